What follows belongs to an exercise in optimizing a design on an open flow for small area and a short achievable clock period; a production flow would make more cautious choices. RTL that was checked went through simulation tests only; none was proved equivalent to the original. Runs are listed by start time; runs that overlapped did not see each other's results, and the first one shown may already differ from the original design. Some runs may be left out. An edit can pass the tests and still lose a function that they never use. The RTL of runs 7 and 12 was laid out without a check of its function.

[config.mk]
export PLATFORM = sky130hd
export DESIGN_NAME = HFT_ALPHA_CORE
export DESIGN_NICKNAME = HFT_ALPHA_CORE
export VERILOG_FILES = /design/flow/design.v
export SDC_FILE = /design/flow/constraint.sdc
export NUM_CORES = 4
export LEC_CHECK = 0
export CAP_MARGIN = 20
export CORE_MARGIN = 2
export CORE_UTILIZATION = 40
export SLEW_MARGIN = 20
[constraint.sdc]
create_clock -name core_clock -period 6.5 [get_ports {clk}]
set_input_delay 1.3000 -clock core_clock [delete_from_list [all_inputs] [get_ports {clk}]]
set_output_delay 1.3000 -clock core_clock [all_outputs]
set_load 0.01 [all_outputs]
[design.v]
`timescale 1ns / 1ps
module HFT_ALPHA_CORE #(
    parameter DATA_W        = 32,
    parameter Q_SCALE       = 16, 
    parameter ALPHA_12      = 10181, 
    parameter ALPHA_26      = 4854,  
    parameter ALPHA_9       = 13107, 
    parameter STOP_LOSS_PTS = 50     
)(
    input wire clk,
    input wire reset,
    input wire valid_tick,
    input wire [DATA_W-1:0] raw_price, 
    input wire [31:0] volume,
    output reg [1:0] order_signal, 
    output reg order_valid
);
    reg signed [47:0] price_q; 
    reg first_run;
    always @(posedge clk or posedge reset) begin
        if (reset)
            price_q <= 0;
        else if (valid_tick)
            price_q <= $signed(raw_price) <<< Q_SCALE; 
    end
    reg signed [47:0] ema_12, ema_26, ema_9_sig;
    reg signed [47:0] macd_line;
    reg signed [47:0] histogram;
    reg signed [47:0] diff_12, diff_26, diff_9;
    reg signed [47:0] prod_12, prod_26, prod_9;
    always @(posedge clk or posedge reset) begin
        if (reset) begin
            ema_12    <= 0;
            ema_26    <= 0;
            diff_12   <= 0;
            diff_26   <= 0;
            prod_12   <= 0;
            prod_26   <= 0;
            first_run <= 1;
        end 
        else if (valid_tick) begin
            if (first_run) begin
                ema_12    <= $signed(raw_price) <<< Q_SCALE;
                ema_26    <= $signed(raw_price) <<< Q_SCALE;
                first_run <= 0;
            end else begin
                diff_12 <= price_q - ema_12;
                diff_26 <= price_q - ema_26;
                prod_12 <= (diff_12 * $signed(ALPHA_12)) >>> Q_SCALE;
                prod_26 <= (diff_26 * $signed(ALPHA_26)) >>> Q_SCALE;
                ema_12 <= ema_12 + prod_12;
                ema_26 <= ema_26 + prod_26;
            end
        end
    end
    always @(posedge clk or posedge reset) begin
        if (reset) begin
            macd_line <= 0;
            diff_9    <= 0;
            prod_9    <= 0;
            ema_9_sig <= 0;
            histogram <= 0;
        end
        else begin
            macd_line <= ema_12 - ema_26;
            diff_9    <= macd_line - ema_9_sig;
            prod_9    <= (diff_9 * $signed(ALPHA_9)) >>> Q_SCALE;
            ema_9_sig <= ema_9_sig + prod_9;
            histogram <= macd_line - ema_9_sig;
        end
    end
    reg [1:0] current_position; 
    reg signed [31:0] entry_price;
    wire signed [31:0] current_price_int;
    assign current_price_int = raw_price; 
    always @(posedge clk or posedge reset) begin
        if (reset) begin
            order_signal <= 0;
            order_valid <= 0;
            current_position <= 0;
            entry_price <= 0;
        end
        else if (valid_tick) begin
            order_valid <= 1'b1;
            order_signal <= 2'b00; 
            if (current_position == 1) begin 
                if ((entry_price - current_price_int) >= STOP_LOSS_PTS) begin
                    order_signal <= 2'b11; 
                    current_position <= 0;
                end
            end
            else if (current_position == 2) begin 
                if ((current_price_int - entry_price) >= STOP_LOSS_PTS) begin
                    order_signal <= 2'b11; 
                    current_position <= 0;
                end
            end
            if (order_signal == 2'b00) begin
                if (histogram > 0 && current_position == 0) begin
                    order_signal <= 2'b01; 
                    current_position <= 1;
                    entry_price <= current_price_int;
                end
                else if (histogram < 0 && current_position == 0) begin
                    order_signal <= 2'b10; 
                    current_position <= 2;
                    entry_price <= current_price_int;
                end
                else if (current_position == 1 && histogram < 0) begin
                    order_signal <= 2'b10; 
                    current_position <= 0;
                end
                else if (current_position == 2 && histogram > 0) begin
                    order_signal <= 2'b01; 
                    current_position <= 0;
                end
            end
        end
        else begin
            order_valid <= 0;
        end
    end
endmodule
[run.sh]
#!/bin/bash
# synth_recipe.tcl (not shown) runs the flow's synth.tcl, then flattens the netlist and writes it again
# the make line also repeats each setting of config.mk as NAME=value (left out here)
make -C /OpenROAD-flow-scripts/flow DESIGN_CONFIG=/design/flow/config.mk WORK_HOME=/design/flow/orfs CLKGATE_MAP_FILE= SYNTH_SCRIPT=/design/flow/synth_recipe.tcl finish
==> results of run 1 <==
-- final cells by class --
cell class / instances / share of cell area [%]
Clock buffer: 93 / 2.860
Clock inverter: 27 / 0.3510
Inverter: 1271 / 6.868
Multi-Input combinational cell: 4869 / 65.52
Sequential cell: 501 / 18.07
Tap cell: 2058 / 3.704
Timing Repair Buffer: 220 / 2.619
-- worst max path at each step --
stage	endpoint	slack, ps
after floorplan	current_position[0]$_DFFE_PP0P_	-1600
after global placement	prod_12[30]$_DFFE_PP0P_	-210
after detailed placement	prod_12[30]$_DFFE_PP0P_	-210
after CTS	prod_12[29]$_DFFE_PP0P_	30
after global routing	prod_9[31]$_DFF_PP0_	-20
final	prod_9[31]$_DFF_PP0_	270
-- flip-flops by register name (all words and copies together) (netlist names), 47 cells and up --
register	cells
ema_12	48
histogram	48
ema_26	48
diff_26	47
ema_9_sig	48
macd_line	48
diff_12	48
-- synth_stat cells (all sizes together) (16+ instances only) --
| cell | number | area, sq um |
|---|---|---|
| a211oi | 51 | 392.9 |
| a21boi | 16 | 120.1 |
| a21o | 197 | 1479 |
| a21oi | 375 | 1877 |
| a221oi | 16 | 152.7 |
| a31oi | 37 | 237.7 |
| and2 | 22 | 137.6 |
| and3 | 33 | 206.5 |
| and4 | 24 | 215.2 |
| buf | 23 | 135.1 |
| clkbuf | 101 | 380.4 |
| dfrtp | 500 | 12510 |
| fa | 684 | 13690 |
| ha | 922 | 11540 |
| inv | 1271 | 4771 |
| mux2 | 36 | 405.4 |
| nand2 | 486 | 1834 |
| nand2b | 49 | 306.5 |
| nand3 | 82 | 410.4 |
| nand4 | 63 | 409.1 |
| nor2 | 268 | 1006 |
| nor2b | 43 | 269.0 |
| nor3 | 79 | 400.4 |
| nor4 | 18 | 125.1 |
| o211ai | 40 | 305.3 |
| o21a | 82 | 615.6 |
| o21ai | 464 | 2322 |
| o21bai | 45 | 337.8 |
| o22ai | 36 | 231.5 |
| o31ai | 43 | 332.8 |
| or3 | 17 | 106.4 |
| xnor2 | 296 | 2592 |
| xor2 | 150 | 1314 |
-- through the flow --
stage / util (%) / TNS (ps) / worst slack [ps] / std cells
floorplan: - / -798820 / -1598 / 6765
global placement: 42.71 / -441.9 / -211.3 / 8903
detailed placement: 42.71 / -423.7 / -206.9 / 8903
CTS: 44.15 / 0 / 32.24 / 9023
global route: 44.45 / -20.59 / -20.59 / 9039
finish: 44.45 / 0 / 271.5 / 9039
-- timing repair --
action                                  CTS  global route
resized for setup                         5            83
endpoints found under the setup margin    5            17
buffers inserted                          0            16
pin swaps                                 0            21
-- worst max-delay path: cells and delay by family (launching register included) --
family          cells  cell delay [ps]
xor+xnor            1              140
compound gates      9             1830
buf+inv             6              500
fa+ha+maj           7             2890
simple gates        2              270
flops               1              450
-- placed cells by master (no fill, tap or decap), types with 49 or more instances in the layout --
| cell type | count |
|---|---|
| clkbuf_16 | 70 |
| nor3_1 | 78 |
| nor2_1 | 267 |
| xor2_1 | 150 |
| ha_1 | 897 |
| nand4_1 | 62 |
| buf_4 | 177 |
| a21oi_1 | 371 |
| fa_1 | 676 |
| nand3_1 | 82 |
| nand2b_1 | 49 |
| dfrtp_1 | 479 |
| nand2_1 | 483 |
| inv_1 | 1262 |
| o21ai_0 | 441 |
| a21o_1 | 197 |
| xnor2_1 | 296 |
| o21a_1 | 82 |
-- layer usage --
layer / vias up / share of wire [%]
li1: 22943 / -
met1: 23224 / 47
met2: 878 / 47
met3: 199 / 3.6
met4: 0 / 2.2
met5: - / 0
-- cell families (layout without fill, tap and decap cells) --
kind of cell    count (synthesis)  count (layout)  synth area share, %
simple gates                 1224            1224                9.118
mux                            42              42               0.7388
fa+ha+maj                    1606            1606                40.05
buf+inv                      1395            1611                8.391
flops                         501             501                19.90
compound gates               1551            1551                15.60
xor+xnor                      446             446                6.201
==> qor.txt, run 1 <==
HP Start -> prod_9[0]$_DFF_PP0_
Asr flop ratio synth -> 100.0%
Status -> timing/DRC/antenna clean
Routed WL per cell -> 17.70 microns
Average vias per placed instance -> 5.227
Tmin final -> 6228 ps
Vias in the first global route -> 49325
H-tree levels -> 3
M2 GR Usage -> 33.93%
Cell Area, Synth -> 63000 sq um
Fin Hold WS -> 468.6 ps
Flop2flop setup slack -> 270 ps
GR Util met3 -> 1.862%
Main synth FF type -> dfrtp_1
Crit Path Max Fanout -> 5
CTS sink count -> 501
Critical Path Slowest Stage Cell -> fa_1
Final Net Count -> 8603
CP max stage delay -> 540 ps
Layout cells sized above 1 -> 6.661%
Post-Synthesis Cells -> 6765
Iter 0 DRT Violations -> 2428
Clk root buf -> clkbuf_16
#FFs+latches synth -> 501
Area Overhead vs Synth -> 10.35%
Hold WC Path Type -> flop to flop
Most frequent CP cell -> inv_1
1st-pass router iterations -> 5
Reg2Reg Launch Point -> histogram[12]$_DFF_PP0_
Total congestion overflow -> 0
# diodes -> 0
Mean Syn Cell Area -> 9.312 sq um
EDFF count, synth -> 0
FF-to-FF path depth -> 25
Area of the multi-input gates -> 45550 sq um
Total global-route track usage -> 20.18%
Final critical-path share of the clock period -> 95.82%
Die area -> 160700 sq um
Max-slew headroom -> 32.07%
Fin. max-slew vios -> 0
DRT Wirelength -> 160.0 mm
Arrival time at the worst endpoint -> 6740 ps
Die Y -> 400.9 microns
Worst Path Class, Setup -> flop to flop
Fmax -> 160.6 MHz
Sequential cell area -> 12560 sq um
IO Port Bufs -> 37
Hold path cells -> 1
Detail Placement HPWL -> 132.0 mm
DRC errors left -> 0
Worst Setup End Kind -> flop
Critical Path Source -> histogram[12]$_DFF_PP0_
Die X -> 400.9 microns
Clock transition at the registers of the reported paths -> 60 ps
Placed cell areas -> 66790 sq um
Placer Congestion -> 0.9177
FF-to-FF End -> prod_9[31]$_DFF_PP0_
Num CTS Buffers -> 67
I/O pin total -> 70
Required @ worst endpoint -> 7020 ps
Min-Delay Endpoint -> ema_9_sig[0]$_DFF_PP0_
Fillcell total -> 15061
Row cnt -> 145
Maxcap violations -> 0
Final Setup Violations -> 0
Syn_nets -> 8438
CTS tree -> yes
Netlist cell types -> 106
Antenna violations before repair -> 2
Initial core utilization -> 40.28%
Post-Route Skew -> 31.57 ps
Clock latency on the worst-skew pair -> 660 ps
GR peak layer -> met2
GR Util met1 -> 27.93%
Fin. Hold Viols -> 0
Clock Tree Buf Depth -> 3
Pin count of the biggest net entering global routing -> 157
Final Cell Area -> 69520 sq um
Hold-fix buffer count after cts -> 0
Vias post-DR -> 47244
CP startpoint kind -> flop
Synth warn -> 1
Routed Antenna Nets -> 0
First-pass GRT wire length -> 263.2 mm
Core area -> 156400 sq um
Worst slew pin tran -> 1019 ps
Register area share after synthesis -> 19.90%
Power of run 1 is not shown: default switching activity piles up to over one toggle a cycle in this logic, so the estimate is an artifact.
==> inputs of run 2 (changes only) <==
==> design.v (replaced) <==
`timescale 1ns / 1ps
module HFT_ALPHA_CORE #(
    parameter DATA_W        = 32,
    parameter Q_SCALE       = 16,
    parameter ALPHA_12      = 10181,
    parameter ALPHA_26      = 4854,
    parameter ALPHA_9       = 13107,
    parameter STOP_LOSS_PTS = 50
)(
    input wire clk,
    input wire reset,
    input wire valid_tick,
    input wire [DATA_W-1:0] raw_price,
    input wire [31:0] volume,
    output reg [1:0] order_signal,
    output reg order_valid
);
    reg [31:0] price_q;
    reg        first_run;
    reg [47:0] ema_12, ema_26, ema_9;
    reg [47:0] diff_12, diff_26;
    reg [31:0] prod_12, prod_26, prod_9;
    reg [47:0] macd_line;
    reg [47:0] hist;         
    wire [47:0] m12 = (diff_12 << 13) + (diff_12 << 11) - (diff_12 << 6) + (diff_12 << 2) + diff_12;
    wire [47:0] m26 = (diff_26 << 12) + (diff_26 << 9) + (diff_26 << 8) - (diff_26 << 3) - (diff_26 << 1);
    wire [47:0] m9  = (hist << 14) - (hist << 12) + (hist << 10) - (hist << 8)
                    + (hist << 6) - (hist << 4) + (hist << 2) - hist;
    wire [31:0] add_12 = valid_tick ? prod_12 : 32'd0;
    wire [31:0] add_26 = valid_tick ? prod_26 : 32'd0;
    wire [47:0] sum_12 = ema_12 + {{16{add_12[31]}}, add_12};
    wire [47:0] sum_26 = ema_26 + {{16{add_26[31]}}, add_26};
    wire [47:0] load   = (valid_tick && first_run) ? {raw_price, 16'd0} : 48'd0;
    always @(posedge clk or posedge reset) begin
        if (reset) begin
            price_q   <= 0;
            first_run <= 1;
            ema_12    <= 0;
            ema_26    <= 0;
            diff_12   <= 0;
            diff_26   <= 0;
            prod_12   <= 0;
            prod_26   <= 0;
        end else begin
            ema_12 <= sum_12 | load;
            ema_26 <= sum_26 | load;
            if (valid_tick) begin
                first_run <= 1'b0;
                price_q   <= raw_price;
                diff_12   <= {price_q, 16'd0} - ema_12;
                diff_26   <= {price_q, 16'd0} - ema_26;
                prod_12   <= m12[47:16];
                prod_26   <= m26[47:16];
            end
        end
    end
    always @(posedge clk or posedge reset) begin
        if (reset) begin
            macd_line <= 0;
            hist      <= 0;
            prod_9    <= 0;
            ema_9     <= 0;
        end else begin
            macd_line <= ema_12 - ema_26;
            hist      <= macd_line - ema_9;
            prod_9    <= m9[47:16];
            ema_9     <= ema_9 + {{16{prod_9[31]}}, prod_9};
        end
    end
    reg [1:0] current_position;
    reg [31:0] entry_price;
    wire [31:0] d_long  = entry_price - raw_price;
    wire [31:0] d_short = raw_price - entry_price;
    wire stop_long  = $signed(d_long)  >= STOP_LOSS_PTS;
    wire stop_short = $signed(d_short) >= STOP_LOSS_PTS;
    wire h_pos = !hist[47] && (hist != 48'd0);
    wire h_neg = hist[47];
    always @(posedge clk or posedge reset) begin
        if (reset) begin
            order_signal     <= 0;
            order_valid      <= 0;
            current_position <= 0;
        end else if (valid_tick) begin
            order_valid  <= 1'b1;
            order_signal <= 2'b00;
            if (current_position == 1) begin
                if (stop_long) begin
                    order_signal     <= 2'b11;
                    current_position <= 0;
                end
            end else if (current_position == 2) begin
                if (stop_short) begin
                    order_signal     <= 2'b11;
                    current_position <= 0;
                end
            end
            if (order_signal == 2'b00) begin
                if (h_pos && current_position == 0) begin
                    order_signal     <= 2'b01;
                    current_position <= 1;
                end else if (h_neg && current_position == 0) begin
                    order_signal     <= 2'b10;
                    current_position <= 2;
                end else if (current_position == 1 && h_neg) begin
                    order_signal     <= 2'b10;
                    current_position <= 0;
                end else if (current_position == 2 && h_pos) begin
                    order_signal     <= 2'b01;
                    current_position <= 0;
                end
            end
        end else begin
            order_valid <= 1'b0;
        end
    end
    always @(posedge clk) begin
        if (valid_tick && order_signal == 2'b00 && current_position == 0 && hist != 48'd0)
            entry_price <= raw_price;
    end
endmodule
==> run 2 against run 1 <==
Via count is 20% lower. Die area is 19% lower. Routed wire length is 19% lower. Sequential share of layout area is 4.9 points higher. Non-clock buffer count is 133 lower. Cell area is 20% lower. Global-route usage is 0.17 points lower.
==> qor.txt, run 2 <==
Cell taking the most area after synthesis -> dfrtp_1
Clock transition at the registers of the reported paths -> 60 ps
Initial core utilization -> 40.38%
H-tree levels -> 2
Fin cells -> 7029
FF-to-FF End -> prod_9[25]$_DFF_PP0_
Commonest cells in the netlist -> inv_1, ha_1, dfrtp_1
Fin. max-slew vios -> 0
Main synth FF type -> dfrtp_1
Post-CTS Setup Bufs -> 0
Most area-consuming cells after synthesis -> dfrtp_1, fa_1, ha_1, xnor2_1, inv_1
Layout cells sized above 1 -> 5.448%
Placed cell count -> 6916
Routed Antenna Nets -> 0
Area Overhead vs Synth -> 8.998%
CTS resizes -> 0
DRT Wirelength -> 129.9 mm
I/O pin total -> 70
Status -> timing/DRC/antenna clean
Clock Tree Buf Depth -> 3
Die area -> 129800 sq um
Highest Signal Layer -> met4
Min-Delay Endpoint -> prod_26[5]$_DFFE_PP0P_
Arrival time at the worst endpoint -> 6400 ps
Post-synth top area share -> 23.07%
CP max stage delay -> 520 ps
Cell Area, Synth -> 50770 sq um
Required @ worst endpoint -> 7080 ps
Clock latency on the worst-skew pair -> 670 ps
Critical Path Slowest Stage Cell -> fa_1
Routed WL per cell -> 18.48 microns
Detail Placement HPWL -> 105.7 mm
Netlist cell types -> 92
Commonest non-fill, non-tap cell in the layout -> inv_1
Vias in the first global route -> 38435
Num CTS Buffers -> 61
Flop2flop setup slack -> 680 ps
Post-Synthesis Cells -> 5275
Worst slew pin tran -> 1009 ps
Total global-route track usage -> 20.01%
Iter 0 DRT Violations -> 2193
Most frequent CP cell -> fa_1
Asr flop ratio synth -> 93.61%
Met1 WL -> 61.30 mm
Worst Path Class, Setup -> flop to flop
CP Buf/Inv Count -> 2
Fillcell total -> 12030
RSZ-0062 raised after global routing -> false
Hold path cells -> 1
Crit path max-delay family -> compound AO/OA/AOI/OAI gates
Syn_nets -> 6359
HP Start -> prod_26[5]$_DFFE_PP0P_
Synth warn -> 1
Total congestion overflow -> 0
Maxcap violations -> 0
Final Net Count -> 6413
Die Y -> 360.3 microns
Max-slew headroom -> 32.73%
CTS sink count -> 501
Tmin final -> 5819 ps
Pin count of the biggest net entering global routing -> 161
Mean Syn Cell Area -> 9.624 sq um
Post-Route Skew -> 25.07 ps
DR WL met2 -> 60.30 mm
Most frequent cells in the layout -> inv_1, ha_1, dfrtp_1, fa_1, a21oi_1
Average vias per placed instance -> 5.381
Final Setup Violations -> 0
Final critical-path share of the clock period -> 89.52%
DRC errors left -> 0
Die X -> 360.3 microns
Worst Setup End Kind -> flop
Routed wl met3 -> 5.266 mm
Setup Total Neg Slack -> 0 ps
Row cnt -> 130
CP startpoint kind -> flop
FF-to-FF path depth -> 18
Vias post-DR -> 37826
Hold-fix buffer count after cts -> 0
EDFF count, synth -> 32
Crit Path Max Fanout -> 6
1st-pass router iterations -> 6
Clk root buf -> clkbuf_16
IO Port Bufs -> 37
Antenna violations before repair -> 0
Hold WC Path Type -> flop to flop
Final Util -> 44.01%
Core area -> 125700 sq um
Crit path cell chain -> inv_1 -> fa_1 -> fa_1 -> fa_1 -> inv_1 -> ha_1 -> ha_1 -> or4_1 -> a221oi_1 -> o31ai_1 -> o21ai_1 -> nand2_1 -> a221o_1 -> a41o_1 -> o41a_1 -> a211o_1 -> a21oi_1 -> xnor2_1
#FFs+latches synth -> 501
CTS tree -> yes
Placer Congestion -> 0.9087
Fmax -> 171.9 MHz
Reg2Reg Launch Point -> hist[4]$_DFF_PP0_
Most frequent cell after synthesis -> inv_1
Fin. Hold Viols -> 0
Register area share after synthesis -> 25.01%
First-pass GRT wire length -> 208.1 mm
run 2: changes by cell type after synthesis, sizes merged, moves of 23 or more:
cell	delta
a21o	+53
and2	+60
dfrtp	-32
edfxtp	+32
fa	-229
ha	-360
inv	-665
mux2	+55
nand2	-136
nand2b	+32
nor2	-23
o21ai	-188
o22ai	-26
run 2: metal layers:
layer  track usage [%]  vias to the layer above
li1                  -                    18319
met2             33.04                      742
met5                 0                        -
met1             28.08                    18574
met4             4.663                        0
met3             2.283                      191
run 2: cell type report:
| type | count | area (sq um) | area share, % |
|---|---|---|---|
| clock buffers | 84 | 1695 | 3.064 |
| diodes | 1 | 2.502 | 0.004522 |
| flip-flops and latches | 501 | 12700 | 22.95 |
| repair buffers | 87 | 800.8 | 1.447 |
| inverters | 607 | 2282 | 4.124 |
| clock inverters | 28 | 354.1 | 0.6399 |
| multi-input cells | 4071 | 35440 | 64.04 |
| well taps | 1650 | 2064 | 3.731 |
run 2: how the worst max path moves through the flow:
stage,from,end,cells past startpoint
finish,hist[4]$_DFF_PP0_,prod_9[25]$_DFF_PP0_,18
global route,hist[4]$_DFF_PP0_,prod_9[31]$_DFF_PP0_,18
CTS,hist[4]$_DFF_PP0_,prod_9[25]$_DFF_PP0_,18
detailed placement,raw_price[0],order_signal[1]$_DFFE_PP0P_,19
global placement,raw_price[0],order_signal[1]$_DFFE_PP0P_,19
floorplan,reset,current_position[0]$_DFFE_PP0P_,1
run 2: stage by stage:
step / instance area, sq um / hold WS, ps / worst slack, ps
after global placement: 53280 / 455.9 / 593.2
after floorplan: 50770 / 443.0 / -1150
after global routing: 55330 / 489.5 / 289.0
after detailed placement: 53280 / 462.4 / 580.1
final: 55330 / 472.8 / 681.0
after CTS: 55330 / 476.6 / 593.0
run 2: kinds of logic after synthesis:
kind of cell / share of synthesized area [%]
compound gates: 16.71
simple gates: 11.65
fa+ha+maj: 31.79
buf+inv: 5.203
flops: 25.01
xor+xnor: 7.350
mux: 2.282
Power of run 2 is left out for the same reason.
==> inputs of run 3 (changes only) <==
--- a/design.v
+++ b/design.v
@@ -17,17 +17,80 @@
 );
-    reg [31:0] price_q;
+    function [47:0] add48;
+        input [47:0] a;
+        input [47:0] b;
+        input        cin;
+        reg   [47:0] g, p, G, P;
+        integer d, i;
+        begin
+            p = a ^ b;
+            g = a & b;
+            g[0] = g[0] | (p[0] & cin);
+            G = g;
+            P = p;
+            for (d = 1; d < 48; d = d * 2)
+                for (i = 2 * d - 1; i < 48; i = i + 2 * d) begin
+                    G[i] = G[i] | (P[i] & G[i - d]);
+                    P[i] = P[i] & P[i - d];
+                end
+            for (d = 16; d >= 1; d = d / 2)
+                for (i = 3 * d - 1; i < 48; i = i + 2 * d) begin
+                    G[i] = G[i] | (P[i] & G[i - d]);
+                    P[i] = P[i] & P[i - d];
+                end
+            add48 = p ^ {G[46:0], cin};
+        end
+    endfunction
+    function [95:0] csa;
+        input [47:0] x;
+        input [47:0] y;
+        input [47:0] z;
+        begin
+            csa[47:0]  = x ^ y ^ z;
+            csa[95:48] = ((x & y) | (x & z) | (y & z)) << 1;
+        end
+    endfunction
+    function [31:0] mul12;
+        input [47:0] x;
+        reg [95:0] r1, r2, r3;
+        reg [47:0] s;
+        begin
+            r1 = csa((x << 13) | 48'd64, x << 11, (~x) << 6);
+            r2 = csa(x << 2, x, r1[47:0]);
+            r3 = csa(r1[95:48], r2[47:0], r2[95:48]);
+            s  = add48(r3[47:0], r3[95:48], 1'b0);
+            mul12 = s[47:16];
+        end
+    endfunction
+    function [31:0] mul26;
+        input [47:0] x;
+        reg [95:0] r1, r2, r3;
+        reg [47:0] s;
+        begin
+            r1 = csa((x << 12) | 48'd266, x << 10, (~x) << 8);
+            r2 = csa((~x) << 3, (~x) << 1, r1[47:0]);
+            r3 = csa(r1[95:48], r2[47:0], r2[95:48]);
+            s  = add48(r3[47:0], r3[95:48], 1'b0);
+            mul26 = s[47:16];
+        end
+    endfunction
+    function [31:0] mul9;
+        input [47:0] x;
+        reg [95:0] r1, r2, r3, r4;
+        reg [47:0] s;
+        begin
+            r1 = csa(x, x << 1, x << 4);
+            r2 = csa(r1[47:0], r1[95:48], x << 5);
+            r3 = csa(r2[47:0], r2[95:48], r2[47:0] << 8);
+            r4 = csa(r3[47:0], r3[95:48], r2[95:48] << 8);
+            s  = add48(r4[47:0], r4[95:48], 1'b0);
+            mul9 = s[47:16];
+        end
+    endfunction
+    reg [31:0] price_q;      
     reg        first_run;
-    reg [47:0] ema_12, ema_26, ema_9;
+    reg [47:0] ema_12, ema_26;
     reg [47:0] diff_12, diff_26;
-    reg [31:0] prod_12, prod_26, prod_9;
-    reg [47:0] macd_line;
-    reg [47:0] hist;         
-    wire [47:0] m12 = (diff_12 << 13) + (diff_12 << 11) - (diff_12 << 6) + (diff_12 << 2) + diff_12;
-    wire [47:0] m26 = (diff_26 << 12) + (diff_26 << 9) + (diff_26 << 8) - (diff_26 << 3) - (diff_26 << 1);
-    wire [47:0] m9  = (hist << 14) - (hist << 12) + (hist << 10) - (hist << 8)
-                    + (hist << 6) - (hist << 4) + (hist << 2) - hist;
+    reg [31:0] prod_12, prod_26;
     wire [31:0] add_12 = valid_tick ? prod_12 : 32'd0;
     wire [31:0] add_26 = valid_tick ? prod_26 : 32'd0;
-    wire [47:0] sum_12 = ema_12 + {{16{add_12[31]}}, add_12};
-    wire [47:0] sum_26 = ema_26 + {{16{add_26[31]}}, add_26};
     wire [47:0] load   = (valid_tick && first_run) ? {raw_price, 16'd0} : 48'd0;
@@ -44,4 +107,4 @@
         end else begin
-            ema_12 <= sum_12 | load;
-            ema_26 <= sum_26 | load;
+            ema_12 <= add48(ema_12, {{16{add_12[31]}}, add_12}, 1'b0) | load;
+            ema_26 <= add48(ema_26, {{16{add_26[31]}}, add_26}, 1'b0) | load;
             if (valid_tick) begin
@@ -49,6 +112,6 @@
                 price_q   <= raw_price;
-                diff_12   <= {price_q, 16'd0} - ema_12;
-                diff_26   <= {price_q, 16'd0} - ema_26;
-                prod_12   <= m12[47:16];
-                prod_26   <= m26[47:16];
+                diff_12   <= add48({price_q, 16'd0}, ~ema_12, 1'b1);
+                diff_26   <= add48({price_q, 16'd0}, ~ema_26, 1'b1);
+                prod_12   <= mul12(diff_12);
+                prod_26   <= mul26(diff_26);
             end
@@ -56,2 +119,5 @@
     end
+    reg [47:0] macd_line, ema_9;
+    reg [47:0] hist;         
+    reg [31:0] prod_9;
     always @(posedge clk or posedge reset) begin
@@ -63,9 +129,9 @@
         end else begin
-            macd_line <= ema_12 - ema_26;
-            hist      <= macd_line - ema_9;
-            prod_9    <= m9[47:16];
-            ema_9     <= ema_9 + {{16{prod_9[31]}}, prod_9};
+            macd_line <= add48(ema_12, ~ema_26, 1'b1);
+            hist      <= add48(macd_line, ~ema_9, 1'b1);
+            prod_9    <= mul9(hist);
+            ema_9     <= add48(ema_9, {{16{prod_9[31]}}, prod_9}, 1'b0);
         end
     end
-    reg [1:0] current_position;
+    reg [1:0]  current_position;
     reg [31:0] entry_price;
==> flow/run.sh (new file) <==
#!/bin/bash
# Standard ORFS flow, except that after the standard synthesis the combinational
# logic is mapped again by ABC without the full-adder extraction (see reopt.ys).
set -euo pipefail
HERE=$(pwd)
FL=$HERE/flow
R=$HERE/orfs/results/$FLOW_PLATFORM/HFT_ALPHA_CORE/base
bash standard.sh synth > 1_synth_standard.log 2>&1
mkdir -p reopt
cp $R/1_2_yosys.v reopt/std.v
cp $FLOW_HOME/platforms/$FLOW_PLATFORM/lib/sky130_fd_sc_hd__tt_025C_1v80.lib reopt/lib.lib
cp $FL/reopt.ys $FL/keep_seq.tcl $FL/abc_run.tcl reopt/
export DONT_USE_LIST="$(grep -oE 'sky130_fd_sc_hd__(probe|lpflow)[a-z0-9_]+' $FLOW_HOME/platforms/$FLOW_PLATFORM/config.mk | sort -u | tr '\n' ' ')"
export ABC_SCRIPT=$FL/map.abc
(cd reopt && yosys -s reopt.ys) > 1_reopt_yosys.log 2>&1
rm -f reopt/lib.lib
cp reopt/reopt.v $R/1_2_yosys.v
bash standard.sh do-1_synth > 1_synth_odb.log 2>&1
bash standard.sh finish > 2_finish.log 2>&1
==> flow/abc_run.tcl (new file) <==
yosys -import
set du {}
foreach c $::env(DONT_USE_LIST) { lappend du -dont_use $c }
abc -script $::env(ABC_SCRIPT) -liberty lib.lib {*}$du
==> flow/keep_seq.tcl (new file) <==
yosys -import
set f [open std.v r]; set t [read $f]; close $f
foreach c [lsort -unique [regexp -all -inline {sky130_fd_sc_hd__(?:df|edf|sdf|dl)[a-z0-9_]+} $t]] {
  setattr -mod -set keep_hierarchy 1 $c
}
==> flow/map.abc (new file) <==
strash
dch
map -B 0.9
topo
stime -c
buffer -c
upsize -c
dnsize -c
==> flow/reopt.ys (new file) <==
# Re-map the combinational logic of the standard synthesis netlist.
# Sequential cells are kept as they are (same instances, names and cell types);
# every combinational cell is dissolved into its logic function and ABC maps it again.
read_liberty -ignore_miss_func lib.lib
read_verilog -sv std.v
hierarchy -top HFT_ALPHA_CORE
tcl keep_seq.tcl
flatten
opt_clean -purge
techmap
opt -fast
tcl abc_run.tcl
hilomap -singleton -hicell sky130_fd_sc_hd__conb_1 HI -locell sky130_fd_sc_hd__conb_1 LO
splitnets
opt_clean -purge
select HFT_ALPHA_CORE
write_verilog -noattr -selected reopt.v
==> standard.sh (new file) <==
#!/bin/bash
# synth_recipe.tcl (not shown) runs the flow's synth.tcl, then flattens the netlist and writes it again
# the make line also repeats each setting of config.mk as NAME=value (left out here)
make -C /OpenROAD-flow-scripts/flow DESIGN_CONFIG=/design/flow/config.mk WORK_HOME=/design/flow/orfs CLKGATE_MAP_FILE= SYNTH_SCRIPT=/design/flow/synth_recipe.tcl "${@:-finish}"
removed: run.sh
==> run 3 against run 2 <==
Routed wire length grew 14%. Hold slack gained 1.2 ps. Cell area decreased by 5.5%. Non-clock buffer count shrank 21. Critical endpoint is now order_signal[0]$_DFFE_PP0P_. Clock skew increased by 3.5 ps. Still clean on timing, DRC and antenna. Highest routed layer is now met5. Largest cell class unchanged. Via count increased by 26%.
==> qor.txt, run 3 <==
CP startpoint kind -> input port
Synth warn -> 1
CP Buf/Inv Count -> 5
Total congestion overflow -> 0
Num CTS Buffers -> 66
I/O pin total -> 70
Antenna violations before repair -> 12
Post-Route Skew -> 28.52 ps
Fin Hold WS -> 474.0 ps
Max-slew headroom -> 32.51%
Initial core utilization -> 40.36%
Die area -> 121900 sq um
Placed cell count -> 9490
CP max stage delay -> 820 ps
Mean Syn Cell Area -> 6.018 sq um
DRC errors left -> 0
Die Y -> 349.2 microns
Total global-route track usage -> 24.12%
Clock latency on the worst-skew pair -> 650 ps
Hold-fix buffer count after cts -> 0
H-tree levels -> 3
Commonest non-fill, non-tap cell in the layout -> nand2_1
Post-Synthesis Cells -> 7919
Required @ worst endpoint -> 7040 ps
Final Net Count -> 8089
Worst Setup End Kind -> flop
Vias post-DR -> 47765
Syn_nets -> 7986
Final Util -> 44.30%
Crit Path Max Fanout -> 4
Row cnt -> 126
Most frequent cells in the layout -> nand2_1, inv_1, nor2_1, o21ai_0, xor2_1
Clock transition at the registers of the reported paths -> 60 ps
CTS tree -> yes
Worst slew pin tran -> 1002 ps
Placer Congestion -> 0.9340
Iter 0 DRT Violations -> 3440
Fin. max-slew vios -> 0
Arrival time at the worst endpoint -> 5650 ps
Routed WL per cell -> 15.39 microns
Routed Antenna Nets -> 0
Pin count of the biggest net entering global routing -> 160
Crit path cell chain -> clkdlybuf4s50_1 -> inv_1 -> nor2_1 -> inv_1 -> nand2_1 -> o21bai_1 -> nand2_1 -> nor2_1 -> o21ai_0 -> o21ai_1 -> o31ai_1 -> buf_4 -> o21ai_0 -> inv_1 -> nand2_1 -> nand2_1 -> o21ai_0 -> nand4_1 -> nor3_1 -> nand4_1 -> nand2_1 -> nand2_1 -> nand2_1 -> nand2_1
CTS resizes -> 0
First-pass GRT wire length -> 235.2 mm
Final critical-path share of the clock period -> 78.68%
Fmax -> 195.5 MHz
Die X -> 349.2 microns
Area Overhead vs Synth -> 9.769%
Clk root buf -> clkbuf_16
Critical Path Slowest Stage Cell -> clkdlybuf4s50_1
Maxcap violations -> 0
Hold WC Path Type -> flop to flop
Final Setup Violations -> 0
Vias in the first global route -> 44250
Cell Area, Synth -> 47660 sq um
RSZ-0062 raised after global routing -> false
CTS sink count -> 501
DRT Wirelength -> 147.9 mm
Layout cells sized above 1 -> 3.779%
Fin cells -> 9607
1st-pass router iterations -> 6
Status -> timing/DRC/antenna clean
IO Port Bufs -> 37
Worst Path Class, Setup -> input port to flop
Clock Tree Buf Depth -> 3
Core area -> 118100 sq um
Tmin final -> 5114 ps
Most frequent CP cell -> nand2_1
Post-CTS Setup Bufs -> 0
Crit path max-delay family -> simple AND/OR/NAND/NOR gates
Average vias per placed instance -> 4.972
Fin. Hold Viols -> 0
Detail Placement HPWL -> 120.4 mm
## run 3: path summary, 6_finish.rpt
path / start / endpoint / slack, ps / cells after the start
max in group asynchronous: reset / diff_12[40]$_DFFE_PP0P_ / 4040 / 3
max: raw_price[3] / order_signal[0]$_DFFE_PP0P_ / 1390 / 24
max reg2reg: ema_12[0]$_DFF_PP0_ / macd_line[47]$_DFF_PP0_ / 2070 / 29
min reg2reg: prod_9[0]$_DFF_PP0_ / ema_9[0]$_DFF_PP0_ / 470 / 1
min in group asynchronous: reset / diff_12[4]$_DFFE_PP0P_ / 1150 / 2
min: prod_9[0]$_DFF_PP0_ / ema_9[0]$_DFF_PP0_ / 470 / 1
## run 3: layer usage
layer | track usage, % | part of all wire [%] | wire length, microns
met4 | 6.510 | 2.5 | 3631
met2 | 40.00 | 45 | 66980
met5 | 0 | 0.018 | 27
met3 | 2.001 | 4.4 | 6533
met1 | 33.57 | 48 | 70690
## run 3: cell type report
type	count	area [sq um]
multi-input combinational	6014	29690
sequential	501	12700
timing repair buffer	66	630.6
inverter	1373	5172
tap	1536	1922
clock inverter	26	370.4
fill	12430	65770
clock buffer	90	1833
antenna	1	2.502
## run 3: worst reg2reg max path: cells and delay by family (launching register included)
family	cells	cell delay, ps
DFF	1	530
and+or+nand+nor	19	2300
AOI/OAI and AO/OA	7	1170
buffers and inverters	3	310
## run 3: stage by stage
stage | cell area, sq um | setup slack, ps | setup TNS [ps]
finish | 52320 | 1386 | 0
global route | 52310 | 892.7 | 0
detailed placement | 50110 | 787.1 | 0
global placement | 50110 | 803.4 | 0
floorplan | 47660 | -1150 | -538230
CTS | 52310 | 1464 | 0
Power of run 3 is left out for the same reason.
==> inputs of run 4 (changes only) <==
--- a/design.v
+++ b/design.v
@@ -93,5 +93,3 @@
     reg [31:0] prod_12, prod_26;
-    wire [31:0] add_12 = valid_tick ? prod_12 : 32'd0;
-    wire [31:0] add_26 = valid_tick ? prod_26 : 32'd0;
-    wire [47:0] load   = (valid_tick && first_run) ? {raw_price, 16'd0} : 48'd0;
+    wire [47:0] load   = first_run ? {raw_price, 16'd0} : 48'd0;
     always @(posedge clk or posedge reset) begin
@@ -107,5 +105,5 @@
         end else begin
-            ema_12 <= add48(ema_12, {{16{add_12[31]}}, add_12}, 1'b0) | load;
-            ema_26 <= add48(ema_26, {{16{add_26[31]}}, add_26}, 1'b0) | load;
             if (valid_tick) begin
+                ema_12    <= add48(ema_12, {{16{prod_12[31]}}, prod_12}, 1'b0) | load;
+                ema_26    <= add48(ema_26, {{16{prod_26[31]}}, prod_26}, 1'b0) | load;
                 first_run <= 1'b0;
@@ -137,6 +135,38 @@
     reg [31:0] entry_price;
-    wire [31:0] d_long  = entry_price - raw_price;
-    wire [31:0] d_short = raw_price - entry_price;
-    wire stop_long  = $signed(d_long)  >= STOP_LOSS_PTS;
-    wire stop_short = $signed(d_short) >= STOP_LOSS_PTS;
+    function cout32;
+        input [31:0] a;
+        input [31:0] b;
+        input        cin;
+        reg   [31:0] G, P;
+        integer d, i;
+        begin
+            G = a & b;
+            P = a ^ b;
+            G[0] = G[0] | (P[0] & cin);
+            for (d = 1; d < 32; d = d * 2)
+                for (i = 2 * d - 1; i < 32; i = i + 2 * d) begin
+                    G[i] = G[i] | (P[i] & G[i - d]);
+                    P[i] = P[i] & P[i - d];
+                end
+            cout32 = G[31];
+        end
+    endfunction
+    function [1:0] top3;
+        input [31:0] x;
+        input [31:0] y;
+        input [31:0] k;
+        reg   [31:0] s;
+        reg   [32:0] c;
+        begin
+            s = x ^ y ^ k;
+            c = {(x & y) | (x & k) | (y & k), 1'b0};
+            top3 = {1'b0, c[32]} + {1'b0, cout32(s, c[31:0], 1'b0)};
+        end
+    endfunction
+    wire cl = cout32(entry_price, ~raw_price, 1'b1);
+    wire cs = cout32(raw_price, ~entry_price, 1'b1);
+    wire stop_long  = (top3(entry_price, ~raw_price, 32'hFFFFFFCF) == {1'b0, cl} + 2'd1)
+                   && (top3(entry_price, ~raw_price, 32'h80000001) == {1'b0, cl});
+    wire stop_short = (top3(raw_price, ~entry_price, 32'hFFFFFFCF) == {1'b0, cs} + 2'd1)
+                   && (top3(raw_price, ~entry_price, 32'h80000001) == {1'b0, cs});
     wire h_pos = !hist[47] && (hist != 48'd0);
--- a/config.mk
+++ b/config.mk
@@ -9,3 +9,5 @@
 export CORE_MARGIN = 2
-export CORE_UTILIZATION = 40
+export CORE_UTILIZATION = 55
+export SETUP_SLACK_MARGIN = 2.5
 export SLEW_MARGIN = 20
+export TNS_END_PERCENT = 100
==> run 4 against run 3 <==
Clock skew up 7.3 ps. Critical path depth down 1. Synthesized cell count up 4.7%. Worst setup slack better by 1400 ps. Routed wire length down 1.6%. Synthesized area up 2.5%. First-iteration DRC count up 17%. Sequential share of layout area down 0.42 points. Utilization up 16 points. Cell area up 2.2%. Hold slack better by 17 ps. Global-route usage up 7.3 points.
==> qor.txt, run 4 <==
Placer Congestion -> 0.9821
H-tree levels -> 2
DRC errors left -> 0
Status -> timing/DRC/antenna clean
Area Overhead vs Synth -> 9.398%
Average vias per placed instance -> 5.263
Mean Syn Cell Area -> 5.890 sq um
Most frequent cells in the layout -> nand2_1, inv_1, nor2_1, nand3_1, o21ai_0
Fin. Hold Viols -> 0
Flop2flop setup slack -> 2750 ps
Arrival time at the worst endpoint -> 4270 ps
Clock latency on the worst-skew pair -> 680 ps
RSZ-0062 raised after global routing -> true
Routed WL per cell -> 15.11 microns
Most frequent CP cell -> nand2_1
HP Start -> price_q[31]$_DFFE_PP0P_
Crit path cell chain -> inv_1 -> nand2_1 -> nand2_1 -> xor2_2 -> inv_1 -> nand2_1 -> nand2_1 -> xor2_2 -> xnor2_2 -> xor2_2 -> nand4_1 -> nor2_2 -> nand3_2 -> nand2_2 -> nand2_2 -> nand3_2 -> nand2_2 -> nand2_2 -> nand2_2 -> nand3b_1 -> nand2_1 -> nand2_1 -> nand2_1
Clock transition at the registers of the reported paths -> 70 ps
Die X -> 302.0 microns
Worst Setup End Kind -> flop
Final critical-path share of the clock period -> 57.63%
Layout cells sized above 1 -> 5.180%
CTS sink count -> 501
Total global-route track usage -> 31.38%
Routed wl met3 -> 9.254 mm
Reg2Reg Launch Point -> hist[19]$_DFF_PP0_
Vias in the first global route -> 45182
Clock Tree Buf Depth -> 3
Required @ worst endpoint -> 7030 ps
Vias post-DR -> 50645
DRT Wirelength -> 145.4 mm
Pin count of the biggest net entering global routing -> 143
Worst slew pin tran -> 1058 ps
Highest Signal Layer -> met5
Final Util -> 60.56%
Maxcap violations -> 0
Post-Route Skew -> 35.78 ps
Post-Synthesis Cells -> 8293
Final Net Count -> 8472
Critical Path Slowest Stage Cell -> dfrtp_1
Initial core utilization -> 55.36%
First-pass GRT wire length -> 230.2 mm
Num CTS Buffers -> 60
Final Cell Area -> 53440 sq um
Crit Path Max Fanout -> 9
CP max stage delay -> 500 ps
Commonest non-fill, non-tap cell in the layout -> nand2_1
Total congestion overflow -> 0
Met1 WL -> 66.83 mm
CTS tree -> yes
Synth warn -> 1
Critical Path Source -> hist[19]$_DFF_PP0_
CP startpoint kind -> flop
I/O pin total -> 70
Setup Total Neg Slack -> 0 ps
Detail Placement HPWL -> 116.0 mm
Fmax -> 267.0 MHz
Fin. max-slew vios -> 0
Core area -> 88240 sq um
Hold WC Path Type -> flop to flop
Routed Antenna Nets -> 0
Placed cell areas -> 50740 sq um
Die Y -> 302.0 microns
Antenna violations before repair -> 6
Syn_nets -> 8360
Cell Area, Synth -> 48850 sq um
Worst Path Class, Setup -> flop to flop
DR WL met2 -> 65.78 mm
Die area -> 91220 sq um
Row cnt -> 109
Max-slew headroom -> 29.30%
Iter 0 DRT Violations -> 4041
Final Setup Violations -> 0
IO Port Bufs -> 37
1st-pass router iterations -> 7
Clk root buf -> clkbuf_16
Tmin final -> 3746 ps
==> run 4: repair_timing <==
item	CTS	global route
hold buffers	0	0
pin swaps	0	8
setup buffers	0	26
setup endpoints to repair	8	71
gates cloned	0	1
resized for setup	2	124
==> run 4: through the flow <==
| stage | hold slack (ps) | instances | worst slack, ps |
|---|---|---|---|
| 6_report | 491.5 | 9623 | 2754 |
| 2_1_floorplan | 438.3 | 8293 | -1150 |
| 3_5_place_dp | 466.0 | 9481 | 1747 |
| 4_1_cts | 494.8 | 9593 | 2506 |
| 5_1_grt | 521.0 | 9621 | 2456 |
| 3_3_place_gp | 468.5 | 9481 | 1773 |
==> run 4: path summary, 6_finish.rpt <==
kind,end,cells past startpoint
min in group asynchronous,prod_26[0]$_DFFE_PP0P_,2
worst min-delay path,price_q[31]$_DFFE_PP0P_,2
worst min register to register,price_q[31]$_DFFE_PP0P_,2
max in group asynchronous,price_q[28]$_DFFE_PP0P_,4
worst max-delay path,prod_9[29]$_DFF_PP0_,23
worst max register to register,prod_9[29]$_DFF_PP0_,23
==> run 4: critical path, delay by kind of cell (launching register included) <==
| family | cells | cell delay [ps] |
|---|---|---|
| xor gates and xnor gates | 4 | 940 |
| DFF | 1 | 500 |
| buffers and inverters | 2 | 310 |
| and+or+nand+nor | 17 | 1870 |
==> run 4: final cells by class <==
type,instances,area (sq um)
inverter,1370,5174
tap,1165,1458
sequential,501,12740
antenna,3,7.507
multi-input combinational,6393,31210
timing repair buffer,78,753.2
timing repair inverter,1,5.005
clock buffer,85,1725
clock inverter,27,360.3
fill,8745,34800
==> run 4: metal layers <==
metal / global-route usage [%] / vias up
met4: 7.909 / 2
met1: 43.79 / 22978
met3: 3.950 / 208
met5: 0 / -
li1: - / 26192
met2: 51.59 / 1265
Power of run 4 is left out for the same reason.
==> inputs of run 5 (changes only) <==
--- a/config.mk
+++ b/config.mk
@@ -10,3 +10,3 @@
 export CORE_UTILIZATION = 55
-export SETUP_SLACK_MARGIN = 2.5
+export SETUP_SLACK_MARGIN = 3.5
 export SLEW_MARGIN = 20
==> run 5 against run 4 <==
Clock skew rose by 2.3 ps. Routed wire length rose by 27%. Synthesized cell count did not move. Critical path type unchanged. Critical endpoint unchanged. Via count rose by 15%. Still clean.
==> qor.txt, run 5 <==
Post-Synthesis Cells -> 8293
Total global-route track usage -> 34.96%
Mean Syn Cell Area -> 5.890 sq um
Post-Route Skew -> 38.13 ps
Placer Congestion -> 0.9877
Arrival time at the worst endpoint -> 4440 ps
Num CTS Buffers -> 58
Worst Setup End Kind -> flop
Core area -> 88240 sq um
Fillcell total -> 6273
Die X -> 302.0 microns
Routed Antenna Nets -> 0
Fin. Hold Viols -> 0
Status -> timing/DRC/antenna clean
Maxcap violations -> 0
Vias post-DR -> 58037
Antenna violations before repair -> 6
Max-slew headroom -> 18.92%
Cell Area, Synth -> 48850 sq um
Area Overhead vs Synth -> 40.83%
Row cnt -> 109
IO Port Bufs -> 37
Clock transition at the registers of the reported paths -> 60 ps
Layout cells sized above 1 -> 32.40%
DRC errors left -> 0
Tmin final -> 3891 ps
Crit Path Max Fanout -> 6
CP startpoint kind -> flop
Hold WC Path Type -> flop to flop
Synth warn -> 1
Hold-fix buffer count after cts -> 0
Required @ worst endpoint -> 7050 ps
Detail Placement HPWL -> 117.6 mm
Routed WL per cell -> 17.79 microns
Setup Total Neg Slack -> 0 ps
Commonest non-fill, non-tap cell in the layout -> nand2_1
Final Net Count -> 9219
Iter 0 DRT Violations -> 5086
First-pass GRT wire length -> 256.2 mm
GR Util met1 -> 45.69%
GR Util met3 -> 4.633%
CTS sink count -> 501
DRT Wirelength -> 184.4 mm
Clk root buf -> clkbuf_16
Clock latency on the worst-skew pair -> 680 ps
Average vias per placed instance -> 5.598
1st-pass router iterations -> 9
Final Setup Violations -> 0
RSZ-0062 raised after global routing -> true
Die area -> 91220 sq um
CTS tree -> yes
Initial core utilization -> 55.36%
Final critical-path share of the clock period -> 59.86%
Fin. max-slew vios -> 0
Total congestion overflow -> 0
Most frequent cells in the layout -> nand2_1, inv_1, nor2_1, buf_4, nand2_2
Fmax -> 257.0 MHz
Syn_nets -> 8360
Fin Hold WS -> 485.0 ps
Die Y -> 302.0 microns
I/O pin total -> 70
M2 GR Usage -> 58.63%
Worst slew pin tran -> 1204 ps
Clock Tree Buf Depth -> 3
Vias in the first global route -> 50844
GR peak layer -> met2
Pin count of the biggest net entering global routing -> 151
H-tree levels -> 2
Worst Path Class, Setup -> flop to flop
==> run 5: cell type report <==
type                            instances  area [sq um]  share of cell area (%)
Timing Repair Buffer                  828          7112                   10.34
Multi-Input combinational cell       6393         40020                   58.17
Clock buffer                           79          1714                   2.492
Sequential cell                       501         12850                   18.67
Clock inverter                         31         326.6                  0.4747
Inverter                             1370          5320                   7.733
Antenna cell                            1         2.502                0.003637
Tap cell                             1165          1458                   2.119
==> run 5: worst max-delay path, stage by stage (launching register included) <==
cell and delay (ps):
dfrtp_2 470, inv_4 110, nand2_1 90, nand2_2 110
xor2_4 190, nand2_1 80, nand2_2 160, inv_2 110
nand2_2 100, nand2_1 100, xor2_2 470, nand3_2 200
nand2_2 140, nand2_1 80, nand2_2 130, nand3_2 120
nor3_4 190, and3_4 230, nand2_4 70, nand3_4 80
nand2_4 60, nand2_4 90, nand2_4 60, nand3b_1 120
nand2_1 60, nand2_1 70, nand2_2 70
==> run 5: what timing repair did <==
action | CTS | global route
gates resized for setup | 1581 | 1327
pin swaps | 436 | 634
setup endpoints to repair | 284 | 281
gates cloned | 0 | 1
buffers inserted | 498 | 277
==> run 5: path summary, 6_finish.rpt <==
check / slack (ps) / from / to / depth (start not counted)
setup / recovery: 2610 / hist[28]$_DFF_PP0_ / prod_9[29]$_DFF_PP0_ / 26
hold / removal: 480 / prod_9[0]$_DFF_PP0_ / ema_9[0]$_DFF_PP0_ / 1
setup reg to reg: 2610 / hist[28]$_DFF_PP0_ / prod_9[29]$_DFF_PP0_ / 26
hold reg to reg: 480 / prod_9[0]$_DFF_PP0_ / ema_9[0]$_DFF_PP0_ / 1
max in group asynchronous: 3940 / reset / diff_26[0]$_DFFE_PP0P_ / 4
min in group asynchronous: 1190 / reset / ema_9[0]$_DFF_PP0_ / 2
==> run 5: stage by stage <==
| step | instance area [sq um] | setup slack (ps) | utilization, % | std cells |
|---|---|---|---|---|
| after floorplan | 48950 | -1150 | - | 8293 |
| after global placement | 50860 | 1840 | 57.64 | 9481 |
| after detailed placement | 50860 | 1846 | 57.64 | 9481 |
| after CTS | 61640 | 3047 | 69.85 | 10089 |
| after global routing | 68790 | 2432 | 77.96 | 10367 |
| final | 68790 | 2609 | 77.96 | 10368 |
==> run 5: metal layers <==
metal	vias up	wire length (microns)
met5	-	41
met4	6	11070
met3	765	15080
met2	2622	85790
met1	26997	72420
li1	27647	-
Power of run 5 is left out for the same reason.
==> inputs of run 6 (changes only) <==
--- a/config.mk
+++ b/config.mk
@@ -10,3 +10,3 @@
 export CORE_UTILIZATION = 55
-export SETUP_SLACK_MARGIN = 3.5
+export SETUP_SLACK_MARGIN = 3.0
 export SLEW_MARGIN = 20
==> run 6 against run 5 <==
First-iteration DRC count fell by 9.7%. Cell area fell by 14%. Sequential cell count did not move. Worst setup slack improved by 320 ps. Via count fell by 9.1%. Clock skew barely moved. Die area did not move. Still clean. Sequential share of layout area rose by 3.0 points. Critical path type unchanged. Routed wire length fell by 16%. Synthesized area did not move. Synthesized cell count did not move.
==> qor.txt, run 6 <==
Status -> timing/DRC/antenna clean
Num CTS Buffers -> 60
Most frequent cells in the layout -> nand2_1, inv_1, nor2_1, nand3_1, o21ai_0
Fin. max-slew vios -> 0
First-pass GRT wire length -> 232.3 mm
CP startpoint kind -> flop
Crit Path Max Fanout -> 5
Die Y -> 302.0 microns
CTS sink count -> 501
Flop2flop setup slack -> 2930 ps
Total global-route track usage -> 31.66%
Hold WC Path Type -> flop to flop
Required @ worst endpoint -> 7040 ps
CP max stage delay -> 440 ps
Routed WL per cell -> 15.64 microns
DRT Wirelength -> 154.2 mm
FF-to-FF End -> prod_9[29]$_DFF_PP0_
Commonest non-fill, non-tap cell in the layout -> nand2_1
Detail Placement HPWL -> 116.0 mm
Fmax -> 280.1 MHz
Min-Delay Endpoint -> price_q[31]$_DFFE_PP0P_
Core area -> 88240 sq um
Clock latency on the worst-skew pair -> 680 ps
Layout cells sized above 1 -> 17.15%
Maxcap violations -> 0
DRC errors left -> 0
Synth warn -> 1
Row cnt -> 109
Clock transition at the registers of the reported paths -> 70 ps
Final Net Count -> 8715
Tmin final -> 3570 ps
Final Setup Violations -> 0
Critical Path Source -> hist[20]$_DFF_PP0_
Most frequent CP cell -> nand2_1
Vias post-DR -> 52783
Initial core utilization -> 55.36%
RSZ-0062 raised after global routing -> true
Placer Congestion -> 0.9821
Area Overhead vs Synth -> 21.10%
1st-pass router iterations -> 6
Post-Route Skew -> 37.92 ps
IO Port Bufs -> 37
Cell Area, Synth -> 48850 sq um
CTS tree -> yes
FF-to-FF path depth -> 28
H-tree levels -> 2
Routed Antenna Nets -> 0
Post-Synthesis Cells -> 8293
Place WS -> 1747 ps
Antenna violations before repair -> 7
Arrival time at the worst endpoint -> 4110 ps
Critical Path Slowest Stage Cell -> dfrtp_1
Vias in the first global route -> 45635
Average vias per placed instance -> 5.351
HP Start -> price_q[31]$_DFFE_PP0P_
Hold path cells -> 2
Reg2Reg Launch Point -> hist[20]$_DFF_PP0_
Max-slew headroom -> 28.09%
Mean Syn Cell Area -> 5.890 sq um
Clk root buf -> clkbuf_16
Fillcell total -> 8041
Pin count of the biggest net entering global routing -> 143
Worst Setup End Kind -> flop
Clock Tree Buf Depth -> 3
Worst Path Class, Setup -> flop to flop
Die X -> 302.0 microns
Syn_nets -> 8360
Worst slew pin tran -> 1076 ps
Total congestion overflow -> 0
Final critical-path share of the clock period -> 54.93%
Final worst slack -> 2930 ps
I/O pin total -> 70
Fin. Hold Viols -> 0
Die area -> 91220 sq um
Iter 0 DRT Violations -> 4594
==> run 6: how the worst max path moves through the flow <==
| stage | endpoint | slack (ps) | cells past startpoint |
|---|---|---|---|
| 6_report | prod_9[29]$_DFF_PP0_ | 2930 | 28 |
| 5_1_grt | prod_9[31]$_DFF_PP0_ | 2660 | 25 |
| 4_1_cts | prod_9[31]$_DFF_PP0_ | 2980 | 27 |
| 3_5_place_dp | order_signal[1]$_DFFE_PP0P_ | 1750 | 20 |
| 3_3_place_gp | order_signal[1]$_DFFE_PP0P_ | 1770 | 20 |
| 2_1_floorplan | current_position[0]$_DFFE_PP0P_ | -1150 | 1 |
==> run 6: timing repair <==
action | 4_1_cts | 5_1_grt
hold buffers | 0 | 0
resized for setup | 252 | 1046
pin swaps | 29 | 283
setup buffers | 41 | 229
endpoints found under the setup margin | 100 | 166
==> run 6: metal layers <==
layer	global-route usage [%]	wire [microns]
met1	44.06	69040
met2	52.47	70820
met3	3.843	9432
met4	7.614	4931
met5	0	23
==> run 6: metrics by stage <==
step	utilization [%]	hold WS [ps]	cell area [sq um]	setup TNS (ps)	std cells
2_1_floorplan	-	438.3	48850	-538230	8293
3_3_place_gp	57.51	468.5	50740	0	9481
3_5_place_dp	57.51	466.0	50740	0	9481
4_1_cts	61.04	494.8	53860	0	9634
5_1_grt	67.04	517.0	59150	0	9864
6_report	67.04	491.7	59150	0	9864
==> run 6: layout make-up <==
| class | instances | area, sq um | share of cell area (%) |
|---|---|---|---|
| repair buffers | 322 | 2654 | 4.486 |
| inverters | 1370 | 5250 | 8.875 |
| clock buffers | 85 | 1725 | 2.917 |
| clock inverters | 27 | 360.3 | 0.6092 |
| well taps | 1165 | 1458 | 2.464 |
| flip-flops and latches | 501 | 12820 | 21.67 |
| diodes | 1 | 2.502 | 0.004230 |
| multi-input cells | 6393 | 34890 | 58.98 |
==> run 6: critical path, delay by kind of cell, from the launching register on <==
kind	cells	cell delay, ps
and+or+nand+nor	21	2060
xor gates and xnor gates	1	150
AOI/OAI and AO/OA	2	270
buffers and inverters	4	520
DFF	1	440
Power of run 6 is left out for the same reason.
==> inputs of run 7 (changes only) <==
--- a/design.v
+++ b/design.v
@@ -76,12 +76,20 @@
     function [31:0] mul9;
-        input [47:0] x;
-        reg [95:0] r1, r2, r3, r4;
+        input [47:0] h3;
+        reg [95:0] r1, r2;
         reg [47:0] s;
         begin
-            r1 = csa(x, x << 1, x << 4);
-            r2 = csa(r1[47:0], r1[95:48], x << 5);
-            r3 = csa(r2[47:0], r2[95:48], r2[47:0] << 8);
-            r4 = csa(r3[47:0], r3[95:48], r2[95:48] << 8);
-            s  = add48(r4[47:0], r4[95:48], 1'b0);
+            r1 = csa(h3, h3 << 4, h3 << 8);
+            r2 = csa(r1[47:0], r1[95:48], h3 << 12);
+            s  = add48(r2[47:0], r2[95:48], 1'b0);
             mul9 = s[47:16];
+        end
+    endfunction
+    function [47:0] times3_diff;
+        input [47:0] m;
+        input [47:0] e;
+        reg [95:0] r1, r2;
+        begin
+            r1 = csa(m, (m << 1) | 48'd1, ~e);
+            r2 = csa(r1[47:0], r1[95:48], ((~e) << 1) | 48'd1);
+            times3_diff = add48(r2[47:0], r2[95:48], 1'b1);
         end
@@ -119,2 +127,3 @@
     reg [47:0] hist;         
+    reg [47:0] hist3;        
     reg [31:0] prod_9;
@@ -124,2 +133,3 @@
             hist      <= 0;
+            hist3     <= 0;
             prod_9    <= 0;
@@ -129,3 +139,4 @@
             hist      <= add48(macd_line, ~ema_9, 1'b1);
-            prod_9    <= mul9(hist);
+            hist3     <= times3_diff(macd_line, ema_9);
+            prod_9    <= mul9(hist3);
             ema_9     <= add48(ema_9, {{16{prod_9[31]}}, prod_9}, 1'b0);
--- a/config.mk
+++ b/config.mk
@@ -10,3 +10,3 @@
 export CORE_UTILIZATION = 55
-export SETUP_SLACK_MARGIN = 3.0
+export SETUP_SLACK_MARGIN = 2.5
 export SLEW_MARGIN = 20
==> run 7 against run 6 <==
First-iteration DRC count is 17% lower. Via count is 5.9% lower. Largest cell class unchanged. Cell area is 7.1% lower. Still clean on timing, DRC and antenna. Critical path type unchanged.
==> qor.txt, run 7 <==
CP max stage delay -> 630 ps
Hold WC Path Type -> flop to flop
Die area -> 93730 sq um
Die X -> 306.2 microns
DRC errors left -> 0
Commonest non-fill, non-tap cell in the layout -> nand2_1
RSZ-0062 raised after global routing -> true
Most frequent CP cell -> nand2_2
Mean Syn Cell Area -> 6.182 sq um
Fmax -> 260.7 MHz
Final Net Count -> 8303
Cell Area, Synth -> 50210 sq um
GR Util met3 -> 3.283%
Detail Placement HPWL -> 115.0 mm
Iter 0 DRT Violations -> 3811
DRT Wirelength -> 144.2 mm
1st-pass router iterations -> 6
Initial core utilization -> 55.61%
Clk root buf -> clkbuf_16
Row cnt -> 110
Vias post-DR -> 49687
Worst slew pin tran -> 961.7 ps
Area Overhead vs Synth -> 9.414%
CTS sink count -> 548
IO Port Bufs -> 37
H-tree levels -> 3
Vias in the first global route -> 45686
Fin. max-slew vios -> 0
Status -> timing/DRC/antenna clean
Arrival time at the worst endpoint -> 4270 ps
Post-Synthesis Cells -> 8122
Final Setup Violations -> 0
Critical Path Slowest Stage Cell -> xor2_1
Die Y -> 306.2 microns
Fin. Hold Viols -> 0
Most frequent cells in the layout -> nand2_1, inv_1, nor2_1, o21ai_0, dfrtp_1
I/O pin total -> 70
GR peak layer -> met2
Synth warn -> 1
Routed Antenna Nets -> 0
Clock latency on the worst-skew pair -> 640 ps
Crit path cell chain -> inv_1 -> nand2_1 -> a21oi_2 -> nor2_2 -> nor2_2 -> nor2_2 -> nor2_2 -> nand2_1 -> nand3_1 -> nand4_2 -> nand2_2 -> nand2_2 -> nand2_4 -> a21oi_2 -> or2_4 -> nand2_2 -> nand3_4 -> nand2_2 -> inv_2 -> o21bai_4 -> o21ai_1 -> nand2_1 -> nand2_2 -> xor2_1
Setup Total Neg Slack -> 0 ps
Required @ worst endpoint -> 6940 ps
Layout cells sized above 1 -> 6.733%
Clock Tree Buf Depth -> 3
Final critical-path share of the clock period -> 59.02%
Core area -> 90290 sq um
Tmin final -> 3837 ps
Total congestion overflow -> 0
Clock transition at the registers of the reported paths -> 60 ps
GR Util met1 -> 42.25%
CP startpoint kind -> flop
Placer Congestion -> 0.9493
Post-Route Skew -> 16.43 ps
Antenna violations before repair -> 5
Pin count of the biggest net entering global routing -> 160
Num CTS Buffers -> 69
Total global-route track usage -> 30.48%
M2 GR Usage -> 50.84%
Max-slew headroom -> 35.89%
First-pass GRT wire length -> 230.7 mm
Crit Path Max Fanout -> 6
Average vias per placed instance -> 5.250
Worst Path Class, Setup -> flop to flop
Syn_nets -> 8189
# diodes -> 0
Hold-fix buffer count after cts -> 0
Routed WL per cell -> 15.23 microns
CTS tree -> yes
Worst Setup End Kind -> flop
Maxcap violations -> 0
-- run 7: per-stage QoR --
step	std cells	hold WS [ps]	area [sq um]	util [%]	setup WS (ps)
2_1_floorplan	8122	465.5	50220	-	-1807
3_3_place_gp	9327	493.0	52190	57.81	1784
3_5_place_dp	9327	489.8	52190	57.81	1810
4_1_cts	9450	506.0	54530	60.40	2516
5_1_grt	9464	543.1	54940	60.85	2476
6_report	9464	511.6	54940	60.85	2663
-- run 7: critical path: cells and delay by family (launching register included) --
kind	cells	cell delay (ps)
AND/OR/NAND/NOR	17	1840
XOR/XNOR	1	630
AO/OA/AOI/OAI	4	550
buffers and inverters	2	150
flip-flops	1	470
-- run 7: final cells by class --
class                           instances  area (sq um)
Clock buffer                           89          1944
Timing Repair Buffer                   72         714.4
Tap cell                             1176          1471
Clock inverter                         34         360.3
Fill cell                            8965         35350
Multi-Input combinational cell       6078         30980
Inverter                             1467          5559
Sequential cell                       548         13910
-- run 7: repair_timing --
item | CTS | global route
endpoints found under the hold margin | 0 | 0
setup endpoints to repair | 7 | 76
pin swaps | 0 | 11
resized for setup | 7 | 91
buffers inserted | 0 | 14
-- run 7: final timing paths --
kind                                              start                       to  slack, ps  depth (start not counted)
max in group asynchronous                         reset  diff_26[29]$_DFFE_PP0P_       3940                          3
worst max register to register    ema_26[1]$_DFFE_PP0P_  macd_line[44]$_DFF_PP0_       2660                         24
min in group asynchronous                         reset   macd_line[1]$_DFF_PP0_       1130                          2
worst min-delay path            prod_26[23]$_DFFE_PP0P_  prod_26[23]$_DFFE_PP0P_        510                          2
worst min register to register  prod_26[23]$_DFFE_PP0P_  prod_26[23]$_DFFE_PP0P_        510                          2
worst max-delay path              ema_26[1]$_DFFE_PP0P_  macd_line[44]$_DFF_PP0_       2660                         24
-- run 7: routing by layer --
layer / share of wire (%) / vias up
met3: 5.5 / 185
met5: 0 / -
li1: - / 25682
met2: 46 / 1062
met4: 2.4 / 0
met1: 46 / 22758
Power of run 7 is left out for the same reason.
==> inputs of run 8 (changes only) <==
--- a/design.v
+++ b/design.v
@@ -76,20 +76,12 @@
     function [31:0] mul9;
-        input [47:0] h3;
-        reg [95:0] r1, r2;
+        input [47:0] x;
+        reg [95:0] r1, r2, r3, r4;
         reg [47:0] s;
         begin
-            r1 = csa(h3, h3 << 4, h3 << 8);
-            r2 = csa(r1[47:0], r1[95:48], h3 << 12);
-            s  = add48(r2[47:0], r2[95:48], 1'b0);
+            r1 = csa(x, x << 1, x << 4);
+            r2 = csa(r1[47:0], r1[95:48], x << 5);
+            r3 = csa(r2[47:0], r2[95:48], r2[47:0] << 8);
+            r4 = csa(r3[47:0], r3[95:48], r2[95:48] << 8);
+            s  = add48(r4[47:0], r4[95:48], 1'b0);
             mul9 = s[47:16];
-        end
-    endfunction
-    function [47:0] times3_diff;
-        input [47:0] m;
-        input [47:0] e;
-        reg [95:0] r1, r2;
-        begin
-            r1 = csa(m, (m << 1) | 48'd1, ~e);
-            r2 = csa(r1[47:0], r1[95:48], ((~e) << 1) | 48'd1);
-            times3_diff = add48(r2[47:0], r2[95:48], 1'b1);
         end
@@ -127,3 +119,2 @@
     reg [47:0] hist;         
-    reg [47:0] hist3;        
     reg [31:0] prod_9;
@@ -133,3 +124,2 @@
             hist      <= 0;
-            hist3     <= 0;
             prod_9    <= 0;
@@ -139,4 +129,3 @@
             hist      <= add48(macd_line, ~ema_9, 1'b1);
-            hist3     <= times3_diff(macd_line, ema_9);
-            prod_9    <= mul9(hist3);
+            prod_9    <= mul9(hist);
             ema_9     <= add48(ema_9, {{16{prod_9[31]}}, prod_9}, 1'b0);
--- a/config.mk
+++ b/config.mk
@@ -10,3 +10,3 @@
 export CORE_UTILIZATION = 55
-export SETUP_SLACK_MARGIN = 2.5
+export SETUP_SLACK_MARGIN = 2.2
 export SLEW_MARGIN = 20
==> run 8 against run 7 <==
Still clean on timing, DRC and antenna. Global-route usage increased by 0.90 points. Register-to-register slack worse by 140 ps. Hold slack worse by 17 ps. Critical path depth is the same. Clock skew is 22 ps higher. Maximum frequency shrank 3.4%. Routed wire length grew 0.40%. Non-clock buffer count down 18. Synthesized cell count is 2.1% higher. Cell area down 3.8%. Critical path type unchanged. Highest routed layer is now met5.
==> qor.txt, run 8 <==
Total congestion overflow -> 0
Area Overhead vs Synth -> 8.232%
Routed WL per cell -> 15.08 microns
Fmax -> 251.7 MHz
Syn_nets -> 8360
I/O pin total -> 70
Vias in the first global route -> 45167
DRC errors left -> 0
Final Cell Area -> 52870 sq um
Clock Tree Buf Depth -> 3
Placed cell areas -> 50740 sq um
Most frequent cells in the layout -> nand2_1, inv_1, nor2_1, nand3_1, o21ai_0
Final critical-path share of the clock period -> 61.12%
Layout cells sized above 1 -> 3.725%
Cell Area, Synth -> 48850 sq um
DRT Wirelength -> 144.7 mm
Final Setup Violations -> 0
Most frequent CP cell -> nand2_1
Pin count of the biggest net entering global routing -> 143
Clock transition at the registers of the reported paths -> 70 ps
Iter 0 DRT Violations -> 4061
Row cnt -> 109
Critical Path Slowest Stage Cell -> o21ai_0
Sequential cell area -> 12700 sq um
Detail Placement HPWL -> 116.0 mm
Final Net Count -> 8447
FF-to-FF path depth -> 24
Fin. Hold Viols -> 0
Die area -> 91220 sq um
Total global-route track usage -> 31.37%
Arrival time at the worst endpoint -> 4500 ps
Reg2Reg Launch Point -> hist[23]$_DFF_PP0_
Hold path cells -> 2
GR Util met3 -> 3.893%
Die X -> 302.0 microns
Tmin final -> 3973 ps
Core area -> 88240 sq um
First-pass GRT wire length -> 230.1 mm
Post-Route Skew -> 38.17 ps
Worst Setup End Kind -> flop
CTS tree -> yes
Area of the multi-input gates -> 30900 sq um
M2 GR Usage -> 51.55%
Clk root buf -> clkbuf_16
Mean Syn Cell Area -> 5.890 sq um
CTS sink count -> 501
Initial core utilization -> 55.36%
Commonest non-fill, non-tap cell in the layout -> nand2_1
CP startpoint kind -> flop
Synth warn -> 1
Final worst slack -> 2527 ps
Average vias per placed instance -> 5.268
Place WS -> 1747 ps
Die Y -> 302.0 microns
FF-to-FF End -> prod_9[29]$_DFF_PP0_
RSZ-0062 raised after global routing -> true
Worst Path Class, Setup -> flop to flop
GR peak layer -> met2
Vias post-DR -> 50561
IO Port Bufs -> 37
Crit Path Max Fanout -> 8
Min-Delay Endpoint -> price_q[31]$_DFFE_PP0P_
Required @ worst endpoint -> 7030 ps
HP Start -> price_q[31]$_DFFE_PP0P_
CP max stage delay -> 540 ps
Placer Congestion -> 0.9821
Max-slew headroom -> 29.66%
Status -> timing/DRC/antenna clean
GR Util met1 -> 43.82%
Fillcell total -> 8817
Antenna violations before repair -> 6
Maxcap violations -> 0
Crit path cell chain -> inv_1 -> nand2_1 -> nand2_1 -> o21ai_0 -> nand2_1 -> nand3_1 -> nand2_1 -> xor2_1 -> nand3_1 -> nand2_1 -> nor2_1 -> nand3_1 -> nor2_1 -> nand3_1 -> nand2_2 -> nand2_2 -> nand3_2 -> nand2_2 -> nand2_2 -> nand2_2 -> nand3b_1 -> nand2_1 -> nand2_1 -> nand2_1
Fin. max-slew vios -> 0
1st-pass router iterations -> 9
Flop2flop setup slack -> 2530 ps
Critical Path Source -> hist[23]$_DFF_PP0_
Num CTS Buffers -> 60
Hold WC Path Type -> flop to flop
Routed Antenna Nets -> 0
Hold-fix buffer count after cts -> 0
H-tree levels -> 2
Post-Synthesis Cells -> 8293
Clock latency on the worst-skew pair -> 680 ps
Worst slew pin tran -> 1053 ps
run 8: cell types whose count changed in the layout (fill, tap and decap cells not counted), moves of 24 or more:
cell / before / now
nand2_1: 2159 / 2701
inv_1: 1398 / 1342
xor2_2: 31 / 6
nand2_2: 74 / 35
inv_2: 57 / 22
nor2_1: 1107 / 1075
o21ai_2: 34 / 8
dfrtp_2: 28 / 4
nor2_2: 36 / 8
nand3_1: 436 / 568
xor2_1: 474 / 430
o21ai_1: 66 / 28
run 8: how the worst max path moves through the flow:
stage	endpoint	slack (ps)
after floorplan	current_position[0]$_DFFE_PP0P_	-1150
after global placement	order_signal[1]$_DFFE_PP0P_	1770
after detailed placement	order_signal[1]$_DFFE_PP0P_	1750
after CTS	prod_9[31]$_DFF_PP0_	2420
after global routing	order_signal[1]$_DFFE_PP0P_	2160
final	prod_9[29]$_DFF_PP0_	2530
run 8: stage by stage:
stage,TNS [ps],std cells,hold WS (ps),utilization [%]
floorplan,-538230,8293,438.3,-
global placement,0,9481,468.5,57.51
detailed placement,0,9481,466.0,57.51
CTS,0,9593,494.8,59.87
global route,0,9596,521.0,59.91
finish,0,9598,494.9,59.92
run 8: critical path: cells and delay by family (launching register included):
kind,cells,cell delay (ps)
compound gates,1,540
xor+xnor,1,170
buf+inv,1,150
flops,1,490
simple gates,21,2510
run 8: layout make-up:
type                       count  area share, %
tap                         1165          2.757
multi-input combinational   6393          58.45
sequential                   501          24.03
clock inverter                27         0.6816
clock buffer                  85          3.263
timing repair buffer          54          1.051
inverter                    1370          9.752
antenna                        3        0.01420
run 8: timing repair:
item                                    in CTS  in global routing
gates resized for setup                      0                  8
endpoints found under the setup margin       0                 10
buffers inserted                             0                  2
run 8: layer usage:
layer  routed length [microns]  up-vias
met2                     65160     1301
met3                      8961      214
met4                      3681        2
li1                          -    26157
met5                        13        -
met1                     66930    22887
Power of run 8 is left out for the same reason.
==> inputs of run 9 (changes only) <==
--- a/config.mk
+++ b/config.mk
@@ -10,3 +10,5 @@
 export CORE_UTILIZATION = 55
-export SETUP_SLACK_MARGIN = 2.2
+export CTS_BUF_LIST = sky130_fd_sc_hd__clkbuf_4 sky130_fd_sc_hd__clkbuf_8
+export CTS_CLUSTER_SIZE = 24
+export SETUP_SLACK_MARGIN = 2.5
 export SLEW_MARGIN = 20
==> run 9 against run 8 <==
Clock skew is 16 ps higher. Sequential cell count unchanged. Cell area increased by 0.93%. Cell count increased by 0.81%. Register-to-register slack improved by 260 ps. Synthesized cell count unchanged. Hold slack got worse by 12 ps.
==> qor.txt, run 9 <==
Worst slew pin tran -> 1061 ps
Arrival time at the worst endpoint -> 4360 ps
DRC errors left -> 0
Hold-fix buffer count after cts -> 0
Maxcap violations -> 0
Worst Path Class, Setup -> input port to flop
Row cnt -> 109
Synth warn -> 1
Final Setup Violations -> 0
Total congestion overflow -> 0
Critical path depth -> 17
Routed WL per cell -> 15.02 microns
Clock latency on the worst-skew pair -> 780 ps
Most frequent cells in the layout -> nand2_1, inv_1, nor2_1, nand3_1, o21ai_0
H-tree levels -> 3
Clock transition at the registers of the reported paths -> 60 ps
Clk root buf -> clkbuf_8
IO Port Bufs -> 37
Fillcell total -> 8800
FF-to-FF path depth -> 30
Clock Tree Buf Depth -> 3
Tmin final -> 3736 ps
Core area -> 88240 sq um
Routed Antenna Nets -> 0
Final worst slack -> 2764 ps
Pin count of the biggest net entering global routing -> 143
CP Buf/Inv Count -> 2
Crit path max-delay family -> compound AO/OA/AOI/OAI gates
Die Y -> 302.0 microns
Critical Path Source -> raw_price[17]
Fmax -> 267.7 MHz
Area Overhead vs Synth -> 9.234%
Place WS -> 1747 ps
RSZ-0062 raised after global routing -> true
Final critical-path share of the clock period -> 57.47%
CTS tree -> yes
CP max stage delay -> 630 ps
Fin cells -> 9676
Most frequent CP cell -> nor2_1
I/O pin total -> 70
Iter 0 DRT Violations -> 4055
Reg2Reg Launch Point -> ema_12[0]$_DFFE_PP0P_
Flop2flop setup slack -> 2790 ps
DRT Wirelength -> 145.3 mm
CTS sink count -> 501
Required @ worst endpoint -> 7130 ps
Average vias per placed instance -> 5.255
Fin Hold WS -> 482.8 ps
Total global-route track usage -> 31.34%
FF-to-FF End -> diff_12[39]$_DFFE_PP0P_
Die area -> 91220 sq um
1st-pass router iterations -> 8
Vias in the first global route -> 45199
Antenna violations before repair -> 5
Placed cell count -> 9481
Critical Path Slowest Stage Cell -> clkdlybuf4s50_1
Detail Placement HPWL -> 116.0 mm
Layout cells sized above 1 -> 5.795%
Status -> timing/DRC/antenna clean
First-pass GRT wire length -> 229.3 mm
Commonest non-fill, non-tap cell in the layout -> nand2_1
Post-Route Skew -> 53.96 ps
Fin. Hold Viols -> 0
Fin. max-slew vios -> 0
Cell Area, Synth -> 48850 sq um
Placer Congestion -> 0.9821
Vias post-DR -> 50843
Post-Synthesis Cells -> 8293
Crit path cell chain -> clkdlybuf4s50_1 -> nor2_1 -> nor2_1 -> inv_1 -> nor2_1 -> nor2_1 -> a211o_1 -> nand2_1 -> o21ai_0 -> o21ai_0 -> a31oi_1 -> o21ai_0 -> a22oi_1 -> o21ai_0 -> nor2_1 -> nor3_1 -> nor2_1
Syn_nets -> 8360
Crit Path Max Fanout -> 5
Setup Total Neg Slack -> 0 ps
Initial core utilization -> 55.36%
Crit path to -> order_signal[1]$_DFFE_PP0P_
Max-slew headroom -> 28.54%
Worst Setup End Kind -> flop
Hold WC Path Type -> flop to flop
CP startpoint kind -> input port
Mean Syn Cell Area -> 5.890 sq um
Final Net Count -> 8503
Num CTS Buffers -> 93
Die X -> 302.0 microns
[run 9: cell count changes in the layout (fill, tap and decap cells not counted), sizes merged]
cell,before,now
clkbuf,85,144
buf,18,40
bufinv,7,2
clkinvlp,4,7
inv,1370,1367
clkdlybuf4s50,35,33
dlymetal6s2s,1,3
clkinv,16,17
diode,3,4
[run 9: routing by layer]
| layer | vias to the layer above | global-route usage, % | share of wire, % | routed length, microns |
|---|---|---|---|---|
| met4 | 0 | 8.003 | 2.3 | 3383 |
| met5 | - | 0 | 0 | 0 |
| li1 | 26243 | - | - | - |
| met2 | 1417 | 51.21 | 45 | 65300 |
| met1 | 22948 | 43.92 | 46 | 66830 |
| met3 | 235 | 3.972 | 6.8 | 9842 |
[run 9: final cells by class]
class                   instances  area, sq um  share of cell area [%]
repair inverters                1        5.005                0.009379
flip-flops and latches        501        12740                   23.88
multi-input cells            6393        31180                   58.44
clock inverters                22        215.2                  0.4033
inverters                    1370         5174                   9.696
diodes                          4        10.01                 0.01876
clock buffers                 144         1851                   3.468
repair buffers                 76        725.7                   1.360
well taps                    1165         1458                   2.732
[run 9: how the worst min path moves through the flow]
stage	startpoint	end	slack, ps	cells after the start
2_1_floorplan	macd_line[0]$_DFF_PP0_	hist[0]$_DFF_PP0_	440	1
3_5_place_dp	prod_9[0]$_DFF_PP0_	ema_9[0]$_DFF_PP0_	470	1
6_report	prod_9[0]$_DFF_PP0_	ema_9[0]$_DFF_PP0_	480	1
3_3_place_gp	prod_9[0]$_DFF_PP0_	ema_9[0]$_DFF_PP0_	470	1
4_1_cts	prod_9[0]$_DFF_PP0_	ema_9[0]$_DFF_PP0_	480	1
5_1_grt	prod_9[0]$_DFF_PP0_	ema_9[0]$_DFF_PP0_	520	1
[run 9: per-stage QoR]
step	area [sq um]	util, %
floorplan	48850	-
global placement	50740	57.51
detailed placement	50740	57.51
CTS	52820	59.86
global route	53360	60.47
finish	53360	60.47
[run 9: timing repair]
| item | in CTS | in global routing |
|---|---|---|
| resized for setup | 1 | 113 |
| setup endpoints to repair | 5 | 68 |
| setup buffers | 0 | 24 |
| pin swaps | 0 | 5 |
| cloned | 0 | 1 |
Power of run 9 is left out for the same reason.
==> inputs of run 10 (changes only) <==
--- a/config.mk
+++ b/config.mk
@@ -9,6 +9,5 @@
 export CORE_MARGIN = 2
-export CORE_UTILIZATION = 55
-export CTS_BUF_LIST = sky130_fd_sc_hd__clkbuf_4 sky130_fd_sc_hd__clkbuf_8
-export CTS_CLUSTER_SIZE = 24
-export SETUP_SLACK_MARGIN = 2.5
+export CORE_UTILIZATION = 65
+export PLACE_DENSITY = 0.72
+export SETUP_SLACK_MARGIN = 2.7
 export SLEW_MARGIN = 20
==> run 10 against run 9 <==
Still clean. Global-route usage is 4.6 points higher. Cell count is 2.2% lower. Routed wire length is 0.24% lower. Clock-buffer cell count is 59 lower. Clock skew is 18 ps lower. Sequential cell count stayed put. Critical path depth is 17 higher. Non-clock buffer count is 41 higher. Utilization is 12 points higher. Die area is 15% lower. Sequential share of layout area is 0.31 points lower. Critical path type is now flop to flop. Largest cell class unchanged.
==> qor.txt, run 10 <==
Routed WL per cell -> 15.33 microns
HP Start -> macd_line[0]$_DFF_PP0_
Fin. max-slew vios -> 0
Post-Synthesis Cells -> 8293
Row cnt -> 100
Worst Path Class, Setup -> flop to flop
Vias post-DR -> 52162
Commonest non-fill, non-tap cell in the layout -> nand2_1
CP max stage delay -> 450 ps
Clock latency on the worst-skew pair -> 660 ps
Die area -> 77360 sq um
Fin. Hold Viols -> 0
Num CTS Buffers -> 58
CTS sink count -> 501
RSZ-0062 raised after global routing -> true
DRT Wirelength -> 145.0 mm
DRC errors left -> 0
Clock transition at the registers of the reported paths -> 60 ps
Fin Hold WS -> 469.6 ps
Die X -> 278.1 microns
Iter 0 DRT Violations -> 4539
Fmax -> 274.3 MHz
Die Y -> 278.1 microns
Syn_nets -> 8360
Placer Congestion -> 0.9816
IO Port Bufs -> 37
I/O pin total -> 70
Max-slew headroom -> 32.49%
CP startpoint kind -> flop
Routed Antenna Nets -> 0
Tmin final -> 3646 ps
Arrival time at the worst endpoint -> 4220 ps
Clk root buf -> clkbuf_16
Antenna violations before repair -> 4
Final critical-path share of the clock period -> 56.09%
Required @ worst endpoint -> 7080 ps
Fillcell total -> 6492
Maxcap violations -> 0
Worst slew pin tran -> 1010 ps
Status -> timing/DRC/antenna clean
Vias in the first global route -> 46336
Crit Path Max Fanout -> 5
Critical Path Source -> ema_12[0]$_DFFE_PP0P_
CTS tree -> yes
Reg2Reg Launch Point -> ema_12[0]$_DFFE_PP0P_
Area of the multi-input gates -> 31870 sq um
Most frequent cells in the layout -> nand2_1, inv_1, nor2_1, nand3_1, o21ai_0
Cell Area, Synth -> 48850 sq um
Clock Tree Buf Depth -> 3
Mean Syn Cell Area -> 5.890 sq um
Pin count of the biggest net entering global routing -> 149
1st-pass router iterations -> 8
Most frequent CP cell -> nand2_2
Total congestion overflow -> 0
Hold-fix buffer count after cts -> 0
Final Net Count -> 8508
Area Overhead vs Synth -> 10.98%
Detail Placement HPWL -> 112.5 mm
Core area -> 74450 sq um
Critical Path Slowest Stage Cell -> dfrtp_2
Hold WC Path Type -> flop to flop
Worst Setup End Kind -> flop
Total global-route track usage -> 35.90%
Layout cells sized above 1 -> 7.564%
First-pass GRT wire length -> 227.8 mm
Sequential cell area -> 12770 sq um
Post-Route Skew -> 35.88 ps
H-tree levels -> 2
Initial core utilization -> 65.62%
Synth warn -> 1
Average vias per placed instance -> 5.515
Final Setup Violations -> 0
-- run 10: path summary, 6_finish.rpt --
check / slack [ps] / cells after the start / endpoint
max: 2850 / 34 / diff_12[47]$_DFFE_PP0P_
min: 470 / 1 / hist[0]$_DFF_PP0_
max reg2reg: 2850 / 34 / diff_12[47]$_DFFE_PP0P_
min reg2reg: 470 / 1 / hist[0]$_DFF_PP0_
max in group asynchronous: 4320 / 3 / diff_12[25]$_DFFE_PP0P_
min in group asynchronous: 1000 / 2 / ema_9[5]$_DFF_PP0_
-- run 10: repair_timing --
item,CTS,global route
buffers inserted,1,65
pin swaps,1,56
gates resized for setup,15,348
setup endpoints to repair,16,118
-- run 10: worst max-delay path: cells and delay by family (launching register included) --
kind,cells,cell delay (ps)
buffers and inverters,1,170
flip-flops,1,450
AND/OR/NAND/NOR,33,2970
-- run 10: through the flow --
step / cells / instance area [sq um] / worst slack, ps / util (%) / TNS, ps
2_1_floorplan: 8293 / 48850 / -1150 / - / -538230
3_3_place_gp: 9284 / 50500 / 1737 / 67.84 / 0
3_5_place_dp: 9284 / 50500 / 1831 / 67.84 / 0
4_1_cts: 9392 / 52660 / 2705 / 70.73 / 0
5_1_grt: 9458 / 54210 / 2598 / 72.82 / 0
6_report: 9459 / 54210 / 2854 / 72.82 / 0
-- run 10: cell type report --
type	count	share of cell area, %
diodes	2	0.009232
clock buffers	85	3.180
clock inverters	22	0.7016
inverters	1370	9.550
multi-input cells	6393	58.78
flip-flops and latches	501	23.56
well taps	969	2.236
repair buffers	117	1.973
-- run 10: layer usage --
layer	GRT usage [%]	up-vias	routed length (microns)
li1	-	26247	-
met1	48.37	23720	62110
met2	59.71	1873	66330
met3	5.104	318	11720
met4	11.17	4	4814
met5	0	-	23
Power of run 10 is left out for the same reason.
==> inputs of run 11 (changes only) <==
--- a/config.mk
+++ b/config.mk
@@ -9,4 +9,4 @@
 export CORE_MARGIN = 2
-export CORE_UTILIZATION = 65
-export PLACE_DENSITY = 0.72
+export CORE_UTILIZATION = 75
+export PLACE_DENSITY = 0.84
 export SETUP_SLACK_MARGIN = 2.7
==> run 11 against run 10 <==
First-iteration DRC count up 54%. Synthesized cell count unchanged. Sequential cell count unchanged. Worst setup slack worse by 240 ps. Largest cell class unchanged. Utilization up 12 points. Synthesized area unchanged. Register-to-register slack worse by 240 ps.
==> qor.txt, run 11 <==
Iter 0 DRT Violations -> 6991
Cell Area, Synth -> 48850 sq um
Pin count of the biggest net entering global routing -> 179
FF-to-FF End -> diff_12[47]$_DFFE_PP0P_
Layout cells sized above 1 -> 8.680%
CP Buf/Inv Count -> 1
Routed WL per cell -> 17.08 microns
Worst slew pin tran -> 1078 ps
Detail Placement HPWL -> 113.3 mm
Flop2flop setup slack -> 2620 ps
H-tree levels -> 2
Maxcap violations -> 0
Die area -> 67190 sq um
Place WS -> 1834 ps
Initial core utilization -> 75.78%
Max-slew headroom -> 27.40%
Worst Path Class, Setup -> flop to flop
Reg2Reg Launch Point -> ema_12[0]$_DFFE_PP0P_
Syn_nets -> 8360
CTS sink count -> 501
Clock Tree Buf Depth -> 3
Total global-route track usage -> 43.50%
Clock latency on the worst-skew pair -> 680 ps
Status -> timing/DRC/antenna clean
Fmax -> 257.4 MHz
Required @ worst endpoint -> 7110 ps
Clock transition at the registers of the reported paths -> 70 ps
Total congestion overflow -> 0
Area Overhead vs Synth -> 11.46%
DRT Wirelength -> 160.1 mm
Routed Antenna Nets -> 0
Antenna violations before repair -> 14
Core area -> 64460 sq um
Tmin final -> 3884 ps
Num CTS Buffers -> 56
Post-Route Skew -> 42.53 ps
CTS tree -> yes
Most frequent CP cell -> nand2_4
Die Y -> 259.2 microns
1st-pass router iterations -> 10
Crit Path Max Fanout -> 3
Crit path max-delay family -> simple AND/OR/NAND/NOR gates
Fin. max-slew vios -> 0
Min-Delay Endpoint -> ema_9[0]$_DFF_PP0_
Fin. Hold Viols -> 0
Hold path cells -> 1
Final critical-path share of the clock period -> 59.76%
Worst Setup End Kind -> flop
Final Setup Violations -> 0
IO Port Bufs -> 37
Synth warn -> 1
DRC errors left -> 0
Hold-fix buffer count after cts -> 0
FF-to-FF path depth -> 34
CP startpoint kind -> flop
HP Start -> prod_9[0]$_DFF_PP0_
Row cnt -> 93
Die X -> 259.2 microns
I/O pin total -> 70
Clk root buf -> clkbuf_16
Average vias per placed instance -> 5.984
Vias post-DR -> 56097
Hold WC Path Type -> flop to flop
CP max stage delay -> 430 ps
Vias in the first global route -> 50022
Final Net Count -> 8536
Final worst slack -> 2616 ps
Most frequent cells in the layout -> nand2_1, inv_1, nor2_1, nand3_1, o21ai_0
Mean Syn Cell Area -> 5.890 sq um
RSZ-0062 raised after global routing -> true
Commonest non-fill, non-tap cell in the layout -> nand2_1
Arrival time at the worst endpoint -> 4490 ps
Critical Path Slowest Stage Cell -> dfrtp_2
First-pass GRT wire length -> 237.8 mm
Post-Synthesis Cells -> 8293
Placer Congestion -> 1.059
## run 11: stage by stage
step                hold WS, ps  cells  setup TNS [ps]  cell area, sq um  utilization (%)
CTS                       488.4   9276               0             52340            81.20
finish                    489.4   9374               0             54450            84.46
floorplan                 438.3   8293         -538230             48850                -
global placement          467.2   9169               0             50330            78.07
global route              510.0   9372               0             54440            84.45
detailed placement        467.5   9169               0             50330            78.07
## run 11: layer usage
| metal | vias up | share of wire, % | GRT usage (%) | wire length [microns] |
|---|---|---|---|---|
| li1 | 26300 | - | - | - |
| met1 | 25199 | 36 | 52.81 | 57630 |
| met2 | 3573 | 45 | 72.30 | 72430 |
| met3 | 1009 | 12 | 9.529 | 18710 |
| met4 | 16 | 7.0 | 23.42 | 11230 |
| met5 | - | 0.092 | 0 | 148 |
## run 11: repair_timing
action	4_1_cts	5_1_grt
pin swaps	1	83
setup endpoints to repair	19	117
setup buffers	4	92
gates resized for setup	24	422
## run 11: area by class of cell
type,count,area (sq um)
multi-input cells,6393,32200
fillers,4154,10020
inverters,1370,5181
well taps,855,1070
diodes,5,12.51
flip-flops and latches,501,12790
clock buffers,75,1598
repair buffers,147,1295
clock inverters,28,301.5
## run 11: worst max-delay path by stage
stage	slack, ps	cells after the start	start	to
detailed placement	1830	22	raw_price[10]	order_signal[1]$_DFFE_PP0P_
global placement	1900	22	raw_price[10]	order_signal[1]$_DFFE_PP0P_
floorplan	-1150	1	reset	current_position[0]$_DFFE_PP0P_
CTS	2690	23	ema_26[0]$_DFFE_PP0P_	macd_line[45]$_DFF_PP0_
global route	2390	24	hist[26]$_DFF_PP0_	prod_9[18]$_DFF_PP0_
finish	2620	34	ema_12[0]$_DFFE_PP0P_	diff_12[47]$_DFFE_PP0P_
Power of run 11 is left out for the same reason.
==> inputs of run 12 (changes only) <==
--- a/design.v
+++ b/design.v
@@ -76,12 +76,20 @@
     function [31:0] mul9;
-        input [47:0] x;
-        reg [95:0] r1, r2, r3, r4;
+        input [47:0] h3;
+        reg [95:0] r1, r2;
         reg [47:0] s;
         begin
-            r1 = csa(x, x << 1, x << 4);
-            r2 = csa(r1[47:0], r1[95:48], x << 5);
-            r3 = csa(r2[47:0], r2[95:48], r2[47:0] << 8);
-            r4 = csa(r3[47:0], r3[95:48], r2[95:48] << 8);
-            s  = add48(r4[47:0], r4[95:48], 1'b0);
+            r1 = csa(h3, h3 << 4, h3 << 8);
+            r2 = csa(r1[47:0], r1[95:48], h3 << 12);
+            s  = add48(r2[47:0], r2[95:48], 1'b0);
             mul9 = s[47:16];
+        end
+    endfunction
+    function [47:0] times3_diff;
+        input [47:0] m;
+        input [47:0] e;
+        reg [95:0] r1, r2;
+        begin
+            r1 = csa(m, (m << 1) | 48'd1, ~e);
+            r2 = csa(r1[47:0], r1[95:48], ((~e) << 1) | 48'd1);
+            times3_diff = add48(r2[47:0], r2[95:48], 1'b1);
         end
@@ -119,2 +127,3 @@
     reg [47:0] hist;         
+    reg [47:0] hist3;        
     reg [31:0] prod_9;
@@ -124,2 +133,3 @@
             hist      <= 0;
+            hist3     <= 0;
             prod_9    <= 0;
@@ -129,3 +139,4 @@
             hist      <= add48(macd_line, ~ema_9, 1'b1);
-            prod_9    <= mul9(hist);
+            hist3     <= times3_diff(macd_line, ema_9);
+            prod_9    <= mul9(hist3);
             ema_9     <= add48(ema_9, {{16{prod_9[31]}}, prod_9}, 1'b0);
--- a/config.mk
+++ b/config.mk
@@ -9,4 +9,4 @@
 export CORE_MARGIN = 2
-export CORE_UTILIZATION = 75
-export PLACE_DENSITY = 0.84
+export CORE_UTILIZATION = 65
+export PLACE_DENSITY = 0.72
 export SETUP_SLACK_MARGIN = 2.7
==> run 12 against run 11 <==
Critical endpoint is now macd_line[38]$_DFF_PP0_. Synthesized area rose by 2.8%. Worst setup slack gained 170 ps. Largest cell class unchanged. Critical path depth decreased by 12. Synthesized cell count shrank 2.1%. Routed wire length decreased by 10%. Cell count decreased by 0.39%.
==> qor.txt, run 12 <==
Reg2Reg Launch Point -> ema_26[1]$_DFFE_PP0P_
Worst slew pin tran -> 1139 ps
CTS sink count -> 548
Clock latency on the worst-skew pair -> 620 ps
Fin. Hold Viols -> 0
Mean Syn Cell Area -> 6.182 sq um
Status -> timing/DRC/antenna clean
Worst Setup End Kind -> flop
DRT Wirelength -> 144.0 mm
Most frequent cells in the layout -> nand2_1, inv_1, nor2_1, o21ai_0, dfrtp_1
Crit Path Max Fanout -> 6
Max-slew headroom -> 23.25%
Fmax -> 269.4 MHz
Routed WL per cell -> 15.42 microns
Final Setup Violations -> 0
Total global-route track usage -> 35.44%
I/O pin total -> 70
Pin count of the biggest net entering global routing -> 160
Num CTS Buffers -> 67
Final Cell Area -> 55560 sq um
Final critical-path share of the clock period -> 57.10%
Row cnt -> 101
Syn_nets -> 8189
Hold WC Path Type -> flop to flop
CP startpoint kind -> flop
Worst Path Class, Setup -> flop to flop
HP Start -> prod_26[19]$_DFFE_PP0P_
Final Net Count -> 8319
Die area -> 79490 sq um
Required @ worst endpoint -> 6950 ps
Detail Placement HPWL -> 110.8 mm
First-pass GRT wire length -> 227.6 mm
Area Overhead vs Synth -> 10.66%
Iter 0 DRT Violations -> 4403
Routed Antenna Nets -> 0
Critical Path Source -> ema_26[1]$_DFFE_PP0P_
Fin. max-slew vios -> 0
Synth warn -> 1
Tmin final -> 3711 ps
H-tree levels -> 3
Initial core utilization -> 65.89%
Vias in the first global route -> 46995
Die Y -> 281.9 microns
Clock Tree Buf Depth -> 3
Clk root buf -> clkbuf_16
IO Port Bufs -> 37
Layout cells sized above 1 -> 8.649%
Antenna violations before repair -> 12
RSZ-0062 raised after global routing -> true
Arrival time at the worst endpoint -> 4160 ps
Final worst slack -> 2789 ps
Placed cell areas -> 51970 sq um
Average vias per placed instance -> 5.487
Vias post-DR -> 51235
Place WS -> 1731 ps
Core area -> 76200 sq um
Post-Synthesis Cells -> 8122
CTS tree -> yes
Post-Route Skew -> 25.93 ps
Commonest non-fill, non-tap cell in the layout -> nand2_1
1st-pass router iterations -> 8
DRC errors left -> 0
Clock transition at the registers of the reported paths -> 60 ps
Die X -> 281.9 microns
Placer Congestion -> 0.9786
Total congestion overflow -> 0
Maxcap violations -> 0
Cell Area, Synth -> 50210 sq um
## run 12: worst paths after layout
| path | end | slack [ps] | depth (start not counted) |
|---|---|---|---|
| max in group asynchronous | ema_26[47]$_DFFE_PP0P_ | 4020 | 3 |
| min | prod_26[19]$_DFFE_PP0P_ | 520 | 2 |
| max | macd_line[38]$_DFF_PP0_ | 2790 | 22 |
| max reg2reg | macd_line[38]$_DFF_PP0_ | 2790 | 22 |
| min in group asynchronous | macd_line[0]$_DFF_PP0_ | 1140 | 2 |
| min reg2reg | prod_26[19]$_DFFE_PP0P_ | 520 | 2 |
## run 12: repair_timing
item	CTS	global route
setup endpoints to repair	20	112
gates resized for setup	22	281
pin swaps	0	54
cloned	0	0
hold buffers	0	0
setup buffers	0	35
## run 12: critical path: stages, from the launching register on
cell,delay (ps)
dfrtp_2,470
inv_1,90
nand2_1,80
a21oi_2,180
nor2_2,50
nor2_2,140
nor2_2,60
nor2_2,110
nand2_1,70
nand3_2,110
nand4_4,100
nand2_2,110
nand2_2,60
nand2_4,110
a21oi_2,80
or2_4,270
nand2_2,90
nand3_4,100
nand2_2,120
a21boi_0,140
o21ai_0,340
a21oi_1,140
xnor2_1,490
## run 12: area by class of cell
| class | instances | area (sq um) |
|---|---|---|
| diodes | 5 | 12.51 |
| fillers | 6443 | 20640 |
| flip-flops and latches | 548 | 13930 |
| repair buffers | 90 | 845.8 |
| clock buffers | 90 | 1928 |
| inverters | 1467 | 5562 |
| well taps | 1030 | 1289 |
| multi-input cells | 6078 | 31670 |
| clock inverters | 29 | 321.6 |
## run 12: per-stage QoR
step	util [%]	TNS [ps]	cells	hold WS, ps
after global placement	68.19	0	9178	491.9
after floorplan	-	-930840	8122	465.5
final	72.92	0	9337	517.8
after CTS	71.27	0	9297	519.4
after detailed placement	68.20	0	9178	500.0
after global routing	72.90	0	9332	533.1
## run 12: routing by layer
layer | wire length, microns | global-route usage, %
met2 | 66320 | 59.08
met5 | 26 | 0
met3 | 9994 | 5.229
met1 | 62560 | 46.64
met4 | 5090 | 13.22
Power of run 12 is left out for the same reason.
==> inputs of run 13 (changes only) <==
--- a/design.v
+++ b/design.v
@@ -76,20 +76,12 @@
     function [31:0] mul9;
-        input [47:0] h3;
-        reg [95:0] r1, r2;
+        input [47:0] x;
+        reg [95:0] r1, r2, r3, r4;
         reg [47:0] s;
         begin
-            r1 = csa(h3, h3 << 4, h3 << 8);
-            r2 = csa(r1[47:0], r1[95:48], h3 << 12);
-            s  = add48(r2[47:0], r2[95:48], 1'b0);
+            r1 = csa(x, x << 1, x << 4);
+            r2 = csa(r1[47:0], r1[95:48], x << 5);
+            r3 = csa(r2[47:0], r2[95:48], r2[47:0] << 8);
+            r4 = csa(r3[47:0], r3[95:48], r2[95:48] << 8);
+            s  = add48(r4[47:0], r4[95:48], 1'b0);
             mul9 = s[47:16];
-        end
-    endfunction
-    function [47:0] times3_diff;
-        input [47:0] m;
-        input [47:0] e;
-        reg [95:0] r1, r2;
-        begin
-            r1 = csa(m, (m << 1) | 48'd1, ~e);
-            r2 = csa(r1[47:0], r1[95:48], ((~e) << 1) | 48'd1);
-            times3_diff = add48(r2[47:0], r2[95:48], 1'b1);
         end
@@ -127,3 +119,2 @@
     reg [47:0] hist;         
-    reg [47:0] hist3;        
     reg [31:0] prod_9;
@@ -133,3 +124,2 @@
             hist      <= 0;
-            hist3     <= 0;
             prod_9    <= 0;
@@ -139,4 +129,3 @@
             hist      <= add48(macd_line, ~ema_9, 1'b1);
-            hist3     <= times3_diff(macd_line, ema_9);
-            prod_9    <= mul9(hist3);
+            prod_9    <= mul9(hist);
             ema_9     <= add48(ema_9, {{16{prod_9[31]}}, prod_9}, 1'b0);
--- a/flow/map.abc
+++ b/flow/map.abc
@@ -1 +1,4 @@
+strash
+dch
+map -B 0.9
 strash
==> run 13 against run 12 <==
Sequential cell count is 47 lower. Highest routed layer is now met4. Clock skew is 11 ps higher. Worst setup slack improved by 57 ps.
==> qor.txt, run 13 <==
Required @ worst endpoint -> 7010 ps
Crit Path Max Fanout -> 7
Worst Path Class, Setup -> flop to flop
Status -> timing/DRC/antenna clean
Final critical-path share of the clock period -> 56.22%
Vias in the first global route -> 46368
Die area -> 78360 sq um
Worst slew pin tran -> 1070 ps
Fin cells -> 9312
Clock latency on the worst-skew pair -> 650 ps
Most frequent CP cell -> nand2_1
Fin. max-slew vios -> 0
Critical Path Slowest Stage Cell -> dfrtp_4
Core area -> 75700 sq um
Antenna violations before repair -> 8
Most frequent cells in the layout -> nand2_1, inv_1, nor2_1, nand3_1, dfrtp_1
Die X -> 279.9 microns
Mean Syn Cell Area -> 6.039 sq um
Sequential cell area -> 12740 sq um
Hold WC Path Type -> flop to flop
DRC errors left -> 0
Num CTS Buffers -> 58
Syn_nets -> 8262
Cell Area, Synth -> 49490 sq um
1st-pass router iterations -> 7
IO Port Bufs -> 37
Total congestion overflow -> 0
First-pass GRT wire length -> 228.4 mm
I/O pin total -> 70
Layout cells sized above 1 -> 8.592%
Commonest non-fill, non-tap cell in the layout -> nand2_1
Average vias per placed instance -> 5.523
Fillcell total -> 6714
Max-slew headroom -> 27.93%
Hold-fix buffer count after cts -> 0
CP startpoint kind -> flop
Worst Setup End Kind -> flop
Crit path cell chain -> nand2_4 -> inv_2 -> nor2_4 -> xor2_1 -> nand2_1 -> nand2_1 -> xor2_2 -> or2_1 -> nand2_1 -> nand2_1 -> nand2_1 -> nor2_4 -> nand3_2 -> nor2_4 -> nand3_4 -> nand2_4 -> nand3_2 -> nand3_1 -> nand2_1 -> o21ai_1 -> o21ai_1 -> xor2_2
Clock transition at the registers of the reported paths -> 60 ps
Row cnt -> 101
Post-Synthesis Cells -> 8195
Fmax -> 273.6 MHz
CTS tree -> yes
Area Overhead vs Synth -> 8.242%
Arrival time at the worst endpoint -> 4160 ps
DRT Wirelength -> 144.3 mm
Tmin final -> 3654 ps
Synth warn -> 1
Vias post-DR -> 51429
Initial core utilization -> 65.37%
Iter 0 DRT Violations -> 4024
Final Setup Violations -> 0
Clk root buf -> clkbuf_16
Pin count of the biggest net entering global routing -> 204
Routed Antenna Nets -> 0
Detail Placement HPWL -> 113.7 mm
Die Y -> 279.9 microns
H-tree levels -> 2
Clock Tree Buf Depth -> 3
Total global-route track usage -> 35.98%
RSZ-0062 raised after global routing -> true
CTS sink count -> 501
Final Cell Area -> 53570 sq um
Placed cell count -> 9191
Area of the multi-input gates -> 32070 sq um
Placer Congestion -> 0.9896
Final Net Count -> 8354
Final Util -> 70.76%
CP max stage delay -> 570 ps
Post-Route Skew -> 36.65 ps
Fin. Hold Viols -> 0
Placed cell areas -> 51120 sq um
Routed WL per cell -> 15.49 microns
Maxcap violations -> 0
-- run 13: through the flow --
step | setup slack (ps) | hold WS (ps) | TNS (ps)
final | 2846 | 460.6 | 0
after global routing | 2650 | 487.4 | 0
after CTS | 2700 | 464.8 | 0
after detailed placement | 2070 | 457.1 | 0
after global placement | 2059 | 456.3 | 0
after floorplan | -1150 | 438.3 | -538230
-- run 13: timing repair --
action                     in CTS  in global routing
setup endpoints to repair       3                 69
pin swaps                       0                  5
setup buffers                   0                 13
resized for setup               3                 89
-- run 13: cell type report --
class | count | share of cell area, %
clock inverters | 29 | 0.6237
repair buffers | 62 | 1.229
clock buffers | 77 | 3.130
multi-input cells | 6412 | 59.87
flip-flops and latches | 501 | 23.79
well taps | 978 | 2.284
diodes | 1 | 0.004672
inverters | 1252 | 9.070
-- run 13: worst paths after layout --
| path | slack [ps] | start | cells past startpoint | to |
|---|---|---|---|---|
| max in group asynchronous | 4040 | reset | 3 | hist[24]$_DFF_PP0_ |
| max | 2850 | hist[20]$_DFF_PP0_ | 22 | prod_9[15]$_DFF_PP0_ |
| min in group asynchronous | 1130 | reset | 2 | prod_9[0]$_DFF_PP0_ |
| min | 460 | macd_line[0]$_DFF_PP0_ | 1 | hist[0]$_DFF_PP0_ |
| max reg2reg | 2850 | hist[20]$_DFF_PP0_ | 22 | prod_9[15]$_DFF_PP0_ |
| min reg2reg | 460 | macd_line[0]$_DFF_PP0_ | 1 | hist[0]$_DFF_PP0_ |
-- run 13: critical path: cells and delay by family, from the launching register on --
kind                      cells  cell delay, ps
AOI/OAI and AO/OA             2             240
DFF                           1             570
xor gates and xnor gates      3             860
and+or+nand+nor              16            1820
buffers and inverters         1              50
-- run 13: per-layer routing --
metal  up-vias  GRT usage, %  wire length [microns]
li1      25914             -                      -
met5         -             0                      0
met3       347         4.529                   9904
met4         0         15.41                   6532
met2      1679         59.46                  65750
met1     23489         47.53                  62090
Power of run 13 is left out for the same reason.
==> inputs of run 14 (changes only) <==
--- a/config.mk
+++ b/config.mk
@@ -10,2 +10,4 @@
 export CORE_UTILIZATION = 65
+export CTS_BUF_LIST = sky130_fd_sc_hd__clkbuf_4 sky130_fd_sc_hd__clkbuf_8
+export CTS_CLUSTER_SIZE = 24
 export PLACE_DENSITY = 0.72
==> run 14 against run 13 <==
Still clean on timing, DRC and antenna. Hold slack worse by 5.2 ps. Non-clock buffer count is 4 higher. Maximum frequency is 0.34% higher. Synthesized cell count stayed put. Synthesized area stayed put. Via count is 0.16% higher. Routed wire length is 0.64% lower. Register-to-register slack hardly changed. Global-route usage is 0.11 points lower. Worst setup slack better by 12 ps. Utilization is 0.094 points lower. Sequential share of layout area hardly changed.
==> qor.txt, run 14 <==
Final Net Count -> 8389
Fin. max-slew vios -> 0
CTS sink count -> 501
Worst Path Class, Setup -> flop to flop
Final Util -> 70.67%
Fillcell total -> 6828
Routed WL per cell -> 15.30 microns
Crit Path Max Fanout -> 7
Clock Tree Buf Depth -> 3
RSZ-0062 raised after global routing -> true
Fin. Hold Viols -> 0
Layout cells sized above 1 -> 9.182%
Status -> timing/DRC/antenna clean
Clock transition at the registers of the reported paths -> 60 ps
Num CTS Buffers -> 89
Most frequent cells in the layout -> nand2_1, inv_1, nor2_1, nand3_1, dfrtp_1
Total congestion overflow -> 0
IO Port Bufs -> 37
Initial core utilization -> 65.37%
H-tree levels -> 3
Vias post-DR -> 51513
Arrival time at the worst endpoint -> 4220 ps
Final critical-path share of the clock period -> 56.03%
Worst Setup End Kind -> flop
Required @ worst endpoint -> 7080 ps
Final Setup Violations -> 0
Core area -> 75700 sq um
1st-pass router iterations -> 6
Iter 0 DRT Violations -> 4012
Die Y -> 279.9 microns
Pin count of the biggest net entering global routing -> 204
Synth warn -> 1
Mean Syn Cell Area -> 6.039 sq um
Post-Route Skew -> 43.88 ps
I/O pin total -> 70
Area Overhead vs Synth -> 8.098%
Sequential cell area -> 12740 sq um
CP startpoint kind -> flop
DRC errors left -> 0
Fmax -> 274.6 MHz
Die X -> 279.9 microns
Commonest non-fill, non-tap cell in the layout -> nand2_1
Average vias per placed instance -> 5.499
Syn_nets -> 8262
Hold WC Path Type -> flop to flop
Tmin final -> 3642 ps
Detail Placement HPWL -> 113.7 mm
Critical Path Source -> hist[20]$_DFF_PP0_
CTS tree -> yes
Area of the multi-input gates -> 32080 sq um
Placer Congestion -> 0.9896
Cell Area, Synth -> 49490 sq um
Worst slew pin tran -> 1075 ps
First-pass GRT wire length -> 227.1 mm
DRT Wirelength -> 143.4 mm
HP Start -> macd_line[0]$_DFF_PP0_
Die area -> 78360 sq um
Row cnt -> 101
Maxcap violations -> 0
Vias in the first global route -> 46463
Routed Antenna Nets -> 0
Clock latency on the worst-skew pair -> 720 ps
Reg2Reg Launch Point -> hist[20]$_DFF_PP0_
Max-slew headroom -> 27.55%
Antenna violations before repair -> 11
Post-Synthesis Cells -> 8195
Clk root buf -> clkbuf_8
Total global-route track usage -> 35.87%
## run 14: layout make-up
cell class / count / share of cell area [%]
inverter: 1252 / 9.082
sequential: 501 / 23.82
clock inverter: 24 / 0.5076
tap: 978 / 2.287
timing repair buffer: 66 / 1.263
clock buffer: 131 / 3.066
multi-input combinational: 6412 / 59.96
antenna: 3 / 0.01403
## run 14: worst max-delay path, cell delays in order (launching register included)
cell and delay (ps):
dfrtp_4 570, nand2_4 110, inv_2 50, nor2_4 100, xor2_1 370, nand2_1 160, nand2_1 130, xor2_2 210
or2_1 150, nand2_1 50, nand2_1 90, nand2_1 120, nor2_4 120, nand3_2 100, nor2_4 190, nand3_4 140
nand2_4 110, nand3_2 90, nand3_1 80, nand2_1 80, o21ai_1 110, o21ai_1 130, xor2_2 270
## run 14: path summary, 6_finish.rpt
path	end	slack, ps	depth (start not counted)
worst max-delay path	prod_9[15]$_DFF_PP0_	2860	22
worst min-delay path	hist[0]$_DFF_PP0_	460	1
worst max register to register	prod_9[15]$_DFF_PP0_	2860	22
worst min register to register	hist[0]$_DFF_PP0_	460	1
max in group asynchronous	hist[25]$_DFF_PP0_	4090	3
min in group asynchronous	prod_9[1]$_DFF_PP0_	1030	2
## run 14: repair_timing
action,in CTS,in global routing
endpoints found under the setup margin,3,70
pin swaps,0,7
gates resized for setup,3,84
buffers inserted,0,17
hold buffers,0,0
gates cloned,0,0
## run 14: routing by layer
metal / part of all wire, % / track usage [%] / routed length, microns
met5: 0 / 0 / 0
met3: 7.3 / 4.570 / 10490
met4: 4.4 / 15.82 / 6263
met2: 45 / 58.89 / 65190
met1: 43 / 47.50 / 61400
## run 14: stage by stage
stage               setup WS, ps  instance area, sq um  std cells  setup TNS [ps]  hold slack, ps
global route                2670                 53490       9365               0           475.5
finish                      2858                 53490       9367               0           455.4
floorplan                  -1150                 49490       8195         -538230           438.3
global placement            2059                 51120       9191               0           456.3
CTS                         2700                 53030       9346               0           458.5
detailed placement          2070                 51120       9191               0           457.1
Power of run 14 is left out for the same reason.
==> inputs of run 15 (changes only) <==
--- a/flow/map.abc
+++ b/flow/map.abc
@@ -4,3 +4,3 @@
 strash
-dch
+dch -f
 map -B 0.9
==> run 15 against run 14 <==
Routed wire length is 0.30% lower. Critical path depth up 1. Cell area shrank 0.61%. Clock skew fell by 4.3 ps. Maximum frequency fell by 0.20%. Non-clock buffer count increased by 3. Cell count decreased by 0.17%. Sequential cell count did not move.
==> qor.txt, run 15 <==
Status -> timing/DRC/antenna clean
Crit Path Max Fanout -> 8
Clk root buf -> clkbuf_8
Fin Hold WS -> 472.5 ps
1st-pass router iterations -> 9
Layout cells sized above 1 -> 8.605%
Detail Placement HPWL -> 112.7 mm
Antenna violations before repair -> 3
H-tree levels -> 3
Fmax -> 274.0 MHz
Placer Congestion -> 0.9885
Clock latency on the worst-skew pair -> 720 ps
Most frequent cells in the layout -> nand2_1, inv_1, nor2_1, nand3_1, o21ai_0
Worst slew pin tran -> 1021 ps
First-pass GRT wire length -> 227.2 mm
Placed cell areas -> 50570 sq um
IO Port Bufs -> 37
CP Buf/Inv Count -> 1
Pin count of the biggest net entering global routing -> 161
I/O pin total -> 70
CTS tree -> yes
DR WL met2 -> 64.35 mm
RSZ-0062 raised after global routing -> true
Fin. Hold Viols -> 0
Commonest non-fill, non-tap cell in the layout -> nand2_1
Routed WL per cell -> 15.28 microns
Iter 0 DRT Violations -> 4888
DRC errors left -> 0
Critical Path Slowest Stage Cell -> dfrtp_2
Core area -> 74450 sq um
Die area -> 77510 sq um
Required @ worst endpoint -> 7060 ps
Area Overhead vs Synth -> 8.622%
Clock transition at the registers of the reported paths -> 60 ps
Die Y -> 278.4 microns
Vias in the first global route -> 46314
Final Cell Area -> 53170 sq um
CTS sink count -> 501
Routed Antenna Nets -> 0
Crit path cell chain -> inv_8 -> o21ai_2 -> xor2_1 -> nand2_2 -> nand2_2 -> xor2_2 -> nand2_1 -> nand4_2 -> nand2_1 -> nor2_2 -> nand3_2 -> nor2_2 -> nand3_4 -> nand2_4 -> nand2_2 -> nand3_2 -> nand2_4 -> nand2_4 -> nand2_2 -> nand3_2 -> nand2_1 -> nand2_1 -> nand2_1
Hold-fix buffer count after cts -> 0
Most frequent CP cell -> nand2_1
Total congestion overflow -> 0
Final Setup Violations -> 0
Max-slew headroom -> 31.76%
Num CTS Buffers -> 93
CP max stage delay -> 540 ps
Post-Synthesis Cells -> 8179
Average vias per placed instance -> 5.500
Initial core utilization -> 65.75%
Flop2flop setup slack -> 2850 ps
Fillcell total -> 6637
Met1 WL -> 61.49 mm
Worst Path Class, Setup -> flop to flop
Row cnt -> 100
Die X -> 278.4 microns
Routed wl met3 -> 12.04 mm
Mean Syn Cell Area -> 5.984 sq um
Hold WC Path Type -> flop to flop
Clock Tree Buf Depth -> 3
Total global-route track usage -> 35.92%
Post-Route Skew -> 39.53 ps
Vias post-DR -> 51430
Fin. max-slew vios -> 0
Highest Signal Layer -> met4
Tmin final -> 3649 ps
Arrival time at the worst endpoint -> 4210 ps
Synth warn -> 1
Final critical-path share of the clock period -> 56.14%
Worst Setup End Kind -> flop
Maxcap violations -> 0
Cell Area, Synth -> 48950 sq um
CP startpoint kind -> flop
Syn_nets -> 8246
DRT Wirelength -> 142.9 mm
Final Net Count -> 8380
Crit path max-delay family -> simple AND/OR/NAND/NOR gates
[run 15: final timing paths]
check	depth (start not counted)	to	start
min	1	hist[0]$_DFF_PP0_	macd_line[0]$_DFF_PP0_
max reg2reg	23	prod_9[29]$_DFF_PP0_	hist[13]$_DFF_PP0_
min reg2reg	1	hist[0]$_DFF_PP0_	macd_line[0]$_DFF_PP0_
min in group asynchronous	2	ema_9[3]$_DFF_PP0_	reset
max in group asynchronous	3	prod_26[31]$_DFFE_PP0P_	reset
max	23	prod_9[29]$_DFF_PP0_	hist[13]$_DFF_PP0_
[run 15: per-stage QoR]
stage / std cells / worst slack, ps / util [%] / TNS, ps
global placement: 9168 / 1913 / 67.93 / 0
floorplan: 8179 / -1150 / - / -538230
global route: 9351 / 2654 / 71.42 / 0
finish: 9351 / 2851 / 71.42 / 0
detailed placement: 9168 / 1904 / 67.93 / 0
CTS: 9329 / 2708 / 70.77 / 0
[run 15: cell type report]
class	instances	area (sq um)	share of cell area, %
Antenna cell	3	7.507	0.01412
Clock buffer	135	1752	3.295
Clock inverter	26	347.8	0.6542
Inverter	1283	4938	9.289
Multi-Input combinational cell	6365	31480	59.20
Sequential cell	501	12760	23.99
Tap cell	969	1212	2.280
Timing Repair Buffer	69	676.9	1.273
[run 15: per-layer routing]
metal  up-vias  global-route usage, %
li1      25957                      -
met1     23273                  48.23
met2      1887                  58.74
met3       313                  5.709
met4         0                  12.81
met5         -                      0
[run 15: timing repair]
item,CTS,global route
gates resized for setup,3,107
gates cloned,0,0
pin swaps,0,6
setup endpoints to repair,5,82
setup buffers,0,19
Power of run 15 is left out for the same reason.
==> inputs of run 16 (changes only) <==
--- a/config.mk
+++ b/config.mk
@@ -13,3 +13,3 @@
 export PLACE_DENSITY = 0.72
-export SETUP_SLACK_MARGIN = 2.7
+export SETUP_SLACK_MARGIN = 2.9
 export SLEW_MARGIN = 20
==> run 16 against run 15 <==
Largest cell class unchanged. Routed wire length increased by 2.6%. Die area is the same. Utilization is 2.4 points higher. First-iteration DRC count is 7.5% higher. Synthesized cell count stayed put. Clock skew rose by 1.6 ps. Sequential cell count unchanged. Via count increased by 1.9%. Non-clock buffer count is 70 higher. Register-to-register slack improved by 40 ps. Hold slack gained 0.73 ps.
==> qor.txt, run 16 <==
Final critical-path share of the clock period -> 55.51%
Synth warn -> 1
Tmin final -> 3608 ps
Core area -> 74450 sq um
Clock Tree Buf Depth -> 3
Die area -> 77510 sq um
Layout cells sized above 1 -> 12.32%
Total global-route track usage -> 36.01%
FF-to-FF path depth -> 29
1st-pass router iterations -> 6
Die Y -> 278.4 microns
Flop2flop setup slack -> 2890 ps
Worst slew pin tran -> 1023 ps
FF-to-FF End -> prod_9[29]$_DFF_PP0_
Reg2Reg Launch Point -> hist[16]$_DFF_PP0_
Hold WC Path Type -> flop to flop
Most frequent cells in the layout -> nand2_1, inv_1, nor2_1, nand3_1, o21ai_0
Initial core utilization -> 65.75%
Final Net Count -> 8450
Arrival time at the worst endpoint -> 4190 ps
Detail Placement HPWL -> 112.7 mm
Hold path cells -> 1
Pin count of the biggest net entering global routing -> 161
Clk root buf -> clkbuf_8
Mean Syn Cell Area -> 5.984 sq um
Worst Path Class, Setup -> flop to flop
Status -> timing/DRC/antenna clean
Min-Delay Endpoint -> ema_9[0]$_DFF_PP0_
Maxcap violations -> 0
Worst Setup End Kind -> flop
DRC errors left -> 0
IO Port Bufs -> 37
First-pass GRT wire length -> 227.7 mm
Fin. max-slew vios -> 0
Vias in the first global route -> 46436
Fin. Hold Viols -> 0
Row cnt -> 100
Antenna violations before repair -> 3
Most frequent CP cell -> nand2_2
CTS sink count -> 501
RSZ-0062 raised after global routing -> true
Iter 0 DRT Violations -> 5255
Total congestion overflow -> 0
Area Overhead vs Synth -> 12.28%
Clock latency on the worst-skew pair -> 730 ps
Routed WL per cell -> 15.57 microns
Post-Synthesis Cells -> 8179
Average vias per placed instance -> 5.560
DRT Wirelength -> 146.7 mm
Num CTS Buffers -> 93
Cell Area, Synth -> 48950 sq um
Commonest non-fill, non-tap cell in the layout -> nand2_1
CP max stage delay -> 550 ps
Final Setup Violations -> 0
Post-Route Skew -> 41.12 ps
Hold-fix buffer count after cts -> 0
Routed Antenna Nets -> 0
I/O pin total -> 70
CTS tree -> yes
Placer Congestion -> 0.9885
Final Util -> 73.82%
CP startpoint kind -> flop
Max-slew headroom -> 31.65%
Crit Path Max Fanout -> 6
Critical Path Slowest Stage Cell -> dfrtp_2
Fmax -> 277.1 MHz
Syn_nets -> 8246
HP Start -> prod_9[0]$_DFF_PP0_
Required @ worst endpoint -> 7080 ps
Die X -> 278.4 microns
Clock transition at the registers of the reported paths -> 60 ps
Vias post-DR -> 52382
H-tree levels -> 3
==> run 16: worst max-delay path, delay by kind of cell (launching register included) <==
kind / cells / cell delay (ps)
buf+inv: 2 / 180
simple gates: 26 / 2530
flops: 1 / 550
xor+xnor: 1 / 210
==> run 16: metal layers <==
metal	wire length [microns]	global-route usage, %	vias to the layer above
met5	0	0	-
met1	62140	48.25	23931
li1	-	-	26081
met4	5730	13.33	0
met2	66490	58.73	1980
met3	12330	5.792	390
==> run 16: cell type report <==
cell class                      count  area, sq um
Multi-Input combinational cell   6365        32580
Inverter                         1283         4954
Timing Repair Buffer              139         1289
Clock buffer                      135         1752
Tap cell                          969         1212
Fill cell                        6313        19490
Clock inverter                     26        347.8
Antenna cell                        3        7.507
Sequential cell                   501        12810
==> run 16: what timing repair did <==
action	4_1_cts	5_1_grt
endpoints found under the setup margin	44	115
resized for setup	36	415
pin swaps	2	82
setup buffers	1	88
==> run 16: worst max path at each step <==
stage,startpoint,to,cells after the start
detailed placement,raw_price[11],order_signal[0]$_DFFE_PP0P_,21
finish,hist[16]$_DFF_PP0_,prod_9[29]$_DFF_PP0_,29
global route,hist[17]$_DFF_PP0_,prod_9[29]$_DFF_PP0_,26
floorplan,reset,current_position[0]$_DFFE_PP0P_,1
global placement,raw_price[11],order_signal[0]$_DFFE_PP0P_,21
CTS,hist[16]$_DFF_PP0_,prod_9[29]$_DFF_PP0_,29
==> run 16: metrics by stage <==
step | instance area [sq um] | hold WS, ps | TNS, ps | setup WS [ps] | cells
6_report | 54960 | 473.3 | 0 | 2892 | 9421
5_1_grt | 54960 | 491.0 | 0 | 2747 | 9421
4_1_cts | 52810 | 470.8 | 0 | 2884 | 9330
3_5_place_dp | 50570 | 457.5 | 0 | 1904 | 9168
3_3_place_gp | 50570 | 455.1 | 0 | 1913 | 9168
2_1_floorplan | 48950 | 438.3 | -538230 | -1150 | 8179
Power of run 16 is left out for the same reason.

==> afterwards: timing with drivers on the ports <==
The flow's constraints put no driver on any port. The routed layouts listed below were extracted and timed again, unchanged, in two steps. Step 1, drivers: a clkbuf_16 drives clk and a buf_2 each remaining input, both assumed. Step 2 times the ports against the registers' clock, not the clock port: input delays grow and output delays shrink by t, the midpoint of the rising clock arrivals with the driver on. Slacks: no drivers / after step 1 / after step 2; pairs: no drivers / after step 1.
run | shift t [ns] | setup slack, ns | hold slack, ns | worst setup path at the end
run 1 | 0.722 | 0.272 / 0.272 / 0.272 | 0.469 / 0.469 / 0.469 | register to register
run 2 | 0.728 | 0.681 / 0.681 / 0.514 | 0.473 / 0.473 / 0.473 | input to register
run 3 | 0.700 | 1.386 / 1.428 / 0.728 | 0.474 / 0.474 / 0.474 | input to register
run 4 | 0.734 | 2.754 / 2.754 / 2.083 | 0.491 / 0.491 / 0.491 | input to register
run 5 | 0.727 | 2.609 / 2.609 / 2.609 | 0.485 / 0.485 / 0.485 | register to register
run 6 | 0.736 | 2.930 / 2.930 / 2.520 | 0.492 / 0.492 / 0.492 | input to register
run 7 | 0.702 | 2.663 / 2.663 / 2.092 | 0.512 / 0.512 / 0.512 | input to register
run 8 | 0.732 | 2.527 / 2.527 / 1.883 | 0.495 / 0.495 / 0.495 | input to register
run 9 | 0.815 | 2.764 / 2.786 / 1.994 | 0.483 / 0.483 / 0.483 | input to register
run 10 | 0.715 | 2.854 / 2.855 / 2.205 | 0.470 / 0.470 / 0.470 | input to register
run 11 | 0.724 | 2.616 / 2.616 / 2.123 | 0.489 / 0.489 / 0.489 | input to register
run 12 | 0.676 | 2.789 / 2.789 / 2.227 | 0.518 / 0.518 / 0.518 | input to register
run 13 | 0.696 | 2.846 / 2.846 / 2.233 | 0.461 / 0.461 / 0.461 | input to register
run 14 | 0.764 | 2.858 / 2.858 / 2.204 | 0.455 / 0.455 / 0.455 | input to register
run 15 | 0.775 | 2.851 / 2.851 / 2.218 | 0.473 / 0.473 / 0.473 | input to register
run 16 | 0.776 | 2.892 / 2.892 / 2.329 | 0.473 / 0.473 / 0.473 | input to register
After both steps every run listed still meets setup and hold. The setup slack of run 9, which loses most, moves by +0.022 ns with the drivers and by -0.770 ns with both steps.
